Source: an optimization exercise on an open RTL-to-GDS flow (aim: small area, a short achievable clock period and few clock cycles per item). Production flows keep margins and buffers that such runs may drop.
In this exercise RTL edits were held to simulation tests only and were not proved equivalent to the original.
The runs stand in the order in which they began. Some may have run side by side, so a run need not build on the results above it, and the first need not be the original design.
Not every run is shown, and edits may drop behaviour that the tests do not exercise.

$ cat flow/design.v
module working_zone
(
    input               i_clk,
    input               i_start,
    input               i_rst,
    input   [7:0]       i_data,
    output reg [15:0]      o_address,
    output reg             o_done,
    output reg             o_en,
    output reg             o_we,
    output reg [7:0]       o_data
);
reg [4:0]   state;
reg [15:0]  o_address_dly;
reg         o_en_dly,o_we_dly;
reg [7:0]   data0;
reg [7:0]   data1;
reg [7:0]   data2;
reg [7:0]   data3;
reg [7:0]   data4;
reg [7:0]   data5;
reg [7:0]   data6;
reg [7:0]   data7;
reg [7:0]   i_addr;
wire            WZ_BIT;
reg     [2:0]   WZ_NUM;
reg     [3:0]   WZ_OFFSET;
reg     [3:0]   WZ_OFFSET_ONE_HOT;
wire    [7:0]   wz;
assign  wz[0]= (data0 <= i_addr ) && ( i_addr <= data0 +   3 );
assign  wz[1]= (data1 <= i_addr ) && ( i_addr <= data1 +   3 );
assign  wz[2]= (data2 <= i_addr ) && ( i_addr <= data2 +   3 );
assign  wz[3]= (data3 <= i_addr ) && ( i_addr <= data3 +   3 );
assign  wz[4]= (data4 <= i_addr ) && ( i_addr <= data4 +   3 );
assign  wz[5]= (data5 <= i_addr ) && ( i_addr <= data5 +   3 );
assign  wz[6]= (data6 <= i_addr ) && ( i_addr <= data6 +   3 );
assign  wz[7]= (data7 <= i_addr ) && ( i_addr <= data7 +   3 );
assign  WZ_BIT  = |wz[7:0];
parameter       WAIT        =   1  ;    
parameter       READ_DATA   =   2  ;
parameter       ENCODE      =   4  ;
parameter       WRITE       =   8   ;
parameter       DONE        =   16  ;    
always@(*)
begin
    if( WZ_BIT  ==  0 )
        o_data   =   i_addr;
    else
        o_data   =   {1'b1,WZ_NUM,WZ_OFFSET_ONE_HOT};
end
always@(*)
begin
    case(wz)
        8'b00000001 :   WZ_NUM  =   3'd0;  
        8'b00000010 :   WZ_NUM  =   3'd1;
        8'b00000100 :   WZ_NUM  =   3'd2;
        8'b00001000 :   WZ_NUM  =   3'd3;
        8'b00010000 :   WZ_NUM  =   3'd4;
        8'b00100000 :   WZ_NUM  =   3'd5;
        8'b01000000 :   WZ_NUM  =   3'd6;
        8'b10000000 :   WZ_NUM  =   3'd7;
        default     :   WZ_NUM  =   3'd0;
    endcase
end
always@(*)
begin
    case(wz)
        8'b00000001 :   WZ_OFFSET  =   i_addr - data0;  
        8'b00000010 :   WZ_OFFSET  =   i_addr - data1;
        8'b00000100 :   WZ_OFFSET  =   i_addr - data2;
        8'b00001000 :   WZ_OFFSET  =   i_addr - data3;
        8'b00010000 :   WZ_OFFSET  =   i_addr - data4;
        8'b00100000 :   WZ_OFFSET  =   i_addr - data5;
        8'b01000000 :   WZ_OFFSET  =   i_addr - data6;
        8'b10000000 :   WZ_OFFSET  =   i_addr - data7;
        default     :   WZ_OFFSET  =   4'd0;
    endcase
end
always@(*)
begin
    case(WZ_OFFSET)
        0 :   WZ_OFFSET_ONE_HOT  =   4'b0001;  
        1 :   WZ_OFFSET_ONE_HOT  =   4'b0010;
        2 :   WZ_OFFSET_ONE_HOT  =   4'b0100;
        3 :   WZ_OFFSET_ONE_HOT  =   4'b1000;
        default :   WZ_OFFSET_ONE_HOT  =   4'd0;
    endcase
end
always@(posedge i_clk)
begin
    if( i_rst )
        o_address    <=  'b0;
    else if( state == WAIT  )
        o_address    <=  'b0;
    else if( state == WRITE  )
        o_address    <=  9;
    else if( state == READ_DATA  )
        o_address    <=  o_address  +   1'b1;
    else
        o_address    <=  o_address;
end
always@(posedge i_clk)
begin
    if( i_rst )
        o_done    <=  1'b0;
    else if( state == DONE  )
        o_done    <=  1'b1;
    else
        o_done    <=  1'b0;
end
always@(*)
begin
    if( i_rst )
        o_en    <=  1'b0;
    else if( state == READ_DATA || state == WRITE )
        o_en    <=  1'b1;
    else
        o_en    <=  1'b0;
end
always@(posedge i_clk)
begin
    if( i_rst ) begin
        o_address_dly   <=  'b0;
        o_en_dly        <=  'b0;
        o_we_dly        <=  'b0;
    end
    else begin
        o_address_dly   <=  o_address;
        o_en_dly        <=  o_en;
        o_we_dly        <=  o_we;
    end
end
always@(*)
begin
    if( state == WRITE )
        o_we    <=  1'b1;
    else
        o_we    <=  1'b0;
end
wire    i_data_en =   o_en_dly && !o_we_dly;
always@(posedge i_clk)
begin
    if( i_rst ) 
        data0   <=  8'b0;
    else if( ( i_data_en ) && ( o_address_dly == 0 ) )       
        data0   <=  i_data;       
end
always@(posedge i_clk)
begin
    if( i_rst ) 
        data1   <=  8'b0;
    else if( ( i_data_en ) && ( o_address_dly == 1 ) )       
        data1   <=  i_data;       
end
always@(posedge i_clk)
begin
    if( i_rst ) 
        data2   <=  8'b0;
    else if( ( i_data_en ) && ( o_address_dly == 2 ) )       
        data2   <=  i_data;       
end
always@(posedge i_clk)
begin
    if( i_rst ) 
        data3   <=  8'b0;
    else if( ( i_data_en ) && ( o_address_dly == 3 ) )       
        data3   <=  i_data;       
end
always@(posedge i_clk)
begin
    if( i_rst ) 
        data4   <=  8'b0;
    else if( ( i_data_en ) && ( o_address_dly == 4 ) )       
        data4   <=  i_data;       
end
always@(posedge i_clk)
begin
    if( i_rst ) 
        data5   <=  8'b0;
    else if( ( i_data_en ) && ( o_address_dly == 5 ) )       
        data5   <=  i_data;       
end
always@(posedge i_clk)
begin
    if( i_rst ) 
        data6   <=  8'b0;
    else if( ( i_data_en ) && ( o_address_dly == 6 ) )       
        data6   <=  i_data;       
end
always@(posedge i_clk)
begin
    if( i_rst ) 
        data7   <=  8'b0;
    else if( ( i_data_en ) && ( o_address_dly == 7 ) )       
        data7   <=  i_data;       
end
always@(posedge i_clk)
begin
    if( i_rst ) 
        i_addr   <=  8'b0;
    else if( ( i_data_en ) && ( o_address_dly == 8 ) )       
        i_addr   <=  i_data;       
end
always@(posedge i_clk)
begin
    if( i_rst )
        state   <=  WAIT;
    else case( state )
        WAIT       : 
            if( i_start )
                state   <=  READ_DATA;
        READ_DATA  :
            if( o_address == 8 )
                state   <=  ENCODE;
        ENCODE     : 
                state   <=  WRITE;
        WRITE      :
                state   <=  DONE;
        DONE       : 
            if( i_start == 0 )
                state   <=  WAIT;
            else
                state   <=  state ;      
    endcase
end
endmodule 
$ cat flow/run.sh
#!/bin/bash
# synth_recipe.tcl (not shown) runs the flow's synth.tcl, then flattens the netlist and writes it again
# the make line also repeats each setting of config.mk as NAME=value (left out here)
make -C /OpenROAD-flow-scripts/flow DESIGN_CONFIG=/design/flow/config.mk WORK_HOME=/design/flow/orfs CLKGATE_MAP_FILE= SYNTH_SCRIPT=/design/flow/synth_recipe.tcl finish
$ cat flow/config.mk
export PLATFORM = sky130hd
export DESIGN_NAME = working_zone
export DESIGN_NICKNAME = working_zone
export VERILOG_FILES = /design/flow/design.v
export SDC_FILE = /design/flow/constraint.sdc
export NUM_CORES = 4
export LEC_CHECK = 0
export CAP_MARGIN = 20
export CORE_MARGIN = 2
export CORE_UTILIZATION = 40
export SLEW_MARGIN = 20
$ cat flow/constraint.sdc
create_clock -name core_clock -period 8.0 [get_ports {i_clk}]
set_input_delay 1.6000 -clock core_clock [delete_from_list [all_inputs] [get_ports {i_clk}]]
set_output_delay 1.6000 -clock core_clock [all_outputs]
set_load 0.01 [all_outputs]
==> out/qor.txt, run 1 <==
Status: timing/DRC/antenna clean
Number of port buffers: 37
Synthesis warning total: 1
Setup TNS: 0 ns
Synthesized flop and latch total: 112
Most used DFF post-synth: dfxtp_1
Hold Buf Count CTS: 0
WL final: 25000 µm
CP max FO: 8
Period Utilization, post-route: 94.9%
Post-synthesis average cell area: 8.49 µm²
Storage element area: 2240 µm²
Post-synthesis cell count: 1021
Pin count of the biggest net entering global routing: 99
Slew margin rel.: 23.1%
Drt via density: 5.67
Number of synthesized flops with an enable pin: 0
Clk root buf: clkbuf_16
Post-Synth Simple-Gate Area: 21.8%
Number of diodes: 0
First-pass GRT wire length: 39700 µm
Die ar.: 22900 µm²
Initial core utilization: 41.0%
Synthesized net count: 1174
Max Freq: 132 MHz
Commonest non-fill, non-tap cell in the layout: ha_1
RSZ-0062 raised after global routing: no
Global-route usage over all layers: 22.7%
Clock sink total: 112
Io pins: 38
Layout cells sized above 1: 4.86%
Clock Tree Buf Depth: 2
Die Y-Extent: 151 µm
Adder-cell share of the synthesized area: 20.6%
Post-synthesis compound-gate area fraction: 14.1%
Core ar.: 21200 µm²
Worst Hold Class: flip-flop to flip-flop
Post-Synth XOR/XNOR Area: 6.87%
Drt drc: 0
Filler cell count: 2077
Post-Layout Inst Area: 9720 µm²
CP startpoint kind: flip-flop
Horiz. Die Dim: 151 µm
Distinct cell type count after synthesis: 69
Cts bufs inserted: 9
Sequential share of the synthesized area: 25.9%
Post-synthesis mux area share: 7.39%
Final GP Congestion: 0.960
Largest family of logic cells by synthesized area: simple AND/OR/NAND/NOR gates
DR vias: 7511
Post-route ant nets: 0
Area Overhead vs Synth: 12.1%
Synth Cell Area: 8670 µm²
Worst EP required: 6.40 ns
Fin. max-slew vios: 0
Post-synth ARST share: 0%
Final number of setup-violating endpoints: 0
Slew at the pin closest to its max-slew limit: 1.15 ns
Layout Nets: 1198
# rows: 53
Worst setup path category: flip-flop to primary output
Htree depth: 3
Skew-Pair Late Insertion Delay: 0.36 ns
DP HPWL: 17500 µm
Multi-input logic area: 6210 µm²
Final count of hold timing violations: 0
TritonCTS clock tree: built
Layout Skew: 0.0167 ns
Clock transition at path regs: 0.08 ns
GRT overflow: 0
WL/cell: 18.8 µm
DR pass1 iterations: 6
DR iter-0 viols: 518
Fin crit period: 7.59 ns
Initial antenna violation count: 0
Maxcap violations: 0
Commonest non-fill, non-tap cells in the layout: ha_1, nor2_1, dfxtp_1
Number of global-route vias before repair: 7271
Placed Area: 9310 µm²
Crit path DAT: 5.99 ns
Critical Path End Type: primary output
Setup Fix Bufs, Post-CTS: 0
## repair_timing
item                       CTS  global route
resized for setup            1            18
pin swaps                    0             1
setup endpoints to repair    3             4
## registers in the layout, summed over array words and instances, names as in the netlist
signal	cells
i_addr	8
data5	8
data2	8
data7	8
data6	8
o_done	1
o_address_dly	16
state	5
o_address	16
o_we_dly	1
data1	8
data0	8
o_en_dly	1
data3	8
data4	8
## through the flow
step | std cells | setup WS [ns] | hold WS, ns | utilization, %
floorplan | 1021 | 1.65 | 0.460 | -
global placement | 1309 | 0.422 | 0.479 | 44.0
detailed placement | 1309 | 0.305 | 0.483 | 44.0
CTS | 1325 | 0.119 | 0.505 | 45.5
global route | 1325 | 0.0244 | 0.542 | 45.9
finish | 1325 | 0.405 | 0.498 | 45.9
## layer usage
metal	global-route usage, %	wire, µm
met4	7.20	541
met1	31.5	11700
met2	35.3	10900
met3	4.49	1810
met5	0	0
## worst max-delay path: stages, from the launching register on
cell and delay [ns]:
dfxtp_1 0.48, inv_1 0.14, ha_1 0.29, xor2_1 0.16, ha_1 0.32, a211oi_2 0.22
nor2_1 0.06, or4_1 0.50, a22o_1 0.32, nand2_1 0.32, nor3_2 0.13, a222oi_1 0.33
and2_1 0.22, and2_1 0.14, ha_1 0.22, a21o_1 0.16, a21oi_1 0.17, xnor2_1 0.21
and2_1 0.17, mux2i_1 0.09, o22a_1 0.25, o31ai_2 0.18, clkdlybuf4s50_1 0.56
## cell families after synthesis
family,count (synthesis)
simple gates,378
compound gates,181
fa+ha+maj,142
flops,112
buf+inv,76
xor+xnor,68
mux,64
## Yosys cell counts (3+ instances only)
master | count | area, µm²
ha_1 | 141 | 1760
nor2_1 | 132 | 495
dfxtp_1 | 112 | 2240
nand2_1 | 71 | 267
mux2i_1 | 64 | 641
a21oi_1 | 59 | 295
inv_1 | 43 | 161
xor2_1 | 42 | 368
nand3_1 | 33 | 165
clkbuf_1 | 30 | 113
o21ai_0 | 29 | 145
nand4_1 | 26 | 163
xnor2_1 | 26 | 228
nor2b_1 | 25 | 156
nor3_1 | 17 | 85.1
a211oi_1 | 15 | 113
and3_1 | 14 | 87.6
nor4_1 | 14 | 87.6
a21o_1 | 13 | 97.6
o2111ai_1 | 10 | 87.6
nand2b_1 | 9 | 56.3
a211o_1 | 5 | 43.8
a22o_1 | 5 | 43.8
and2_1 | 5 | 31.3
nand3b_1 | 5 | 37.5
o211ai_1 | 5 | 37.5
o22ai_1 | 5 | 31.3
a222oi_1 | 4 | 40.0
nor4bb_1 | 4 | 40.0
and4_1 | 3 | 26.3
nand4b_1 | 3 | 26.3
o21ai_1 | 3 | 15.0
o22a_1 | 3 | 26.3
## layout make-up
cell class | count | area share, %
Clock buffer | 10 | 2.46
Sequential cell | 112 | 23.1
Inverter | 43 | 1.66
Clock inverter | 6 | 0.850
Timing Repair Buffer | 46 | 4.45
Tap cell | 275 | 3.54
Multi-Input combinational cell | 833 | 63.9
## final timing paths
kind / depth (start not counted) / slack (ns) / from / end
max reg2reg: 6 / 5.10 / o_address_dly[5] / data0[7]
min: 1 / 0.50 / state[0] / state[0]
max: 22 / 0.41 / data1[0] / o_data[3]
min reg2reg: 1 / 0.50 / state[0] / state[0]
Testbench counts, summed over its fixed seeds: cycles 13,032, encodings 768.
Power of run 1 is not shown: the default activity estimate is doubtful for this run.
==> inputs of run 2 (changes only) <==
==> flow/design.v (replaced) <==
module working_zone
(
    input               i_clk,
    input               i_start,
    input               i_rst,
    input   [7:0]       i_data,
    output     [15:0]   o_address,
    output              o_done,
    output              o_en,
    output              o_we,
    output     [7:0]    o_data
);
localparam [3:0] LAST = 4'b1000;
localparam [3:0] WHIT = 4'b1001;
localparam [3:0] IDLE = 4'b1010;
localparam [3:0] DONE = 4'b1100;
reg  [3:0]  st;
reg  [6:0]  res;         
wire        scan  = ~st[3];
wire        first = scan & (st[2:0] == 3'd0);            
wire        check = (scan & ~first) | (st == LAST);       
wire [2:0]  zone  = st[2:0] - 3'd1;                      
wire [4:0]  a_hi  = res[6:2];
wire [4:0]  a_hm1 = res[6:2] - 5'd1;
wire [1:0]  a_lo  = res[1:0];
wire [1:0]  b_lo  = i_data[1:0];
wire        lo_le = b_lo <= a_lo;
wire        match = (i_data[6:2] == a_hi) ? lo_le :
                    (i_data[6:2] == a_hm1) & ~lo_le & (a_hi != 5'd0);
wire        hit   = check & match;
wire [1:0]  off   = a_lo - b_lo;
always @(posedge i_clk) begin
    if (i_rst)
        st <= IDLE;
    else if (hit)
        st <= WHIT;
    else if (scan)
        st <= st + 4'd1;
    else case (st)
        LAST:    st <= DONE;
        WHIT:    st <= DONE;
        IDLE:    if (i_start) st <= 4'd0;
        DONE:    if (~i_start) st <= IDLE;
        default: st <= IDLE;
    endcase
end
always @(posedge i_clk) begin
    if (first)
        res <= i_data[6:0];
    else if (hit)
        res <= {zone, off == 2'd3, off == 2'd2, off == 2'd1, off == 2'd0};
end
wire        we = st[3] & ~st[2] & ~st[1];     
assign o_en      = ~i_rst;
assign o_we      = we;
assign o_address = {12'd0, st[3], st[2:1] & {2{scan}}, st[0] | we};
assign o_data    = {st[0] & st[3], res};
assign o_done    = i_start & st[3] & st[2];
endmodule
==> flow/flow/run.sh (new file) <==
#!/bin/bash
# The standard layout, with two changes to how it is built:
# - port buffers are sky130_fd_sc_hd__buf_1 (buffer_ports' default here is a
#   delay cell, clkdlybuf4s50_1, slow and large)
# - the constant outputs share one tie cell instead of one each
set -euo pipefail
export BUFFER_PORTS_ARGS="-buffer_cell sky130_fd_sc_hd__buf_1"
export SKIP_REPAIR_TIE_FANOUT=1
bash standard.sh > standard.log 2>&1
==> flow/standard.sh (new file) <==
#!/bin/bash
# synth_recipe.tcl (not shown) runs the flow's synth.tcl, then flattens the netlist and writes it again
# the make line also repeats each setting of config.mk as NAME=value (left out here)
make -C /OpenROAD-flow-scripts/flow DESIGN_CONFIG=/design/flow/config.mk WORK_HOME=/design/flow/orfs CLKGATE_MAP_FILE= SYNTH_SCRIPT=/design/flow/synth_recipe.tcl "${@:-finish}"
--- a/flow/config.mk
+++ b/flow/config.mk
@@ -6,6 +6,6 @@
 export NUM_CORES = 4
 export LEC_CHECK = 0
 export CAP_MARGIN = 20
-export CORE_MARGIN = 2
-export CORE_UTILIZATION = 40
+export CORE_AREA = 2.3 2.72 67.7 67.28
+export DIE_AREA = 0 0 70 70
 export SLEW_MARGIN = 20
removed: flow/run.sh
==> out/qor.txt, run 2 <==
RSZ-0062 raised after global routing: no
Worst Hold Class: flip-flop to flip-flop
DP HPWL: 1560 µm (-91%)
# rows: 23 (-57%)
Htree depth: 1 (-2)
Cell taking the most area after synthesis: edfxtp_1
Max reg flops: 7
Core ar.: 4090 µm² (-81%)
Final count of hold timing violations: 0 (unchanged)
Commonest non-fill, non-tap cells in the layout: buf_1, a21oi_1, inv_1
WL final: 1940 µm (-92%)
Pin count of the biggest net entering global routing: 20 (-80%)
Die ar.: 4900 µm² (-79%)
Horiz. Die Dim: 70 µm (-54%)
Number of synthesized flops with an enable pin: 7 (+7)
Top reg by flops: res
Post-synthesis cell count: 119 (-88%)
WL/cell: 10.7 µm (-43%)
Status: timing/DRC/antenna clean
Synth top area cells: edfxtp_1, ha_1, buf_4
Setup Fix Bufs, Post-CTS: 0 (unchanged)
DR iter-0 viols: 30 (-94%)
Post-synth ARST share: 0% (unchanged)
Clk root buf: clkbuf_8
Io pins: 38 (unchanged)
Hold Buf Count CTS: 0 (unchanged)
Count leader, synth: buf_4
Period Utilization, post-route: 46.5% (-48 points)
CP startpoint kind: input port
Commonest non-fill, non-tap cell in the layout: buf_1
Worst setup path category: input port to primary output
Layout Nets: 152 (-87%)
Filler cell count: 450 (-78%)
Final GP Congestion: 0.799 (-17%)
Maxcap violations: 0 (unchanged)
Fin. max-slew vios: 0 (unchanged)
Drt drc: 0 (unchanged)
Inst Count DP: 177 (-86%)
Clock Tree Buf Depth: 2 (unchanged)
Pre-CTS setup slack: 4.27 ns (+3.96 ns)
GRT overflow: 0 (unchanged)
Initial core utilization: 24.8% (-16 points)
Global-route usage over all layers: 8.15% (-15 points)
Cts bufs inserted: 3 (-6)
Number of port buffers: 24 (-35%)
Layout Skew: 0.00393 ns (-0.0127 ns)
Clock transition at path regs: 0.05 ns (-0.03 ns)
CP max FO: 6 (-2)
DR vias: 804 (-89%)
Area Overhead vs Synth: 8.89%
Clock sink total: 11 (-90%)
Initial antenna violation count: 0 (unchanged)
Synthesized flop and latch total: 11 (-90%)
Final number of setup-violating endpoints: 0 (unchanged)
Fin crit period: 3.72 ns (-3.87 ns)
Post-route ant nets: 0 (unchanged)
Slew margin rel.: 63.9% (+41 points)
TritonCTS clock tree: built
Slew at the pin closest to its max-slew limit: 0.540 ns (-0.611 ns)
Hold path cells: 2 (+1)
Synth Cell Area: 1010 µm² (-88%)
Final WS setup: 4.28 ns (+3.87 ns)
Synth top cells by count: buf_4, a21oi_1, inv_1, nand2_1, nor2_1
First-pass GRT wire length: 3280 µm (-92%)
Worst EP required: 6.40 ns (about the same)
DR pass1 iterations: 4 (-2)
Top Registers: res: 7 flops, st: 4 flops
Layout Cells excl Fill: 181 (-86%)
R2r worst-path depth: 8 (+2)
Layout cells sized above 1: 8.40% (+3.5 points)
Post-synthesis average cell area: 8.52 µm² (+0.30%)
Synthesis warning total: 1 (unchanged)
Number of diodes: 0 (unchanged)
Share of the synthesized area in the top cell type: 20.7% (-5.1 points)
Post-CTS resize count: 0 (-1)
Distinct cell type count after synthesis: 39 (-43%)
Crit path DAT: 2.12 ns (-3.87 ns)
Setup TNS: 0 ns (unchanged)
Max Freq: 269 MHz (+100%)
Sequential share of the synthesized area: 28.6% (+2.8 points)
Die Y-Extent: 70 µm (-54%)
Most used DFF post-synth: edfxtp_1
Critical Path End Type: primary output
Synthesized net count: 139 (-88%)
Drt via density: 4.44 (-22%)
Number of global-route vias before repair: 721 (-90%)
Skew-Pair Late Insertion Delay: 0.24 ns (-0.12 ns)
[run 2: cell count changes in the layout (fill, tap and decap cells not counted), sizes merged, moves of 48 or more]
cell,previous run,this run
ha,141,8
nor2,132,9
dfxtp,112,4
mux2i,64,0
nand2,72,9
a21oi,59,11
[run 2: critical path, cell delays in order]
cell and delay [ns]:
buf_1 0.19, and3_1 0.18, buf_1 0.15
[run 2: worst paths after layout]
kind / from / end / slack (ns)
worst max register to register: st[0] / res[1] / 5.54
worst max-delay path: i_start / o_done / 4.28
worst min register to register: st[2] / st[3] / 0.59
worst min-delay path: st[2] / st[3] / 0.59
[run 2: routing by layer]
| metal | up-vias | track usage, % | wire (µm) |
|---|---|---|---|
| met5 | - | 0 | 0 |
| met4 | 0 | 4.49 | 49 |
| met3 | 5 | 1.44 | 103 |
| met2 | 23 | 13.5 | 917 |
| met1 | 359 | 9.89 | 872 |
| li1 | 417 | - | - |
[run 2: final cells by class]
cell class / count / area [µm²] / share of cell area, %
well taps: 50 / 62.6 / 5.67
clock inverters: 1 / 5.00 / 0.454
multi-input cells: 82 / 577 / 52.3
clock buffers: 3 / 41.3 / 3.74
inverters: 10 / 37.5 / 3.40
flip-flops and latches: 11 / 290 / 26.3
repair buffers: 24 / 90.1 / 8.16
[run 2: through the flow]
step / cell area, µm² / util, % / hold slack [ns]
3_5_place_dp: 1060 / 25.9 / 0.590
4_1_cts: 1100 / 27.0 / 0.596
6_report: 1100 / 27.0 / 0.590
2_1_floorplan: 1010 / - / 0.551
5_1_grt: 1100 / 27.0 / 0.620
3_3_place_gp: 1060 / 25.9 / 0.602
[run 2: cell families after synthesis]
| family | Yosys count | share of synthesized area [%] |
|---|---|---|
| compound gates | 25 | 17.9 |
| xor+xnor | 7 | 6.05 |
| fa+ha+maj | 9 | 11.9 |
| buf+inv | 26 | 14.4 |
| flops | 11 | 28.6 |
| other cells | 1 | 0.370 |
| simple gates | 40 | 20.7 |
Testbench counts for the RTL of run 2, summed over its fixed seeds: cycles 7,900, encodings 768.
Power of run 2 is not shown: the default activity estimate is doubtful for this run.
==> inputs of run 3 (changes only) <==
--- a/flow/design.v
+++ b/flow/design.v
@@ -17,25 +17,31 @@
 reg  [3:0]  st;
 reg  [6:0]  res;         
 wire        scan  = ~st[3];
-wire        first = scan & (st[2:0] == 3'd0);            
-wire        check = (scan & ~first) | (st == LAST);       
-wire [2:0]  zone  = st[2:0] - 3'd1;                      
-wire [4:0]  a_hi  = res[6:2];
-wire [4:0]  a_hm1 = res[6:2] - 5'd1;
+wire        first = scan & (st[2:0] == 3'd0);
+wire        check = (scan & ~first) | (st == LAST);
+wire [2:0]  zone  = {st[2] ^ ~(st[1] | st[0]), st[1] ^ ~st[0], ~st[0]};
+wire [4:0]  x = i_data[6:2];
+wire [4:0]  y = res[6:2];
 wire [1:0]  a_lo  = res[1:0];
 wire [1:0]  b_lo  = i_data[1:0];
-wire        lo_le = b_lo <= a_lo;
-wire        match = (i_data[6:2] == a_hi) ? lo_le :
-                    (i_data[6:2] == a_hm1) & ~lo_le & (a_hi != 5'd0);
+wire        gt    = (b_lo[1] & ~a_lo[1]) | (~(b_lo[1] ^ a_lo[1]) & b_lo[0] & ~a_lo[0]);
+wire [5:0]  k;
+assign k[0] = gt;
+genvar i;
+generate for (i = 0; i < 5; i = i + 1) begin : g
+    assign k[i+1] = k[i] & x[i];
+end endgenerate
+wire        match = ((x ^ k[4:0]) == y);
 wire        hit   = check & match;
-wire [1:0]  off   = a_lo - b_lo;
+wire [1:0]  off   = {a_lo[1] ^ b_lo[1] ^ (~a_lo[0] & b_lo[0]), a_lo[0] ^ b_lo[0]};
+wire [3:0]  inc   = {st[3] ^ (st[2] & st[1] & st[0]), st[2] ^ (st[1] & st[0]), st[1] ^ st[0], ~st[0]};
 always @(posedge i_clk) begin
     if (i_rst)
         st <= IDLE;
     else if (hit)
         st <= WHIT;
     else if (scan)
-        st <= st + 4'd1;
+        st <= inc;
     else case (st)
         LAST:    st <= DONE;
         WHIT:    st <= DONE;
@@ -50,7 +56,7 @@
     else if (hit)
         res <= {zone, off == 2'd3, off == 2'd2, off == 2'd1, off == 2'd0};
 end
-wire        we = st[3] & ~st[2] & ~st[1];     
+wire        we = st[3] & ~st[2] & ~st[1];
 assign o_en      = ~i_rst;
 assign o_we      = we;
 assign o_address = {12'd0, st[3], st[2:1] & {2{scan}}, st[0] | we};
==> flow/flow/run.sh (replaced) <==
#!/bin/bash
# The standard layout, with these changes to how it is built:
# - synthesis is synth_recipe.tcl (the standard synthesis) with ABC's mapping
#   script replaced by an area-oriented one (flow/abc_area.script), and
#   without ORFS's full-adder extraction (ADDER_MAP_FILE empty); registers
#   are mapped exactly as in the standard synthesis
# - port buffers are sky130_fd_sc_hd__buf_1 (buffer_ports' default here is a
#   delay cell, clkdlybuf4s50_1, slow and large)
# - the constant outputs share one tie cell instead of one each
set -euo pipefail
here=$(pwd)
{ cat flow/synth_prefix.tcl; cat synth_recipe.tcl; } > my_synth.tcl
sed "s#SYNTH_SCRIPT=[^ ]*#SYNTH_SCRIPT=$here/my_synth.tcl ADDER_MAP_FILE=#" standard.sh > my_standard.sh
export FLOW_ABC_SCRIPT=$here/flow/abc_area.script
export BUFFER_PORTS_ARGS="-buffer_cell sky130_fd_sc_hd__buf_1"
export SKIP_REPAIR_TIE_FANOUT=1
bash my_standard.sh > standard.log 2>&1
==> flow/flow/abc_area.script (new file) <==
strash
ifraig
dc2
dch -f
amap -F 5 -A 20
==> flow/flow/synth_prefix.tcl (new file) <==
# Map with an area-oriented ABC script instead of ORFS's delay-oriented one;
# every other step is the standard synthesis.
proc abc {args} {
  set i [lsearch -exact $args -script]
  if {$i >= 0} {
    set args [lreplace $args $i [expr {$i + 1}] -script $::env(FLOW_ABC_SCRIPT)]
  }
  yosys abc {*}$args
}
==> out/qor.txt, run 3 <==
Number of global-route vias before repair: 676 (-6.2%)
DR pass1 iterations: 4 (unchanged)
Fin. max-slew vios: 0 (unchanged)
Fin crit period: 4.25 ns (+0.527 ns)
Clock Tree Buf Depth: 2 (unchanged)
Top reg by flops: res
Post-Synth XOR/XNOR Area: 1.15% (-4.9 points)
Placed Area: 816 µm² (-23%)
Clock transition at path regs: 0.05 ns (about the same)
DP HPWL: 1390 µm (-11%)
Sequential share of the synthesized area: 38.2% (+9.5 points)
Max Freq: 235 MHz (-12%)
Post-synth ARST share: 0% (unchanged)
Post-route ant nets: 0 (unchanged)
Initial antenna violation count: 0 (unchanged)
Most used cell, CP: a21oi_1
WL final: 1700 µm (-13%)
RSZ-0062 raised after global routing: no
Critical Path End Type: flip-flop
Setup Fix Bufs, Post-CTS: 0 (unchanged)
DR iter-0 viols: 9 (-70%)
Hold Buf Count CTS: 0 (unchanged)
# rows: 23 (unchanged)
Setup TNS: 0 ns (unchanged)
Synthesized net count: 112 (-19%)
Slowest cell on the critical path: nor4_1
Hold slack: 0.553 ns (-0.0366 ns)
TritonCTS clock tree: built
Worst setup path category: input port to flip-flop
Synth top area cells: edfxtp_1, buf_4, dfxtp_1
Count leader, synth: nor2_1
Pre-CTS setup slack: 3.49 ns (-0.782 ns)
Crit path DAT: 4.13 ns (+2.01 ns)
Horiz. Die Dim: 70 µm (unchanged)
Synth Cell Area: 761 µm² (-25%)
Layout Skew: 0.000966 ns (-0.00297 ns)
Maxcap violations: 0 (unchanged)
Final WS setup: 3.75 ns (-0.527 ns)
Largest family of logic cells by synthesized area: compound AO/OA/AOI/OAI gates
Worst Hold Class: flip-flop to flip-flop
Post-synthesis compound-gate area fraction: 22.4% (+4.5 points)
Pin count of the biggest net entering global routing: 13 (-35%)
Final count of hold timing violations: 0 (unchanged)
Post-Synth Simple-Gate Area: 19.1% (-1.7 points)
CP Cell Sequence: buf_1, clkinv_1, a21oi_1, a21oi_1, nor2_1, nand2_1, o21ai_0, nor2_1, a21oi_1, o2111ai_1, nor4_1, or2_0
Die ar.: 4900 µm² (unchanged)
Top Registers: res: 7 flops, st: 4 flops
GRT overflow: 0 (unchanged)
CP max FO: 7 (+1)
First-pass GRT wire length: 2820 µm (-14%)
Adder-cell share of the synthesized area: 0% (-12 points)
Global-route usage over all layers: 7.27% (-0.88 points)
Final number of setup-violating endpoints: 0 (unchanged)
Commonest non-fill, non-tap cells in the layout: buf_1, nor2_1, clkinv_1
Slew margin rel.: 46.2% (-18 points)
DR vias: 713 (-11%)
Number of port buffers: 24 (unchanged)
Htree depth: 1 (unchanged)
Initial core utilization: 18.6% (-6.2 points)
Clk root buf: clkbuf_8
Distinct cell type count after synthesis: 23 (-41%)
Cts bufs inserted: 3 (unchanged)
Drt via density: 4.30 (-3.3%)
Layout cells sized above 1: 2.59% (-5.8 points)
Area Overhead vs Synth: 13.2%
Clock sink total: 11 (unchanged)
Io pins: 38 (unchanged)
Drt drc: 0 (unchanged)
Skew-Pair Late Insertion Delay: 0.24 ns (about the same)
Status: timing/DRC/antenna clean
WL/cell: 10.2 µm (-4.9%)
Most used DFF post-synth: edfxtp_1
Post-Layout Inst Area: 861 µm² (-22%)
Commonest non-fill, non-tap cell in the layout: buf_1
Post-synthesis mux area share: 0% (unchanged)
Number of synthesized flops with an enable pin: 7 (unchanged)
Core ar.: 4090 µm² (unchanged)
Crit-path max cell delay: 0.73 ns (+0.54 ns)
Number of diodes: 0 (unchanged)
Worst EP required: 7.88 ns (+1.48 ns)
Share of the synthesized area in the top cell type: 27.6% (+6.9 points)
Final GP Congestion: 0.753 (-5.8%)
Die Y-Extent: 70 µm (unchanged)
Cell taking the most area after synthesis: edfxtp_1
Synthesis warning total: 1 (unchanged)
Post-synthesis average cell area: 7.53 µm² (-12%)
Post-CTS resize count: 0 (unchanged)
Synthesized flop and latch total: 11 (unchanged)
Max reg flops: 7 (unchanged)
Period Utilization, post-route: 53.1% (+6.6 points)
Layout Nets: 128 (-16%)
Slew at the pin closest to its max-slew limit: 0.799 ns (+0.259 ns)
Synth top cells by count: nor2_1, buf_4, clkinv_1, a21oi_1
Post-synthesis cell count: 101 (-15%)
CP startpoint kind: input port
[run 3: critical path, delay by kind of cell]
| family | cells | cell delay [ns] |
|---|---|---|
| AND/OR/NAND/NOR | 5 | 1.57 |
| AO/OA/AOI/OAI | 5 | 0.81 |
| buffers and inverters | 2 | 0.15 |
[run 3: layout make-up]
| cell class | count | area [µm²] |
|---|---|---|
| Multi-Input combinational cell | 65 | 328 |
| Timing Repair Buffer | 24 | 90.1 |
| Fill cell | 483 | 3230 |
| Tap cell | 50 | 62.6 |
| Inverter | 12 | 45.0 |
| Sequential cell | 11 | 290 |
| Clock buffer | 4 | 45.0 |
[run 3: through the flow]
stage               std cells  utilization (%)
global route              166             21.1
floorplan                 101                -
finish                    166             21.1
detailed placement        162             20.0
CTS                       166             21.1
global placement          162             20.0
[run 3: per-layer routing]
metal  wire [µm]  up-vias  global-route usage, %
met5           0        -                      0
met3         133        5                   2.45
met1         774      307                   8.71
met4          42        0                   3.85
li1            -      364                      -
met2         744       37                   11.4
[run 3: final timing paths]
path	start	endpoint	slack, ns	cells past startpoint
setup / recovery	i_data[1]	res[2]	3.75	12
hold / removal	st[0]	res[4]	0.55	1
hold reg to reg	st[0]	res[4]	0.55	1
setup reg to reg	res[1]	res[2]	4.85	11
[run 3: logic make-up (layout without fill, tap and decap cells)]
group / Yosys count / count (layout)
AO/OA/AOI/OAI: 28 / 28
XOR/XNOR: 1 / 1
buffers and inverters: 25 / 40
flip-flops: 11 / 11
other: 1 / 1
AND/OR/NAND/NOR: 35 / 35
Testbench counts for the RTL of run 3, summed over its fixed seeds: cycles 7,900, encodings 768.
Power of run 3 is not shown: the default activity estimate is doubtful for this run.
==> inputs of run 4 (changes only) <==
==> flow/design.v (replaced) <==
module working_zone
(
    input               i_clk,
    input               i_start,
    input               i_rst,
    input   [7:0]       i_data,
    output     [15:0]   o_address,
    output              o_done,
    output              o_en,
    output              o_we,
    output     [7:0]    o_data
);
localparam [3:0] LAST = 4'b1000;
localparam [3:0] WHIT = 4'b1001;
localparam [3:0] IDLE = 4'b1010;
localparam [3:0] DONE = 4'b1100;
reg  [3:0]  st;
reg  [6:0]  res;         
wire        scan  = ~st[3];
wire        first = scan & (st[2:0] == 3'd0);            
wire        check = (scan & ~first) | (st == LAST);       
wire [2:0]  zone  = st[2:0] - 3'd1;                      
wire [4:0]  a_hi  = res[6:2];
wire [4:0]  a_hm1 = res[6:2] - 5'd1;
wire [1:0]  a_lo  = res[1:0];
wire [1:0]  b_lo  = i_data[1:0];
wire        lo_le = b_lo <= a_lo;
wire        match = (i_data[6:2] == a_hi) ? lo_le :
                    (i_data[6:2] == a_hm1) & ~lo_le & (a_hi != 5'd0);
wire        hit   = check & match;
wire [1:0]  off   = a_lo - b_lo;
always @(posedge i_clk) begin
    if (i_rst)
        st <= IDLE;
    else if (hit)
        st <= WHIT;
    else if (scan)
        st <= st + 4'd1;
    else case (st)
        LAST:    st <= DONE;
        WHIT:    st <= DONE;
        IDLE:    if (i_start) st <= 4'd0;
        DONE:    if (~i_start) st <= IDLE;
        default: st <= IDLE;
    endcase
end
always @(posedge i_clk) begin
    if (first)
        res <= i_data[6:0];
    else if (hit)
        res <= {zone, off == 2'd3, off == 2'd2, off == 2'd1, off == 2'd0};
end
wire        we = st[3] & ~st[2] & ~st[1];     
assign o_en      = ~i_rst;
assign o_we      = we;
assign o_address = {12'd0, st[3], st[2:1] & {2{scan}}, st[0] | we};
assign o_data    = {st[0] & st[3], res};
assign o_done    = i_start & st[3] & st[2];
endmodule
==> out/qor.txt, run 4 <==
Hold slack: 0.609 ns (+0.0561 ns)
Max Freq: 261 MHz (+11%)
Worst Hold Class: flip-flop to flip-flop
R2r worst-path depth: 7 (-4)
Critical Path End Type: primary output
Pin count of the biggest net entering global routing: 13 (unchanged)
Distinct cell type count after synthesis: 22 (-4.3%)
Post-synthesis average cell area: 7.48 µm² (-0.64%)
Fin. max-slew vios: 0 (unchanged)
Number of synthesized flops with an enable pin: 7 (unchanged)
Slew at the pin closest to its max-slew limit: 0.507 ns (-0.293 ns)
Maxcap violations: 0 (unchanged)
Synthesis warning total: 1 (unchanged)
Setup TNS: 0 ns (unchanged)
CP startpoint kind: input port
Slowest cell on the critical path: nor3_1
Io pins: 38 (unchanged)
Hold Buf Count CTS: 0 (unchanged)
Post-synth ARST share: 0% (unchanged)
GRT overflow: 0 (unchanged)
Drt via density: 4.37 (+1.8%)
CP max FO: 2 (-5)
Crit-path max cell delay: 0.26 ns (-0.47 ns)
Horiz. Die Dim: 70 µm (unchanged)
Post-route ant nets: 0 (unchanged)
Synth Cell Area: 793 µm² (+4.3%)
Number of diodes: 0 (unchanged)
DR vias: 748 (+4.9%)
Initial core utilization: 19.4% (+0.80 points)
Clock Tree Buf Depth: 2 (unchanged)
Cts bufs inserted: 3 (unchanged)
Clk root buf: clkbuf_8
Post-synthesis cell count: 106 (+5.0%)
Setup Fix Bufs, Post-CTS: 0 (unchanged)
CP Cell Sequence: buf_1, clkinv_1, nor3_1, buf_1
Clock sink total: 11 (unchanged)
Global-route usage over all layers: 7.38% (+0.12 points)
First-pass GRT wire length: 2900 µm (+2.7%)
Count leader, synth: clkinv_1
Worst EP required: 6.40 ns (-1.48 ns)
# rows: 23 (unchanged)
Cell taking the most area after synthesis: edfxtp_1
Synthesized flop and latch total: 11 (unchanged)
Top reg by flops: res
Die Y-Extent: 70 µm (unchanged)
Status: timing/DRC/antenna clean
Slew margin rel.: 66.0% (+20 points)
Clock transition at path regs: 0.05 ns (about the same)
Post-CTS resize count: 0 (unchanged)
Sequential share of the synthesized area: 36.6% (-1.6 points)
Share of the synthesized area in the top cell type: 26.5% (-1.1 points)
Most used DFF post-synth: edfxtp_1
Period Utilization, post-route: 47.9% (-5.2 points)
Layout cells sized above 1: 2.48% (-0.11 points)
DR iter-0 viols: 35 (+26)
Drt drc: 0 (unchanged)
Number of port buffers: 24 (unchanged)
WL final: 1830 µm (+8.1%)
Final cell utilization of the core: 21.9% (+0.80 points)
Initial antenna violation count: 0 (unchanged)
Synth top area cells: edfxtp_1, buf_4, dfxtp_1
Max reg flops: 7 (unchanged)
Number of global-route vias before repair: 673 (-0.44%)
Die ar.: 4900 µm² (unchanged)
DR pass1 iterations: 4 (unchanged)
Skew-Pair Late Insertion Delay: 0.24 ns (about the same)
Crit path DAT: 2.23 ns (-1.90 ns)
Htree depth: 1 (unchanged)
Fin crit period: 3.83 ns (-0.416 ns)
Final number of setup-violating endpoints: 0 (unchanged)
Synth top cells by count: clkinv_1, buf_4, nor2_1, o21ai_0, a21oi_1
Worst setup path category: input port to primary output
Synthesized net count: 117 (+4.5%)
WL/cell: 10.7 µm (+5.0%)
DP HPWL: 1470 µm (+5.8%)
TritonCTS clock tree: built
Commonest non-fill, non-tap cells in the layout: buf_1, clkinv_1, nor2_1
Top Registers: res: 7 flops, st: 4 flops
Core ar.: 4090 µm² (unchanged)
Commonest non-fill, non-tap cell in the layout: buf_1
Final GP Congestion: 0.811 (+7.8%)
RSZ-0062 raised after global routing: no
Layout Skew: 0.00265 ns (+0.00168 ns)
Final count of hold timing violations: 0 (unchanged)
Hold path cells: 1 (unchanged)
Area Overhead vs Synth: 12.6%
Layout Nets: 133 (+3.9%)
Most used cell, CP: buf_1
## run 4: kinds of logic (layout without fill, tap and decap cells)
kind of cell | Yosys count | after routing | synth area share, %
buffers and inverters | 31 | 46 | 20.8
AOI/OAI and AO/OA | 32 | 32 | 24.9
other | 1 | 1 | 0.473
DFF | 11 | 11 | 36.6
and+or+nand+nor | 31 | 31 | 17.2
## run 4: final timing paths
path | startpoint | end | slack, ns
max reg2reg | res[2] | res[1] | 5.44
max | i_start | o_done | 4.17
min | st[0] | res[4] | 0.61
min reg2reg | st[0] | res[4] | 0.61
## run 4: layout make-up
type | instances | area, µm²
clock buffer | 4 | 45.0
fill | 492 | 3190
inverter | 18 | 67.6
multi-input combinational | 64 | 338
sequential | 11 | 290
tap | 50 | 62.6
timing repair buffer | 24 | 90.1
## run 4: critical path, delay by kind of cell
kind,cells,cell delay (ns)
buffers and inverters,3,0.36
and+or+nand+nor,1,0.26
## run 4: routing by layer
metal,vias up,part of all wire [%],wire [µm],track usage [%]
li1,388,-,-,-
met1,332,49,898,9.40
met2,24,44,813,11.3
met3,4,4.6,85,1.59
met4,0,1.9,35,4.49
met5,-,0,0,0
## run 4: per-stage QoR
stage	cell area, µm²	setup WS (ns)	instances
2_1_floorplan	793	4.40	106
3_3_place_gp	848	4.16	167
3_5_place_dp	848	4.19	167
4_1_cts	893	4.19	171
5_1_grt	893	4.07	171
6_report	893	4.17	171
Testbench counts for the RTL of run 4, summed over its fixed seeds: cycles 7,900, encodings 768.
Power of run 4 is not shown: the default activity estimate is doubtful for this run.
==> inputs of run 5 (changes only) <==
--- a/flow/config.mk
+++ b/flow/config.mk
@@ -8,4 +8,5 @@
 export CAP_MARGIN = 20
 export CORE_AREA = 2.3 2.72 67.7 67.28
 export DIE_AREA = 0 0 70 70
+export SETUP_SLACK_MARGIN = 4.7
 export SLEW_MARGIN = 20
==> out/qor.txt, run 5 <==
CP Cell Sequence: buf_6, clkinv_8, nor3_4, buf_2
Clock sink total: 11 (unchanged)
R2R Path Start: res[2]
Drt drc: 0 (unchanged)
DR vias: 747 (-0.13%)
Hold Path End: res[4]
Number of global-route vias before repair: 630 (-6.4%)
Die Y-Extent: 70 µm (unchanged)
Synthesized net count: 117 (unchanged)
Post-synth ARST share: 0% (unchanged)
Number of port buffers: 24 (unchanged)
Pre-CTS setup slack: 4.17 ns (-0.0216 ns)
Initial antenna violation count: 0 (unchanged)
Commonest non-fill, non-tap cells in the layout: buf_1, clkinv_1, nor2_1
Layout Nets: 137 (+3.0%)
Worst EP required: 6.40 ns (about the same)
Post-synthesis average cell area: 7.48 µm² (unchanged)
CP startpoint kind: input port
Synth top cells by count: clkinv_1, buf_4, nor2_1, o21ai_0, a21oi_1
Count leader, synth: clkinv_1
R2r worst-path depth: 7 (unchanged)
Post-route ant nets: 0 (unchanged)
Max reg flops: 7 (unchanged)
Final cell utilization of the core: 24.4% (+2.5 points)
# rows: 23 (unchanged)
Worst setup path category: input port to primary output
Hold Buf Count CTS: 0 (unchanged)
Critical Path End Type: primary output
Filler cell count: 469 (-4.7%)
Maxcap violations: 0 (unchanged)
FF-to-FF End: res[2]
Number of synthesized flops with an enable pin: 7 (unchanged)
Final count of hold timing violations: 0 (unchanged)
Synthesized flop and latch total: 11 (unchanged)
TritonCTS clock tree: built
Layout Skew: 0.00445 ns (+0.00180 ns)
DP HPWL: 1480 µm (+0.39%)
Multi-input logic area: 362 µm² (+7.0%)
Hold path cells: 1 (unchanged)
Status: timing/DRC/antenna clean
Layout cells sized above 1: 14.4% (+12 points)
Post-synthesis cell count: 106 (unchanged)
Skew-Pair Late Insertion Delay: 0.24 ns (about the same)
GRT overflow: 0 (unchanged)
Setup TNS: 0 ns (unchanged)
Crit path DAT: 2.00 ns (-0.23 ns)
Io pins: 38 (unchanged)
Share of the synthesized area in the top cell type: 26.5% (unchanged)
Pin count of the biggest net entering global routing: 13 (unchanged)
Area Overhead vs Synth: 25.6%
WL/cell: 10.4 µm (-2.7%)
Fin crit period: 3.60 ns (-0.230 ns)
CP max FO: 2 (unchanged)
Slowest cell on the critical path: buf_2
Top reg by flops: res
Commonest non-fill, non-tap cell in the layout: buf_1
Most used DFF post-synth: edfxtp_1
Clock Tree Buf Depth: 2 (unchanged)
Synthesis warning total: 1 (unchanged)
Clk root buf: clkbuf_8
Max Freq: 278 MHz (+6.4%)
Hold slack: 0.625 ns (+0.0151 ns)
Flop-to-flop setup slack: 5.91 ns (+0.47 ns)
DR iter-0 viols: 26 (-26%)
Die ar.: 4900 µm² (unchanged)
Final WS setup: 4.40 ns (+0.230 ns)
Number of diodes: 0 (unchanged)
Horiz. Die Dim: 70 µm (unchanged)
Distinct cell type count after synthesis: 22 (unchanged)
Synth top area cells: edfxtp_1, buf_4, dfxtp_1
WL final: 1830 µm (-0.38%)
Final number of setup-violating endpoints: 0 (unchanged)
Drt via density: 4.27 (-2.4%)
Worst Hold Class: flip-flop to flip-flop
Crit-path max cell delay: 0.15 ns (-0.11 ns)
Sequential share of the synthesized area: 36.6% (unchanged)
Htree depth: 1 (unchanged)
Storage element area: 290 µm² (unchanged)
HP Start: st[0]
Period Utilization, post-route: 45.0% (-2.9 points)
First-pass GRT wire length: 2850 µm (-1.7%)
Global-route usage over all layers: 7.39% (about the same)
Cts bufs inserted: 3 (unchanged)
DR pass1 iterations: 6 (+2)
RSZ-0062 raised after global routing: yes
Clock transition at path regs: 0.05 ns (about the same)
Final GP Congestion: 0.814 (+0.36%)
Top Registers: res: 7 flops, st: 4 flops
Cell taking the most area after synthesis: edfxtp_1
Core ar.: 4090 µm² (unchanged)
Initial core utilization: 19.4% (unchanged)
Fin. max-slew vios: 0 (unchanged)
Synth Cell Area: 793 µm² (unchanged)
## run 5: cell counts after synthesis
No cell type changed its count.
## run 5: repair_timing
action	4_1_cts	5_1_grt
endpoints found under the hold margin	0	0
cloned	0	0
setup buffers	1	3
setup endpoints to repair	10	11
gates resized for setup	13	3
pin swaps	0	1
## run 5: routing by layer
layer	up-vias	GRT usage [%]	share of wire (%)	routed length, µm
met3	4	1.30	5.1	93
met5	-	0	0	0
li1	396	-	-	-
met1	322	9.95	48	868
met2	25	10.6	45	825
met4	0	5.13	2.1	38
## run 5: worst max-delay path: cells and delay by family
kind | cells | cell delay (ns)
AND/OR/NAND/NOR | 1 | 0.11
buffers and inverters | 3 | 0.29
## run 5: area by class of cell
type,instances,share of cell area (%)
Multi-Input combinational cell,64,36.3
Clock buffer,4,4.52
Sequential cell,11,29.1
Inverter,18,8.92
Tap cell,50,6.28
Timing Repair Buffer,28,14.8
## run 5: cells by family (layout without fill, tap and decap cells)
group / after synthesis / in the layout / share of synthesized area (%)
simple gates: 31 / 31 / 17.2
other cells: 1 / 1 / 0.473
buf+inv: 31 / 50 / 20.8
flops: 11 / 11 / 36.6
compound gates: 32 / 32 / 24.9
## run 5: worst max path at each step
stage / from / endpoint / slack, ns / cells after the start
global placement: i_start / o_done / 4.17 / 4
floorplan: i_start / o_done / 4.62 / 2
finish: i_start / o_done / 4.40 / 4
global route: i_start / o_done / 4.37 / 4
CTS: i_start / o_done / 4.38 / 4
detailed placement: i_start / o_done / 4.17 / 4
## run 5: through the flow
step	cell area (µm²)	instances
final	996	175
after global routing	996	175
after CTS	962	172
after detailed placement	872	167
after global placement	872	167
after floorplan	817	106
Power of run 5 is not shown: the default activity estimate is doubtful for this run.
==> inputs of run 6 (changes only) <==
==> flow/design.v (replaced) <==
module working_zone
(
    input               i_clk,
    input               i_start,
    input               i_rst,
    input   [7:0]       i_data,
    output     [15:0]   o_address,
    output              o_done,
    output              o_en,
    output              o_we,
    output     [7:0]    o_data
);
localparam [3:0] LAST = 4'b1000;
localparam [3:0] WHIT = 4'b1001;
localparam [3:0] IDLE = 4'b1010;
reg  [3:0]  st;
reg         rdy;         
reg  [6:0]  res;         
wire        scan  = ~st[3];
wire        first = scan & (st[2:0] == 3'd0);            
wire        check = (scan & ~first) | (st == LAST);       
wire [2:0]  zone  = st[2:0] - 3'd1;                      
wire [4:0]  a_hi  = res[6:2];
wire [4:0]  a_hm1 = res[6:2] - 5'd1;
wire [1:0]  a_lo  = res[1:0];
wire [1:0]  b_lo  = i_data[1:0];
wire        lo_le = b_lo <= a_lo;
wire        match = lo_le ? (i_data[6:2] == a_hi) : (i_data[6:2] == a_hm1);
wire        hit   = check & match;
wire [1:0]  off   = a_lo - b_lo;
always @(posedge i_clk) begin
    if (i_rst)
        st <= IDLE;
    else if (hit)
        st <= WHIT;
    else if (scan)
        st <= st + 4'd1;
    else if (st == IDLE)
        st <= (i_start & ~rdy) ? 4'd0 : IDLE;
    else
        st <= IDLE;
end
always @(posedge i_clk) begin
    if (i_rst)
        rdy <= 1'b0;
    else if (st == WHIT || (st == LAST && !hit))
        rdy <= 1'b1;
    else if (~i_start)
        rdy <= 1'b0;
end
always @(posedge i_clk) begin
    if (first)
        res <= i_data[6:0];
    else if (hit)
        res <= {zone, off == 2'd3, off == 2'd2, off == 2'd1, off == 2'd0};
end
wire        we = st[3] & ~st[1];     
assign o_en      = ~i_rst;
assign o_we      = we;
assign o_address = {12'd0, st[3], st[2:1] & {2{scan}}, st[0] | we};
assign o_data    = {st[0] & st[3], res};
assign o_done    = i_start & rdy;
endmodule
--- a/flow/config.mk
+++ b/flow/config.mk
@@ -8,5 +8,4 @@
 export CAP_MARGIN = 20
 export CORE_AREA = 2.3 2.72 67.7 67.28
 export DIE_AREA = 0 0 70 70
-export SETUP_SLACK_MARGIN = 4.7
 export SLEW_MARGIN = 20
==> out/qor.txt, run 6 <==
DR vias: 690 (-7.6%)
Cell taking the most area after synthesis: edfxtp_1
Commonest non-fill, non-tap cells in the layout: buf_1, nor2_1, clkinv_1
Status: timing/DRC/antenna clean
Hold Buf Count CTS: 0 (unchanged)
Initial antenna violation count: 0 (unchanged)
Post-synth ARST share: 0% (unchanged)
DR pass1 iterations: 4 (-2)
Fin. max-slew vios: 0 (unchanged)
Worst setup path category: input port to flip-flop
Distinct cell type count after synthesis: 19 (-14%)
Htree depth: 1 (unchanged)
Final GP Congestion: 0.780 (-4.2%)
Synthesis warning total: 1 (unchanged)
Max reg flops: 7 (unchanged)
Number of synthesized flops with an enable pin: 7 (unchanged)
Adder-cell share of the synthesized area: 0% (unchanged)
Post-Synth XOR/XNOR Area: 1.10% (+1.1 points)
Io pins: 38 (unchanged)
Sequential share of the synthesized area: 38.9% (+2.3 points)
Count leader, synth: nor2_1
Worst EP required: 8.17 ns (+1.77 ns)
TritonCTS clock tree: built
Clk root buf: clkbuf_8
Layout Skew: 0.00630 ns (+0.00185 ns)
Synth Cell Area: 797 µm² (+0.47%)
Horiz. Die Dim: 70 µm (unchanged)
Clock transition at path regs: 0.06 ns (about the same)
Most used DFF post-synth: edfxtp_1
Die ar.: 4900 µm² (unchanged)
Most used cell, CP: nor2_1
Buf/Inv on CP: 5 (+2)
Layout Nets: 136 (-0.73%)
Clock Tree Buf Depth: 2 (unchanged)
Layout Cells excl Fill: 174 (-0.57%)
First-pass GRT wire length: 2860 µm (+0.25%)
Inst Count DP: 170 (+1.8%)
Post-Synth Simple-Gate Area: 18.1% (+0.86 points)
WL/cell: 9.86 µm (-5.5%)
Crit-path leading delay family: simple AND/OR/NAND/NOR gates
Pin count of the biggest net entering global routing: 13 (unchanged)
Drt via density: 3.97 (-7.1%)
Skew-Pair Late Insertion Delay: 0.24 ns (about the same)
Post-route ant nets: 0 (unchanged)
Drt drc: 0 (unchanged)
DP HPWL: 1400 µm (-5.1%)
Crit path DAT: 4.12 ns (+2.12 ns)
Max Freq: 253 MHz (-8.7%)
Post-synthesis compound-gate area fraction: 20.3% (-4.7 points)
Crit-path max cell delay: 0.45 ns (+0.30 ns)
Post-synthesis cell count: 109 (+2.8%)
Top Registers: res: 7 flops, st: 4 flops, rdy: 1 flops
Synthesized net count: 120 (+2.6%)
Area Overhead vs Synth: 12.6%
Number of port buffers: 24 (unchanged)
CP Cell Sequence: buf_1, clkinv_1, o22ai_1, clkinv_1, nand2_1, o21ai_0, nor2_1, nand2_1, nor2_1, clkinv_1, nor2_1, a21oi_1, nor2_1, a21oi_1, nand4_1, clkinv_1, a2111oi_0, nor2_1, nor2_1
Clock sink total: 12 (+1)
Critical Path End Type: flip-flop
Worst Hold Class: flip-flop to flip-flop
Synthesized flop and latch total: 12 (+1)
Largest family of logic cells by synthesized area: buffers and inverters
Slowest cell on the critical path: a2111oi_0
Setup Fix Bufs, Post-CTS: 0 (-1)
Layout cells sized above 1: 2.42% (-12 points)
# rows: 23 (unchanged)
Post-synthesis average cell area: 7.31 µm² (-2.3%)
Top reg by flops: res
DR iter-0 viols: 9 (-65%)
GRT overflow: 0 (unchanged)
Core ar.: 4090 µm² (unchanged)
Fin crit period: 3.95 ns (+0.343 ns)
Setup TNS: 0 ns (unchanged)
Number of global-route vias before repair: 646 (+2.5%)
Synth top area cells: edfxtp_1, dfxtp_1, buf_4
Share of the synthesized area in the top cell type: 26.4% (-0.12 points)
Final WS setup: 4.05 ns (-0.343 ns)
Period Utilization, post-route: 49.3% (+4.3 points)
WL final: 1720 µm (-6.0%)
Final count of hold timing violations: 0 (unchanged)
Cts bufs inserted: 3 (unchanged)
Post-synthesis mux area share: 0% (unchanged)
Post-CTS resize count: 0 (-13)
Pre-CTS setup slack: 3.82 ns (-0.354 ns)
CP startpoint kind: input port
Initial core utilization: 19.5% (+0.092 points)
Die Y-Extent: 70 µm (unchanged)
Number of diodes: 0 (unchanged)
Final number of setup-violating endpoints: 0 (unchanged)
Commonest non-fill, non-tap cell in the layout: buf_1
RSZ-0062 raised after global routing: no
Global-route usage over all layers: 7.23% (-0.16 points)
Synth top cells by count: nor2_1, clkinv_1, buf_4, o21ai_0, a21oi_1
CP max FO: 4 (+2)
Maxcap violations: 0 (unchanged)
## run 6: cell families after synthesis
family / count (synthesis)
compound gates: 28
xor+xnor: 1
other cells: 1
buf+inv: 32
flops: 12
simple gates: 35
## run 6: through the flow
stage / hold slack, ns / cell area, µm² / utilization, %
after floorplan: 0.497 / 797 / -
after global placement: 0.518 / 852 / 20.9
after detailed placement: 0.522 / 852 / 20.9
after CTS: 0.538 / 897 / 22.0
after global routing: 0.595 / 897 / 22.0
final: 0.537 / 897 / 22.0
## run 6: cell type report
cell class	instances	area [µm²]
repair buffers	24	90.1
multi-input cells	65	318
well taps	50	62.6
clock buffers	3	41.3
inverters	19	71.3
flip-flops and latches	12	310
clock inverters	1	3.75
fillers	491	3190
## run 6: worst paths after layout
check                           depth (start not counted)     end       from  slack (ns)
worst min-delay path                                    1  res[4]      st[0]        0.54
worst max register to register                         18     rdy     res[1]        5.12
worst max-delay path                                   19     rdy  i_data[1]        4.05
worst min register to register                          1  res[4]      st[0]        0.54
## run 6: layer usage
layer	GRT usage (%)	share of wire, %
met1	9.65	52
met4	3.21	0.87
met3	1.73	3.8
met5	0	0
met2	11.0	43
Testbench counts for the RTL of run 6, summed over its fixed seeds: cycles 7,900, encodings 768.
Power of run 6 is not shown: the default activity estimate is doubtful for this run.
==> inputs of run 7 (changes only) <==
--- a/flow/flow/run.sh
+++ b/flow/flow/run.sh
@@ -14,4 +14,5 @@
 export FLOW_ABC_SCRIPT=$here/flow/abc_area.script
 export BUFFER_PORTS_ARGS="-buffer_cell sky130_fd_sc_hd__buf_1"
 export SKIP_REPAIR_TIE_FANOUT=1
+export CTS_ARGS="-sink_clustering_enable -repair_clock_nets -dont_use_dummy_load -buf_list sky130_fd_sc_hd__clkbuf_4 -root_buf sky130_fd_sc_hd__clkbuf_4 -sink_clustering_size 16 -sink_clustering_max_diameter 200"
 bash my_standard.sh > standard.log 2>&1
==> out/qor.txt, run 7 <==
Met2 Use GR: 10.8% (-0.21 points)
Fin crit period: 3.92 ns (-0.0234 ns)
Clock sink total: 12 (unchanged)
Commonest non-fill, non-tap cells in the layout: buf_1, nor2_1, clkinv_1
Post-route ant nets: 0 (unchanged)
Number of port buffers: 24 (unchanged)
Number of global-route vias before repair: 628 (-2.8%)
Pin count of the biggest net entering global routing: 13 (unchanged)
Commonest non-fill, non-tap cell in the layout: buf_1
Cell taking the most area after synthesis: edfxtp_1
Post-synth ARST share: 0% (unchanged)
Worst setup path category: input port to flip-flop
Max reg flops: 7 (unchanged)
Initial core utilization: 19.5% (unchanged)
Synth top area cells: edfxtp_1, dfxtp_1, buf_4
Final count of hold timing violations: 0 (unchanged)
Synth Cell Area: 797 µm² (unchanged)
DR iter-0 viols: 10 (+1)
Final GP Congestion: 0.780 (unchanged)
Layout Skew: 0.0158 ns (+0.00954 ns)
Post-synthesis average cell area: 7.31 µm² (unchanged)
DR vias: 681 (-1.3%)
Fin. max-slew vios: 0 (unchanged)
Status: timing/DRC/antenna clean
Multi-input logic area: 318 µm² (unchanged)
Die ar.: 4900 µm² (unchanged)
Setup TNS: 0 ns (unchanged)
Synthesized flop and latch total: 12 (unchanged)
WL/cell: 9.90 µm (+0.40%)
DP HPWL: 1400 µm (unchanged)
Area Overhead vs Synth: 9.73%
Top Registers: res: 7 flops, st: 4 flops, rdy: 1 flops
Setup Fix Bufs, Post-CTS: 0 (unchanged)
Grt met1 use: 9.74% (+0.087 points)
Final number of setup-violating endpoints: 0 (unchanged)
Synthesized net count: 120 (unchanged)
Hold Buf Count CTS: 0 (unchanged)
Die Y-Extent: 70 µm (unchanged)
Most used DFF post-synth: edfxtp_1
Synth top cells by count: nor2_1, clkinv_1, buf_4, o21ai_0, a21oi_1
Count leader, synth: nor2_1
Critical Path End Type: flip-flop
Initial antenna violation count: 0 (unchanged)
Sequential share of the synthesized area: 38.9% (unchanged)
Period Utilization, post-route: 49.0% (-0.29 points)
Worst EP required: 8.20 ns (+0.03 ns)
RSZ-0062 raised after global routing: no
Htree depth: 1 (unchanged)
Post-CTS resize count: 0 (unchanged)
TritonCTS clock tree: built
Core ar.: 4090 µm² (unchanged)
Layout cells sized above 1: 2.44% (+0.020 points)
Clock Tree Buf Depth: 2 (unchanged)
Max Freq: 255 MHz (+0.60%)
Filler cell count: 494 (+0.61%)
Number of synthesized flops with an enable pin: 7 (unchanged)
Drt via density: 3.94 (-0.73%)
Post-synthesis cell count: 109 (unchanged)
WL final: 1710 µm (-0.17%)
Worst Hold Class: flip-flop to flip-flop
CP startpoint kind: input port
Global-route usage over all layers: 7.38% (+0.15 points)
Skew-Pair Late Insertion Delay: 0.27 ns (+0.03 ns)
Distinct cell type count after synthesis: 19 (unchanged)
Cts bufs inserted: 3 (unchanged)
First-pass GRT wire length: 2860 µm (+0.25%)
Share of the synthesized area in the top cell type: 26.4% (unchanged)
Drt drc: 0 (unchanged)
Clk root buf: clkbuf_4
Crit path DAT: 4.12 ns (about the same)
Horiz. Die Dim: 70 µm (unchanged)
DR pass1 iterations: 4 (unchanged)
Top reg by flops: res
Number of diodes: 0 (unchanged)
Io pins: 38 (unchanged)
CP max FO: 4 (unchanged)
Storage element area: 310 µm² (unchanged)
Layout Nets: 136 (unchanged)
Synthesis warning total: 1 (unchanged)
Clock transition at path regs: 0.08 ns (+0.02 ns)
# rows: 23 (unchanged)
GRT overflow: 0 (unchanged)
Most Crowded Layer GR: met2
Maxcap violations: 0 (unchanged)
Met3 Use GR: 2.60% (+0.87 points)
run 7: cell count changes in the layout (fill, tap and decap cells not counted), sizes merged:
| cell | before | now |
|---|---|---|
| clkinv | 20 | 19 |
run 7: worst paths after layout:
check             from  endpoint  slack (ns)  cells after the start
max          i_data[1]       rdy        4.08                     19
min              st[0]    res[4]        0.54                      1
max reg2reg     res[1]       rdy        5.10                     18
min reg2reg      st[0]    res[4]        0.54                      1
run 7: area by class of cell:
class                           instances  area share (%)
Clock buffer                            3            2.58
Inverter                               19            8.15
Multi-Input combinational cell         65            36.3
Sequential cell                        12            35.5
Tap cell                               50            7.15
Timing Repair Buffer                   24            10.3
run 7: cell families (layout without fill, tap and decap cells):
group / after synthesis / count (layout) / share of synthesized area, %
other cells: 1 / 1 / 0.471
compound gates: 28 / 28 / 20.3
simple gates: 35 / 35 / 18.1
buf+inv: 32 / 46 / 21.2
flops: 12 / 12 / 38.9
xor+xnor: 1 / 1 / 1.10
run 7: metrics by stage:
step	cells	instance area [µm²]	utilization, %	hold WS (ns)	setup WS [ns]
global route	173	875	21.4	0.598	3.67
finish	173	875	21.4	0.543	4.08
detailed placement	170	852	20.9	0.522	3.82
floorplan	109	797	-	0.497	4.37
global placement	170	852	20.9	0.518	3.85
CTS	173	875	21.4	0.545	4.07
run 7: metal layers:
metal  up-vias  wire (µm)
met2        16        725
met4         0         11
met1       284        909
met3         2         67
met5         -          0
li1        379          -
run 7: worst max-delay path, cell delays in order:
cell and delay, ns:
buf_1 0.12, clkinv_1 0.10, o22ai_1 0.19, clkinv_1 0.13, nand2_1 0.08, o21ai_0 0.12
nor2_1 0.18, nand2_1 0.10, nor2_1 0.15, clkinv_1 0.10, nor2_1 0.16, a21oi_1 0.08
nor2_1 0.09, a21oi_1 0.05, nand4_1 0.12, clkinv_1 0.13, a2111oi_0 0.45, nor2_1 0.07
nor2_1 0.09
Power of run 7 is not shown: the default activity estimate is doubtful for this run.
==> inputs of run 8 (changes only) <==
--- a/flow/flow/run.sh
+++ b/flow/flow/run.sh
@@ -14,5 +14,5 @@
 export FLOW_ABC_SCRIPT=$here/flow/abc_area.script
 export BUFFER_PORTS_ARGS="-buffer_cell sky130_fd_sc_hd__buf_1"
 export SKIP_REPAIR_TIE_FANOUT=1
-export CTS_ARGS="-sink_clustering_enable -repair_clock_nets -dont_use_dummy_load -buf_list sky130_fd_sc_hd__clkbuf_4 -root_buf sky130_fd_sc_hd__clkbuf_4 -sink_clustering_size 16 -sink_clustering_max_diameter 200"
+export CTS_ARGS="-repair_clock_nets -dont_use_dummy_load -buf_list sky130_fd_sc_hd__clkbuf_4 -root_buf sky130_fd_sc_hd__clkbuf_4"
 bash my_standard.sh > standard.log 2>&1
==> flow/flow/abc_area.script (replaced) <==
strash
dc2
dch -f
map -D 1000
strash
dch -f
map -D 1000
==> out/qor.txt, run 8 <==
Status: timing/DRC/antenna clean
Synthesized flop and latch total: 12 (unchanged)
Setup TNS: 0 ns (unchanged)
Final number of setup-violating endpoints: 0 (unchanged)
Distinct cell type count after synthesis: 20 (+1)
RSZ-0062 raised after global routing: no
Most used DFF post-synth: edfxtp_1
Sequential share of the synthesized area: 37.6% (-1.4 points)
Synthesis warning total: 1 (unchanged)
Post-route ant nets: 0 (unchanged)
Synth top area cells: edfxtp_1, dfxtp_1, buf_4
DP HPWL: 1410 µm (+0.56%)
Layout Nets: 138 (+1.5%)
Maxcap violations: 0 (unchanged)
Clock sink total: 12 (unchanged)
Max reg flops: 7 (unchanged)
Number of global-route vias before repair: 702 (+12%)
Initial antenna violation count: 0 (unchanged)
Io pins: 38 (unchanged)
Synthesized net count: 122 (+1.7%)
Layout Skew: 0.00656 ns (-0.00928 ns)
Core ar.: 4090 µm² (unchanged)
Final count of hold timing violations: 0 (unchanged)
Commonest non-fill, non-tap cells in the layout: buf_1, nand2_1, clkinv_1
GRT overflow: 0 (unchanged)
Drt drc: 0 (unchanged)
Post-CTS resize count: 0 (unchanged)
CP max FO: 4 (unchanged)
Area Overhead vs Synth: 9.39%
Worst setup path category: input port to primary output
Drt via density: 4.15 (+5.4%)
Worst Hold Class: flip-flop to flip-flop
Synth Cell Area: 826 µm² (+3.6%)
Number of diodes: 0 (unchanged)
Post-synthesis cell count: 111 (+1.8%)
Worst EP required: 6.40 ns (-1.80 ns)
Count leader, synth: nand2_1
Layout cells sized above 1: 3.20% (+0.76 points)
Clock transition at path regs: 0.07 ns (about the same)
Top reg by flops: res
DR vias: 726 (+6.6%)
Clock Tree Buf Depth: 2 (unchanged)
WL/cell: 9.43 µm (-4.7%)
Number of synthesized flops with an enable pin: 7 (unchanged)
Post-synthesis average cell area: 7.44 µm² (+1.7%)
Post-Layout Inst Area: 903 µm² (+3.3%)
Htree depth: 1 (unchanged)
Placed Area: 881 µm² (+3.4%)
First-pass GRT wire length: 2840 µm (-0.73%)
Critical Path End Type: primary output
Share of the synthesized area in the top cell type: 25.5% (-0.92 points)
CP startpoint kind: input port
Crit path DAT: 2.04 ns (-2.08 ns)
Die Y-Extent: 70 µm (unchanged)
Period Utilization, post-route: 45.5% (-3.6 points)
Number of port buffers: 24 (unchanged)
Top Registers: res: 7 flops, st: 4 flops, rdy: 1 flops
Skew-Pair Late Insertion Delay: 0.26 ns (about the same)
# rows: 23 (unchanged)
Hold Buf Count CTS: 0 (unchanged)
Cell taking the most area after synthesis: edfxtp_1
DR iter-0 viols: 19 (+9)
Global-route usage over all layers: 7.22% (-0.16 points)
Post-synth ARST share: 0% (unchanged)
Max Freq: 275 MHz (+7.8%)
Synth top cells by count: nand2_1, clkinv_1, buf_4, nor2_1, edfxtp_1
Final GP Congestion: 0.794 (+1.7%)
Horiz. Die Dim: 70 µm (unchanged)
Initial core utilization: 20.2% (+0.70 points)
Fin crit period: 3.64 ns (-0.285 ns)
Clk root buf: clkbuf_4
Commonest non-fill, non-tap cell in the layout: buf_1
Setup Fix Bufs, Post-CTS: 0 (unchanged)
TritonCTS clock tree: built
DR pass1 iterations: 4 (unchanged)
Fin. max-slew vios: 0 (unchanged)
Pin count of the biggest net entering global routing: 13 (unchanged)
Die ar.: 4900 µm² (unchanged)
WL final: 1650 µm (-3.6%)
Cts bufs inserted: 3 (unchanged)
[run 8: layer usage]
layer | up-vias | part of all wire [%] | track usage [%]
li1 | 385 | - | -
met1 | 330 | 46 | 8.06
met2 | 9 | 50 | 12.4
met3 | 2 | 2.6 | 2.89
met4 | 0 | 0.85 | 2.56
met5 | - | 0 | 0
[run 8: layout make-up]
type	count	area (µm²)
clock buffers	3	22.5
well taps	50	62.6
inverters	17	63.8
repair buffers	24	90.1
fillers	480	3180
multi-input cells	69	354
flip-flops and latches	12	310
[run 8: final timing paths]
| check | end | depth (start not counted) | from | slack [ns] |
|---|---|---|---|---|
| max reg2reg | res[0] | 8 | st[0] | 5.69 |
| min | st[2] | 2 | st[2] | 0.53 |
| max | o_en | 3 | i_rst | 4.36 |
| min reg2reg | st[2] | 2 | st[2] | 0.53 |
[run 8: through the flow]
stage | setup slack [ns] | hold WS [ns] | std cells | utilization [%]
2_1_floorplan | 4.56 | 0.510 | 111 | -
3_3_place_gp | 4.36 | 0.528 | 172 | 21.6
3_5_place_dp | 4.36 | 0.528 | 172 | 21.6
4_1_cts | 4.35 | 0.539 | 175 | 22.1
5_1_grt | 4.30 | 0.586 | 175 | 22.1
6_report | 4.36 | 0.534 | 175 | 22.1
[run 8: kinds of logic after synthesis]
kind of cell | count (synthesis) | synth area share, %
and+or+nand+nor | 44 | 21.7
xor gates and xnor gates | 5 | 7.43
other | 1 | 0.454
AOI/OAI and AO/OA | 19 | 13.3
buffers and inverters | 30 | 19.5
DFF | 12 | 37.6
[run 8: critical path, stage by stage]
cell and delay, ns:
buf_1 0.14, clkinv_1 0.14, buf_1 0.15
Power of run 8 is not shown: the default activity estimate is doubtful for this run.
==> inputs of run 9 (changes only) <==
--- a/flow/flow/run.sh
+++ b/flow/flow/run.sh
@@ -14,5 +14,5 @@
 export FLOW_ABC_SCRIPT=$here/flow/abc_area.script
 export BUFFER_PORTS_ARGS="-buffer_cell sky130_fd_sc_hd__buf_1"
 export SKIP_REPAIR_TIE_FANOUT=1
-export CTS_ARGS="-repair_clock_nets -dont_use_dummy_load -buf_list sky130_fd_sc_hd__clkbuf_4 -root_buf sky130_fd_sc_hd__clkbuf_4"
+export CTS_ARGS="-sink_clustering_enable -repair_clock_nets -dont_use_dummy_load -buf_list sky130_fd_sc_hd__clkbuf_4 -root_buf sky130_fd_sc_hd__clkbuf_4 -sink_clustering_size 16 -sink_clustering_max_diameter 200"
 bash my_standard.sh > standard.log 2>&1
==> out/qor.txt, run 9 <==
HP Start: st[2]
Fin. max-slew vios: 0 (unchanged)
Sequential share of the synthesized area: 37.6% (unchanged)
Cell taking the most area after synthesis: edfxtp_1
Fin crit period: 3.64 ns (unchanged)
Placed Area: 881 µm² (unchanged)
Core ar.: 4090 µm² (unchanged)
Period Utilization, post-route: 45.5% (unchanged)
Synthesized flop and latch total: 12 (unchanged)
Critical Path End Type: primary output
FF-to-FF End: res[0]
Synthesized net count: 122 (unchanged)
Io pins: 38 (unchanged)
Top Registers: res: 7 flops, st: 4 flops, rdy: 1 flops
Max reg flops: 7 (unchanged)
Number of port buffers: 24 (unchanged)
Post-synthesis average cell area: 7.44 µm² (unchanged)
Flop-to-flop setup slack: 5.69 ns (about the same)
Die Y-Extent: 70 µm (unchanged)
Max Freq: 275 MHz (unchanged)
DR iter-0 viols: 19 (unchanged)
Crit path DAT: 2.04 ns (about the same)
Setup TNS: 0 ns (unchanged)
Hold path cells: 2 (unchanged)
CP max FO: 4 (unchanged)
RSZ-0062 raised after global routing: no
DR pass1 iterations: 4 (unchanged)
Layout Skew: 0.00656 ns (unchanged)
CP startpoint kind: input port
First-pass GRT wire length: 2840 µm (unchanged)
Layout cells sized above 1: 3.20% (unchanged)
Hold slack: 0.534 ns (unchanged)
DP HPWL: 1410 µm (unchanged)
Post-CTS resize count: 0 (unchanged)
GRT overflow: 0 (unchanged)
Status: timing/DRC/antenna clean
Hold Buf Count CTS: 0 (unchanged)
Clk root buf: clkbuf_4
Final count of hold timing violations: 0 (unchanged)
Drt via density: 4.15 (unchanged)
Skew-Pair Late Insertion Delay: 0.26 ns (about the same)
Post-Layout Inst Area: 903 µm² (unchanged)
Area Overhead vs Synth: 9.39% (unchanged)
Die ar.: 4900 µm² (unchanged)
Pin count of the biggest net entering global routing: 13 (unchanged)
Synth top area cells: edfxtp_1, dfxtp_1, buf_4
Clock transition at path regs: 0.07 ns (about the same)
Initial antenna violation count: 0 (unchanged)
Post-synthesis cell count: 111 (unchanged)
Hold Path End: st[2]
TritonCTS clock tree: built
Number of diodes: 0 (unchanged)
Most used DFF post-synth: edfxtp_1
Worst setup path category: input port to primary output
Cts bufs inserted: 3 (unchanged)
WL/cell: 9.43 µm (unchanged)
Htree depth: 1 (unchanged)
Layout Nets: 138 (unchanged)
Maxcap violations: 0 (unchanged)
Distinct cell type count after synthesis: 20 (unchanged)
Post-synth ARST share: 0% (unchanged)
Count leader, synth: nand2_1
Synth top cells by count: nand2_1, clkinv_1, buf_4, nor2_1, edfxtp_1
# rows: 23 (unchanged)
Worst EP required: 6.40 ns (about the same)
Initial core utilization: 20.2% (unchanged)
Global-route usage over all layers: 7.22% (unchanged)
Horiz. Die Dim: 70 µm (unchanged)
Commonest non-fill, non-tap cells in the layout: buf_1, nand2_1, clkinv_1
WL final: 1650 µm (unchanged)
Number of global-route vias before repair: 702 (unchanged)
Commonest non-fill, non-tap cell in the layout: buf_1
Worst Hold Class: flip-flop to flip-flop
DR vias: 726 (unchanged)
Synth Cell Area: 826 µm² (unchanged)
Post-route ant nets: 0 (unchanged)
Clock Tree Buf Depth: 2 (unchanged)
Setup Fix Bufs, Post-CTS: 0 (unchanged)
R2R Path Start: st[0]
Share of the synthesized area in the top cell type: 25.5% (unchanged)
Final GP Congestion: 0.794 (unchanged)
Top reg by flops: res
Final number of setup-violating endpoints: 0 (unchanged)
Number of synthesized flops with an enable pin: 7 (unchanged)
Clock sink total: 12 (unchanged)
Drt drc: 0 (unchanged)
Synthesis warning total: 1 (unchanged)
R2r worst-path depth: 8 (unchanged)
-- run 9: routing by layer --
metal	track usage [%]	routed length (µm)
met5	0	0
met4	2.56	14
met3	2.89	43
met2	12.4	828
met1	8.06	764
-- run 9: kinds of logic after synthesis --
family                    Yosys count  share of synthesized area, %
buffers and inverters              30                          19.5
and+or+nand+nor                    44                          21.7
AOI/OAI and AO/OA                  19                          13.3
other                               1                         0.454
DFF                                12                          37.6
xor gates and xnor gates            5                          7.43
-- run 9: final cells by class --
| class | count | area (µm²) |
|---|---|---|
| sequential | 12 | 310 |
| inverter | 17 | 63.8 |
| fill | 480 | 3180 |
| multi-input combinational | 69 | 354 |
| tap | 50 | 62.6 |
| clock buffer | 3 | 22.5 |
| timing repair buffer | 24 | 90.1 |
-- run 9: metrics by stage --
step / setup slack, ns / cells / utilization, %
floorplan: 4.56 / 111 / -
global placement: 4.36 / 172 / 21.6
detailed placement: 4.36 / 172 / 21.6
CTS: 4.35 / 175 / 22.1
global route: 4.30 / 175 / 22.1
finish: 4.36 / 175 / 22.1
-- run 9: how the worst max path moves through the flow --
stage / depth (start not counted) / startpoint / slack (ns) / end
2_1_floorplan: 2 / i_start / 4.56 / o_done
3_3_place_gp: 3 / i_rst / 4.36 / o_en
3_5_place_dp: 3 / i_rst / 4.36 / o_en
4_1_cts: 3 / i_rst / 4.35 / o_en
5_1_grt: 3 / i_rst / 4.30 / o_en
6_report: 3 / i_rst / 4.36 / o_en
-- run 9: critical path, cell delays in order --
cell and delay (ns):
buf_1 0.14, clkinv_1 0.14, buf_1 0.15
Power of run 9 is not shown: the default activity estimate is doubtful for this run.
==> inputs of run 10 (changes only) <==
--- a/flow/config.mk
+++ b/flow/config.mk
@@ -8,4 +8,5 @@
 export CAP_MARGIN = 20
 export CORE_AREA = 2.3 2.72 67.7 67.28
 export DIE_AREA = 0 0 70 70
+export SETUP_SLACK_MARGIN = 4.5
 export SLEW_MARGIN = 20
==> out/qor.txt, run 10 <==
Status: timing/DRC/antenna clean
Clock transition at path regs: 0.07 ns (about the same)
Synthesized net count: 122 (unchanged)
WL/cell: 9.52 µm (+0.94%)
Fin. max-slew vios: 0 (unchanged)
Post-route ant nets: 0 (unchanged)
Final GP Congestion: 0.794 (unchanged)
Post-synthesis average cell area: 7.44 µm² (unchanged)
Synth top area cells: edfxtp_1, dfxtp_1, buf_4
Synth Cell Area: 826 µm² (unchanged)
Crit path DAT: 1.91 ns (-0.13 ns)
Synth top cells by count: nand2_1, clkinv_1, buf_4, nor2_1, edfxtp_1
Share of the synthesized area in the top cell type: 25.5% (unchanged)
Period Utilization, post-route: 43.8% (-1.6 points)
DR iter-0 viols: 12 (-7)
Layout Skew: 0.00721 ns (+0.000649 ns)
Initial antenna violation count: 0 (unchanged)
DP HPWL: 1410 µm (unchanged)
Buf/Inv on CP: 3 (unchanged)
Count leader, synth: nand2_1
Max reg flops: 7 (unchanged)
Worst Hold Class: flip-flop to flip-flop
Core ar.: 4090 µm² (unchanged)
Top Registers: res: 7 flops, st: 4 flops, rdy: 1 flops
Crit-path leading delay family: buffers and inverters
DR vias: 728 (+0.28%)
# rows: 23 (unchanged)
Clk root buf: clkbuf_4
Cts bufs inserted: 3 (unchanged)
CP Cell Sequence: buf_8, inv_4, nor2_4, buf_6
Initial core utilization: 20.2% (unchanged)
Global-route usage over all layers: 7.22% (unchanged)
Number of global-route vias before repair: 702 (unchanged)
Drt drc: 0 (unchanged)
Layout cells sized above 1: 9.52% (+6.3 points)
GRT overflow: 0 (unchanged)
Horiz. Die Dim: 70 µm (unchanged)
Worst EP required: 6.40 ns (about the same)
Commonest non-fill, non-tap cells in the layout: nand2_1, buf_1, clkinv_1
WL final: 1680 µm (+1.5%)
TritonCTS clock tree: built
Die Y-Extent: 70 µm (unchanged)
Post-synth ARST share: 0% (unchanged)
Number of synthesized flops with an enable pin: 7 (unchanged)
Setup TNS: 0 ns (unchanged)
RSZ-0062 raised after global routing: yes
Htree depth: 1 (unchanged)
CP startpoint kind: input port
Post-synthesis cell count: 111 (unchanged)
Maxcap violations: 0 (unchanged)
Synthesis warning total: 1 (unchanged)
Number of port buffers: 24 (unchanged)
Distinct cell type count after synthesis: 20 (unchanged)
Number of diodes: 0 (unchanged)
Synthesized flop and latch total: 12 (unchanged)
Crit-path max cell delay: 0.11 ns (-0.04 ns)
Worst setup path category: input port to primary output
Sequential share of the synthesized area: 37.6% (unchanged)
Critical Path End Type: primary output
Final count of hold timing violations: 0 (unchanged)
Commonest non-fill, non-tap cell in the layout: nand2_1
Most used DFF post-synth: edfxtp_1
Skew-Pair Late Insertion Delay: 0.26 ns (about the same)
DR pass1 iterations: 4 (unchanged)
Layout Nets: 139 (+0.72%)
Cell taking the most area after synthesis: edfxtp_1
Final number of setup-violating endpoints: 0 (unchanged)
Slowest cell on the critical path: buf_6
Io pins: 38 (unchanged)
Clock Tree Buf Depth: 2 (unchanged)
Die ar.: 4900 µm² (unchanged)
Max Freq: 285 MHz (+3.7%)
Drt via density: 4.14 (-0.29%)
Filler cell count: 472 (-1.7%)
CP max FO: 2 (-2)
Top reg by flops: res
First-pass GRT wire length: 2840 µm (unchanged)
Fin crit period: 3.51 ns (-0.130 ns)
Pin count of the biggest net entering global routing: 13 (unchanged)
Clock sink total: 12 (unchanged)
Area Overhead vs Synth: 15.5%
[run 10: what timing repair did]
item / 4_1_cts / 5_1_grt
hold buffers: 0 / 0
pin swaps: 0 / 1
gates resized for setup: 3 / 13
setup buffers: 0 / 1
setup endpoints to repair: 2 / 2
[run 10: metal layers]
| layer | global-route usage, % | routed length [µm] |
|---|---|---|
| met5 | 0 | 0 |
| met3 | 2.89 | 44 |
| met4 | 2.56 | 14 |
| met2 | 12.4 | 847 |
| met1 | 8.06 | 770 |
[run 10: kinds of logic (layout without fill, tap and decap cells)]
logic type             count (synthesis)  after routing  share of synthesized area [%]
AO/OA/AOI/OAI                         19             19                           13.3
XOR/XNOR                               5              5                           7.43
buffers and inverters                 30             45                           19.5
flip-flops                            12             12                           37.6
other                                  1              1                          0.454
AND/OR/NAND/NOR                       44             44                           21.7
[run 10: layout make-up]
type                    count  area (µm²)  area share [%]
clock buffers               3        22.5            2.36
inverters                  17        68.8            7.22
multi-input cells          69         362            37.9
flip-flops and latches     12         310            32.5
well taps                  50        62.6            6.56
repair buffers             25         128            13.4
[run 10: worst reg2reg max path: cells and delay by family, from the launching register on]
family                 cells  cell delay [ns]
buffers and inverters      2             0.28
DFF                        1             0.49
and+or+nand+nor            6             1.21
[run 10: through the flow]
stage	instances	setup WS [ns]	area (µm²)	utilization [%]	hold slack (ns)
after global placement	172	4.36	881	21.6	0.528
final	176	4.49	953	23.3	0.534
after global routing	176	4.47	953	23.3	0.586
after detailed placement	172	4.36	881	21.6	0.528
after floorplan	111	4.56	826	-	0.510
after CTS	175	4.40	907	22.2	0.539
[run 10: final timing paths]
| path | start | endpoint | slack (ns) | cells past startpoint |
|---|---|---|---|---|
| setup / recovery | i_start | o_done | 4.49 | 4 |
| hold reg to reg | st[2] | st[2] | 0.53 | 2 |
| setup reg to reg | st[0] | res[0] | 5.69 | 8 |
| hold / removal | st[2] | st[2] | 0.53 | 2 |
Power of run 10 is not shown: the default activity estimate is doubtful for this run.

separate check: timing with driven ports:
The flow's constraints put no driver on any port. The routed layouts listed below were extracted and timed again, unchanged, in two steps.
Step 1 (the two cells are an assumption about what drives the block):
set clk [get_ports {i_clk}]
set_driving_cell -lib_cell sky130_fd_sc_hd__clkbuf_16 $clk
set_driving_cell -lib_cell sky130_fd_sc_hd__buf_2 [delete_from_list [all_inputs] $clk]
Step 2 also shifts input and output timing later by t, the mid clock arrival at the registers, as if the neighbouring blocks saw the same clock.
a / b / c = no drivers / after step 1 / after step 2; a / b = the first two.
| run | t, ns | setup WS [ns] | worst slew at a driven data input, ns |
|---|---|---|---|
| run 1 | 0.394 | 0.405 / 0.365 / 0.759 | 0.06 |
| run 2 | 0.260 | 4.279 / 4.257 / 4.257 | 0.03 |
| run 3 | 0.262 | 3.752 / 3.749 / 3.488 | 0.04 |
| run 4 | 0.259 | 4.168 / 4.143 / 4.143 | 0.04 |
| run 5 | 0.259 | 4.398 / 4.359 / 4.359 | 0.05 |
| run 6 | 0.258 | 4.054 / 4.056 / 3.798 | 0.04 |
| run 7 | 0.283 | 4.078 / 4.076 / 3.792 | 0.04 |
| run 8 | 0.277 | 4.363 / 4.341 / 4.341 | 0.03 |
| run 9 | 0.277 | 4.363 / 4.341 / 4.341 | 0.03 |
| run 10 | 0.277 | 4.493 / 4.437 / 4.437 | 0.05 |
After both steps setup and hold are still met in every run listed. The setup slack of run 7, which loses most, moves by -0.002 ns with the drivers and by -0.286 ns with both steps.
